This is an optimization exercise on Yosys and OpenROAD, whose aim is small area, not a production implementation. In this exercise RTL edits were held to simulation tests only and were not proved equivalent to the original. The runs stand in the order in which they began. Some may have run side by side, so a run need not build on the results above it, and the first need not be the original design. The series may have gaps, and a smaller design here may also do less where the tests do not look. In runs 8 to 14 the design's own scripts or RTL, not TritonCTS, make the clock network. The clock input has no modelled driver; a real chip could not lean on it and would need a root buffer or a full tree. Power and IR drop assume default switching activity.

===== flow/design.v =====
`timescale 1ns/1ps
module button_control(clk,rst,button,valid_vote);
input clk,rst,button;
output reg valid_vote;
reg [30:0]counter;
always@(posedge clk)begin 
	if(rst) counter<=0;
	else begin 
		if(button && counter<11) counter<=counter+1;
		else if(button!=0) counter<=0;
	end
end
always@(posedge clk)begin 
	if(rst) valid_vote<=1'b0;
	else begin 
		if(counter==10) valid_vote<=1'b1;
		else valid_vote<=1'b0;
	end
end
endmodule
module mode_control(
input clk,rst,mode,valid_vote_casted,
input [7:0] cand1_vote,cand2_vote,cand3_vote,cand4_vote,
input cand1_button_press,cand2_button_press,cand3_button_press,cand4_button_press,
output reg [7:0] leds);
reg [30:0]counter;
always@(posedge clk)begin 
	if(rst) counter<=0;
	else if(valid_vote_casted) counter<=counter+1;
	else if(counter!=0 && counter<10) counter<=counter+1;
	else counter<=0;
end
always@(posedge clk)begin 
	if(rst) leds <=0;
	else begin 
		if(mode==0 && counter>0) leds <=8'hFF;
		else if(mode==0) leds <=8'h00;
		else if(mode==1) begin 
			if(cand1_button_press) leds<=cand1_vote;
			else if(cand2_button_press) leds<=cand2_vote;
			else if(cand3_button_press) leds<=cand3_vote;
			else if(cand4_button_press) leds<=cand4_vote;
		end
	end
end
endmodule
module Voter_Logger( clk,rst,mode,cand1_valid_vote,cand2_valid_vote,cand3_valid_vote,cand4_valid_vote, cand1_vote_rcvd,cand2_vote_rcvd,cand3_vote_rcvd,cand4_vote_rcvd);
input clk,rst,mode;
input cand1_valid_vote;
input cand2_valid_vote;
input cand3_valid_vote;
input cand4_valid_vote;
output reg  [7:0] cand1_vote_rcvd,cand2_vote_rcvd,cand3_vote_rcvd,cand4_vote_rcvd;
always@(posedge clk)begin 
	if(rst) begin 
		cand1_vote_rcvd <=0;
		cand2_vote_rcvd <=0;
		cand3_vote_rcvd <=0;
		cand4_vote_rcvd <=0;
	end
	else begin 
		if(cand1_valid_vote && mode==0) cand1_vote_rcvd<=cand1_vote_rcvd+1;
		else if(cand2_valid_vote && mode==0) cand2_vote_rcvd<=cand2_vote_rcvd+1;
		else if(cand3_valid_vote && mode==0) cand3_vote_rcvd<=cand3_vote_rcvd+1;
		else if(cand4_valid_vote && mode==0) cand4_vote_rcvd<=cand4_vote_rcvd+1;
	end
end
endmodule
module voting_machine(clk,rst,mode,button1,button2,button3,button4,led);
input clk,rst,mode,button1,button2,button3,button4;
output  [7:0] led;
wire [7:0]cand1_vote_rcvd;
wire [7:0]cand2_vote_rcvd;
wire [7:0]cand3_vote_rcvd;
wire [7:0]cand4_vote_rcvd;
wire valid_vote1;
wire valid_vote2;
wire valid_vote3;
wire valid_vote4;
wire any_valid_vote;
assign any_valid_vote=valid_vote1|valid_vote2|valid_vote3|valid_vote4;
button_control bc1(.clk(clk),.rst(rst),.button(button1),.valid_vote(valid_vote1));
button_control bc2(.clk(clk),.rst(rst),.button(button2),.valid_vote(valid_vote2));
button_control bc3(.clk(clk),.rst(rst),.button(button3),.valid_vote(valid_vote3));
button_control bc4(.clk(clk),.rst(rst),.button(button4),.valid_vote(valid_vote4));
Voter_Logger vl(.clk(clk),
.rst(rst),
.mode(mode),
.cand1_valid_vote(valid_vote1),
.cand2_valid_vote(valid_vote2),
.cand3_valid_vote(valid_vote3),
.cand4_valid_vote(valid_vote4),
.cand1_vote_rcvd(cand1_vote_rcvd),
.cand2_vote_rcvd(cand2_vote_rcvd),
.cand3_vote_rcvd(cand3_vote_rcvd),
.cand4_vote_rcvd(cand4_vote_rcvd));
mode_control mc(.clk(clk),
.rst(rst),
.mode(mode),
.valid_vote_casted(any_valid_vote),
.cand1_vote(cand1_vote_rcvd),
.cand2_vote(cand2_vote_rcvd),
.cand3_vote(cand3_vote_rcvd),
.cand4_vote(cand4_vote_rcvd),
.cand1_button_press(valid_vote1),
.cand2_button_press(valid_vote2),
.cand3_button_press(valid_vote3),
.cand4_button_press(valid_vote4),
.leds(led));
endmodule

===== flow/run.sh =====
#!/bin/bash
# synth_recipe.tcl (not shown) runs the flow's synth.tcl, then flattens the netlist and writes it again
# the make line also repeats each setting of config.mk as NAME=value (left out here)
make -C /OpenROAD-flow-scripts/flow DESIGN_CONFIG=/design/flow/config.mk WORK_HOME=/design/flow/orfs CLKGATE_MAP_FILE= SYNTH_SCRIPT=/design/flow/synth_recipe.tcl finish

===== flow/config.mk =====
export PLATFORM = sky130hd
export DESIGN_NAME = voting_machine
export DESIGN_NICKNAME = voting_machine
export VERILOG_FILES = /design/flow/design.v
export SDC_FILE = /design/flow/constraint.sdc
export NUM_CORES = 4
export LEC_CHECK = 0
export CAP_MARGIN = 20
export CORE_MARGIN = 2
export CORE_UTILIZATION = 40
export SLEW_MARGIN = 20

===== flow/constraint.sdc =====
create_clock -name core_clock -period 5.0 [get_ports {clk}]
set_input_delay 1.0000 -clock core_clock [delete_from_list [all_inputs] [get_ports {clk}]]
set_output_delay 1.0000 -clock core_clock [all_outputs]
set_load 0.01 [all_outputs]

==> results_dict.tcl, run 1 <==
set metrics [dict create \
    finalSetupViolations 0 \
    syn-num-nets 863 \
    min_to "bc2.counter[25]" \
    crit_chain "clkdlybuf4s50_1, or3_1, o31ai_1, a311oi_1" \
    die_area_sq_mm 0.0209 \
    start_util_pct 40.6 \
    max-slew-margin-rel_pct 40.8 \
    nFillCells 1851 \
    gp_congestion 0.796 \
    startpoint_type "input pin" \
    ys_warn_count 3 \
    fmax_mhz 371 \
    fin_cells 1111 \
    cts_sinks 199 \
    core_area_sq_mm 0.0195 \
    synth_edf_count 0 \
    finish.utilization_pct 45.5 \
    die_h_microns 145 \
    layout_commonest_cell "dfxtp_1" \
    dr.pass1.iters 4 \
    synth_seq_area_share_pct 50.4 \
    r2r_start "mc.counter[1]" \
    slew_violations 0 \
    synth_seq_cells 199 \
    grt_first_pass_wirelength_microns 24900 \
    worstHoldStart "bc2.counter[25]" \
    crit_family "buffers and inverters" \
    rows 51 \
    grt_max_degree 63 \
    critPathMaxFanout 16 \
    ys.flop_type "dfxtp_1" \
    tightest_slew_ns 0.884 \
    grt_pass1_vias 5312 \
    synth_area_sq_mm 0.00791 \
    skew_ns 0.0132 \
    fp.dieW_microns 145 \
    rsz0062_at_grt "no" \
    dp_slack_ns 1.90 \
    diodes 0 \
    outcome "complete, no violations" \
    power.leakage_nw 3.13 \
    dpl_cell_area_sq_mm 0.00823 \
    cts_made_buffers 17 \
    worst-path-buf-inv 1 \
    max_stage_delay_ns 0.76 \
    clk_pin_slew_worst_paths_ns 0.07 \
    wl_per_cell_microns 12.9 \
    cellPowerDensity_mw_per_mm2 350 \
    min_period_over_period_pct 53.9 \
    critPathKind "input pin to flip-flop" \
    synthArstFlopShare_pct 0 \
    vias 5696 \
    r2r-end "mc.counter[26]" \
    fin_area_sq_mm 0.00885 \
    synth_cell_types 56 \
    hpwl_microns 9380 \
    hp-class "flip-flop to flip-flop" \
    required_ns 5.27 \
    clk_latency_ns 0.43 \
    ioPinCount 15 \
    post_cts_buffers 0 \
    dp_cells 1079 \
    synthToLayoutAreaGrowth_pct 11.8 \
    fin_nets 854 \
    finalWirelength_microns 14400 \
    clockRootBuffer "clkbuf_16" \
    layout_common_cells "199 x dfxtp_1, 66 x nor2_1, 66 x and2_1, 47 x nor3b_1" \
    r2r_cells 5 \
    min_period_ns 2.70 \
    crit_path_end_kind "flip-flop" \
    synthCells 842 \
    setup_tns_ns 0 \
    cts_tree "yes" \
    post_cts_resized 0 \
    ant_nets 0 \
    min_path_cells 1 \
    drc 0 \
    grtUsageTotal_pct 14.7 \
    peakVddDrop_uv 247 \
    maxCapViolCount 0 \
    viasPerCell 5.13 \
    clock_path_buffers 2 \
    reg2reg_slack_ns 2.68 \
    hold_viol 0 \
    cp_slowest_cell "clkdlybuf4s50_1" \
    cp.arrival_ns 2.97 \
    synth_area_per_cell_sq_um 9.40 \
    fin_ws_ns 2.30 \
    drive_gt1_share_pct 5.20 \
    io_buffer_count 14 \
    cts_htree_levels 4 \
    hold_buffers 0 \
    drt_iter0_drc 284 \
    grt.overflow.total 0 \
    antenna_found_initial 0 \
]
==> worst max path at each step <==
stage | start | slack (ns) | cells after the start | endpoint
floorplan | mode | 2.81 | 5 | vl.cand3_vote_rcvd[5]
global placement | mode | 1.89 | 5 | vl.cand3_vote_rcvd[7]
detailed placement | mode | 1.90 | 5 | vl.cand3_vote_rcvd[6]
CTS | mode | 2.37 | 5 | vl.cand3_vote_rcvd[7]
global route | mode | 2.23 | 5 | vl.cand3_vote_rcvd[4]
finish | mode | 2.30 | 4 | mc.leds[7]
==> worst reg2reg max path: stages (launching register included) <==
cell and delay, ns:
dfxtp_1 0.46, ha_1 0.38, nand3_1 0.10, or4_1 0.63
or4_1 0.54, a21oi_1 0.14
==> registers in the layout, summed over array words and instances, names as in the netlist, 8 cells and up <==
name	flops
vl.cand2_vote_rcvd	8
mc.leds	8
bc3.counter	31
vl.cand3_vote_rcvd	8
mc.counter	31
bc4.counter	31
bc1.counter	31
vl.cand4_vote_rcvd	8
vl.cand1_vote_rcvd	8
bc2.counter	31
==> metrics by stage <==
| step | hold WS [ns] | power [mW] |
|---|---|---|
| after global routing | 0.473 | 3.22 |
| after CTS | 0.465 | 3.13 |
| after floorplan | 0.430 | 1.68 |
| after detailed placement | 0.447 | 1.70 |
| final | 0.462 | 3.09 |
| after global placement | 0.444 | 1.70 |
==> cell families after synthesis <==
group | synth area share, %
flip-flops | 50.4
buffers and inverters | 3.15
adder cells (fa/ha/maj) | 2.21
AO/OA/AOI/OAI | 8.21
multiplexers | 1.80
XOR/XNOR | 4.32
AND/OR/NAND/NOR | 30.0
==> routing by layer <==
metal | vias up | part of all wire (%) | track usage, %
met5 | - | 0 | 0
li1 | 2999 | - | -
met2 | 53 | 45 | 23.4
met3 | 8 | 2.6 | 4.11
met4 | 0 | 0.68 | 3.93
met1 | 2636 | 52 | 19.5
==> report_power, final <==
part / internal [mW] / switching, mW / leakage [nW]
sequential: 1.59 / 0.00870 / 1.60
combinational: 0.0243 / 0.0413 / 1.23
clock: 0.778 / 0.651 / 0.300
total: 2.39 / 0.701 / 3.13
==> Yosys cell counts, drive strengths merged (9+ instances only) <==
library cell / count / area, sq um
o21ai: 27 / 135
buf: 9 / 46.3
mux2i: 12 / 120
and3: 13 / 81.3
ha: 14 / 175
inv: 17 / 63.8
clkbuf: 37 / 139
and2: 66 / 413
nor3: 11 / 55.1
nand3: 22 / 115
nand4: 46 / 288
or3: 14 / 87.6
nor3b: 48 / 365
nor2: 66 / 248
xnor2: 10 / 87.6
nor4: 37 / 231
or4: 11 / 82.6
dfxtp: 199 / 3980
a21oi: 33 / 165
xor2: 29 / 254
nand2: 46 / 173
==> area by class of cell <==
class / count / area, sq um / share of cell area (%)
tap: 265 / 332 / 3.75
inverter: 17 / 63.8 / 0.721
timing repair buffer: 18 / 168 / 1.90
clock buffer: 18 / 439 / 4.96
sequential: 199 / 3980 / 45.0
multi-input combinational: 580 / 3680 / 41.6
clock inverter: 14 / 183 / 2.06
==> inputs of run 2 (changes only) <==
==> flow/design.v (replaced) <==
`timescale 1ns/1ps
module button_control(clk,rst,button,valid_vote);
input clk,rst,button;
output valid_vote;
localparam [3:0] S10A = 4'd10, S11A = 4'd11, S10B = 4'd14, S11B = 4'd15;
reg [3:0] c;
always@(posedge clk)begin
	if(rst) c<=4'd0;
	else if(button) begin
		if(c==S11A || c==S11B) c<=4'd0;
		else if(c==S10A || c==S10B) c<=S11A;
		else c<=c+4'd1;
	end
	else if(c==S10A) c<=S10B;
	else if(c==S11A) c<=S11B;
end
assign valid_vote = (c==S10B) | (c==S11A);
endmodule
module voting_machine(clk,rst,mode,button1,button2,button3,button4,led);
input clk,rst,mode,button1,button2,button3,button4;
output [7:0] led;
wire v1,v2,v3,v4;
button_control bc1(.clk(clk),.rst(rst),.button(button1),.valid_vote(v1));
button_control bc2(.clk(clk),.rst(rst),.button(button2),.valid_vote(v2));
button_control bc3(.clk(clk),.rst(rst),.button(button3),.valid_vote(v3));
button_control bc4(.clk(clk),.rst(rst),.button(button4),.valid_vote(v4));
wire any_v = v1|v2|v3|v4;
reg [7:0] n1,n2,n3,n4;
always@(posedge clk)begin
	if(rst) begin n1<=0; n2<=0; n3<=0; n4<=0; end
	else if(!mode) begin
		if(v1) n1<=n1+8'd1;
		else if(v2) n2<=n2+8'd1;
		else if(v3) n3<=n3+8'd1;
		else if(v4) n4<=n4+8'd1;
	end
end
reg [3:0] m;
always@(posedge clk)begin
	if(rst) m<=0;
	else if(any_v) m<=(m==4'd10) ? m : m+4'd1;
	else if(m!=0 && m!=4'd10) m<=m+4'd1;
	else m<=0;
end
reg [2:0] sel;
always@(posedge clk)begin
	if(rst) sel<=3'd0;
	else if(!mode) sel<={2'b00, m!=0};
	else if(v1) sel<=3'd4;
	else if(v2) sel<=3'd5;
	else if(v3) sel<=3'd6;
	else if(v4) sel<=3'd7;
end
reg [7:0] t;
always@(*)begin
	case(sel[1:0])
	2'd0: t=n1;
	2'd1: t=n2;
	2'd2: t=n3;
	default: t=n4;
	endcase
end
assign led = sel[2] ? t : {8{sel[0]}};
endmodule
==> run 2 against run 1 <==
Still clean on timing, DRC and antenna. Combinational power shrank 9.9%. Die area decreased by 56%. Synthesized cell count is 54% lower. Routed wire length shrank 48%. Final area down 60%. Core utilization shrank 1.9 points. Synthesized area fell by 57%. First-iteration DRC count down 45%. Fmax down 15%. Largest cell class is now multi-input gates. Largest power group unchanged. Highest routed layer unchanged.
==> results_dict.tcl, run 2 <==
set metrics [dict create \
    layout_common_cells "55 x dfxtp_1, 38 x nand2_1, 30 x a21oi_1, 27 x nor2_1, 20 x inv_1" \
    peakVddDrop_uv 124 \
    r2r-end "n2[5]" \
    core_area_sq_mm 0.00822 \
    required_ns 4.00 \
    min_to "n2[7]" \
    sw_frac_of_total_pct 24.9 \
    yosysTopAreaCellShare_pct 32.6 \
    p_int_mw 0.563 \
    cp_slowest_cell "dfxtp_1" \
    dp_cells 485 \
    cts_htree_levels 2 \
    worst-path-buf-inv 1 \
    cp.arrival_ns 2.16 \
    power.leakage_nw 1.16 \
    crit_path_end_kind "output port" \
    io_buffer_count 14 \
    outcome "complete, no violations" \
    synth_seq_area_share_pct 32.6 \
    synthTopCellsByCount "55 x dfxtp_1, 38 x nand2_1, 30 x a21oi_1, 27 x nor2_1, 20 x inv_1" \
    crit_family "flip-flops" \
    drive_gt1_share_pct 7.51 \
    cts_made_buffers 5 \
    clk_latency_ns 0.31 \
    min_period_over_period_pct 63.3 \
    crit_chain "mux4_2, nand2_1, nand2_1, clkdlybuf4s50_1" \
    finalSetupViolations 0 \
    grt_pass1_vias 2515 \
    fin_nets 409 \
    maxCapViolCount 0 \
    yosysMostFrequentCell "dfxtp_1" \
    worstHoldStart "n2[7]" \
    tightest_slew_ns 0.796 \
    grt_max_degree 45 \
    synth_area_sq_mm 0.00338 \
    p_sw_mw 0.187 \
    drt_iter0_drc 157 \
    start_util_pct 41.1 \
    hp-class "flip-flop to flip-flop" \
    clock_path_buffers 2 \
    clk_pin_slew_worst_paths_ns 0.09 \
    ys_warn_count 2 \
    hpwl_microns 5270 \
    hold_buffers 0 \
    critPathKind "flip-flop to output port" \
    fmax_mhz 316 \
    antenna_found_initial 0 \
    grtUsageTotal_pct 16.4 \
    synth_seq_cells 55 \
    synthTopCellsByArea "dfxtp_1 33%, ha_1 5.6%, mux4_2 5.3%, a21oi_1 4.4%, nand2_1 4.2%" \
    cts_sinks 55 \
    ys.flop_type "dfxtp_1" \
    finalWirelength_microns 7390 \
    fp.dieW_microns 95.9 \
    pwr-share-seq_pct 60.7 \
    rsz0062_at_grt "no" \
    critPathMaxFanout 10 \
    syn-num-nets 412 \
    gp_congestion 0.879 \
    clockRootBuffer "clkbuf_8" \
    yosysTopAreaCell "dfxtp_1" \
    slew_violations 0 \
    die_h_microns 95.9 \
    reg2reg_slack_ns 2.77 \
    startpoint_type "flip-flop" \
    synth_edf_count 0 \
    synthToLayoutAreaGrowth_pct 6.00 \
    r2r_start "bc1.c[0]" \
    hold_viol 0 \
    cts_tree "yes" \
    synthArstFlopShare_pct 0 \
    wl_per_cell_microns 15.1 \
    die_area_sq_mm 0.00919 \
    cp_common_cell "nand2_1" \
    synth_cell_types 52 \
    post_cts_buffers 0 \
    min_path_cells 2 \
    r2r_cells 6 \
    layout_commonest_cell "dfxtp_1" \
    grt_first_pass_wirelength_microns 12100 \
    synthCells 390 \
    max-slew-margin-rel_pct 46.9 \
    vias 2851 \
    fin_cells 491 \
    min_period_ns 3.16 \
    clkPwrFrac_pct 31.4 \
    dr.pass1.iters 7 \
    rows 33 \
    cellPowerDensity_mw_per_mm2 209 \
    drc 0 \
    setup_tns_ns 0 \
    post_cts_resized 0 \
    viasPerCell 5.81 \
    skew_ns 0.00707 \
    ioPinCount 15 \
    nFillCells 831 \
    max_stage_delay_ns 0.66 \
    diodes 0 \
    synth_area_per_cell_sq_um 8.66 \
    grt.overflow.total 0 \
    ant_nets 0 \
    combinationalPowerShare_pct 7.9 \
]
[run 2: cell count changes after synthesis, moves of 11 or more]
| cell | before | now |
|---|---|---|
| xor2_1 | 29 | 1 |
| o21ai_0 | 27 | 16 |
| nand4_1 | 46 | 7 |
| and2_1 | 66 | 2 |
| nor2_1 | 66 | 27 |
| dfxtp_1 | 199 | 55 |
| nor3b_1 | 47 | 0 |
| and3_1 | 13 | 0 |
| nor4_1 | 37 | 6 |
| clkbuf_1 | 37 | 10 |
[run 2: cell type report]
| cell class | count | area, sq um | share of cell area [%] |
|---|---|---|---|
| tap | 105 | 131 | 3.67 |
| inverter | 22 | 87.6 | 2.45 |
| clock buffer | 6 | 72.6 | 2.03 |
| multi-input combinational | 288 | 2040 | 57.1 |
| sequential | 55 | 1100 | 30.8 |
| timing repair buffer | 15 | 143 | 3.99 |
[run 2: how the worst max path moves through the flow]
stage,from,to,slack (ns),cells past startpoint
after detailed placement,mode,n4[5],2.10,5
after global routing,sel[0],led[7],1.73,4
after floorplan,sel[0],led[2],2.63,4
after global placement,mode,n4[7],2.17,5
final,sel[0],led[7],1.84,4
after CTS,sel[0],led[2],1.83,4
[run 2: power groups by stage]
stage / combinational (mW) / clock, mW / sequential, mW
2_1_floorplan: 0.0498 / 0 / 0.461
3_3_place_gp: 0.0580 / 0 / 0.465
3_5_place_dp: 0.0595 / 0 / 0.465
4_1_cts: 0.0597 / 0.245 / 0.455
5_1_grt: 0.0654 / 0.259 / 0.457
6_report: 0.0591 / 0.235 / 0.455
[run 2: cell families (layout without fill, tap and decap cells)]
group | Yosys count | count (layout) | share of synthesized area, %
multiplexers | 24 | 24 | 11.4
buffers and inverters | 47 | 43 | 6.86
AND/OR/NAND/NOR | 146 | 146 | 22.0
XOR/XNOR | 5 | 5 | 1.30
flip-flops | 55 | 55 | 32.6
adder cells (fa/ha/maj) | 15 | 15 | 5.56
AO/OA/AOI/OAI | 98 | 98 | 20.2
[run 2: metrics by stage]
step | power (mW) | utilization, % | worst slack, ns | hold slack (ns) | cell area [sq um]
finish | 0.750 | 43.6 | 1.84 | 0.500 | 3580
global route | 0.781 | 43.6 | 1.73 | 0.524 | 3580
CTS | 0.760 | 43.6 | 1.83 | 0.504 | 3580
detailed placement | 0.525 | 42.7 | 2.10 | 0.488 | 3510
global placement | 0.523 | 42.7 | 2.17 | 0.480 | 3510
floorplan | 0.510 | - | 2.63 | 0.449 | 3380
[run 2: layer usage]
| metal | track usage (%) | wire length [microns] |
|---|---|---|
| met4 | 3.57 | 49 |
| met5 | 0 | 0 |
| met1 | 22.3 | 3720 |
| met2 | 27.4 | 3420 |
| met3 | 2.90 | 205 |
[run 2: tightest hold or removal path: stages (launching register included)]
cell,delay (ns)
dfxtp_1,0.33
o31ai_1,0.07
a21oi_1,0.06
==> inputs of run 3 (changes only) <==
--- a/flow/config.mk
+++ b/flow/config.mk
@@ -7,2 +7,3 @@
 export LEC_CHECK = 0
+export ABC_AREA = 1
 export CAP_MARGIN = 20
==> run 3 against run 2 <==
Register-to-register slack gained 0.23 ns. Clock power grew 3%. Largest cell class unchanged. Critical path type unchanged. Final area grew 1.0%. Core utilization grew 0.89 points. Still clean on timing, DRC and antenna. Die area shrank 1.4%. Worst setup slack gained 0.083 ns. Clock skew shrank 0.0014 ns. Clock-buffer cell count is the same. Highest routed layer unchanged.
==> results_dict.tcl, run 3 <==
set metrics [dict create \
    outcome "complete, no violations" \
    cts_made_buffers 5 \
    min_period_ns 3.08 \
    drive_gt1_share_pct 5.12 \
    hold_buffers 0 \
    power.leakage_nw 1.51 \
    peakVddDrop_uv 91.7 \
    r2r-end "n2[4]" \
    post_cts_resized 0 \
    clk_latency_ns 0.31 \
    critPathMaxFanout 8 \
    synth_area_per_cell_sq_um 6.68 \
    cts_htree_levels 2 \
    drt_iter0_drc 181 \
    ant_nets 0 \
    die_area_sq_mm 0.00906 \
    synth_seq_area_share_pct 33.1 \
    die_h_microns 95.2 \
    grt_util_met2_pct 27.5 \
    gp_congestion 0.875 \
    ioPinCount 15 \
    cts_tree "yes" \
    hp-class "flip-flop to flip-flop" \
    grt_pass1_vias 2767 \
    grt_max_degree 31 \
    slew_violations 0 \
    rsz0062_at_grt "no" \
    fin_nets 531 \
    synth_cell_types 33 \
    grt_first_pass_wirelength_microns 12600 \
    layout_common_cells "120 x nand2_1, 58 x inv_1, 55 x dfxtp_1, 49 x nor2_1" \
    yosysTopAreaCellShare_pct 33.1 \
    worst-path-buf-inv 1 \
    startpoint_type "flip-flop" \
    drc 0 \
    cp_slowest_cell "clkdlybuf4s50_1" \
    clock_path_buffers 2 \
    gr-max-usage-layer "met2" \
    cp.arrival_ns 2.08 \
    synth_area_sq_mm 0.00333 \
    r2r_cells 8 \
    vias 3097 \
    start_util_pct 40.9 \
    synthToLayoutAreaGrowth_pct 8.69 \
    grt.overflow.total 0 \
    hold_viol 0 \
    layout_commonest_cell "nand2_1" \
    reg2reg_slack_ns 3.00 \
    io_buffer_count 14 \
    seqCellArea_sq_mm 0.00110 \
    core_area_sq_mm 0.00813 \
    finalWirelength_microns 7430 \
    power_mw 0.799 \
    tightest_slew_ns 0.741 \
    viasPerCell 5.05 \
    ys.flop_type "dfxtp_1" \
    setup_tns_ns 0 \
    syn-num-nets 520 \
    min_period_over_period_pct 61.6 \
    maxCapViolCount 0 \
    crit_start "sel[0]" \
    crit_path_end_kind "output port" \
    hpwl_microns 5430 \
    cellPowerDensity_mw_per_mm2 221 \
    cts_sinks 55 \
    yosysTopAreaCell "dfxtp_1" \
    synthTopCellsByCount "120 x nand2_1, 58 x inv_1, 55 x dfxtp_1, 49 x nor2_1" \
    post_cts_buffers 0 \
    diodes 0 \
    use_met1_pct 24.1 \
    critPathCapture "led[1]" \
    wl_per_cell_microns 12.1 \
    synth_seq_cells 55 \
    r2r_start "bc2.c[0]" \
    clk_pin_slew_worst_paths_ns 0.10 \
    critPathKind "flip-flop to output port" \
    finalSetupViolations 0 \
    skew_ns 0.00564 \
    rows 33 \
    nFillCells 840 \
    synthCells 498 \
    yosysMostFrequentCell "nand2_1" \
    grtUsageTotal_pct 17.4 \
    clockRootBuffer "clkbuf_8" \
    met3_usage_pct 3.08 \
    multi_input_area_sq_mm 0.00194 \
    path_depth 6 \
    synthArstFlopShare_pct 0 \
    synth_edf_count 0 \
    ys_warn_count 2 \
    synthTopCellsByArea "dfxtp_1 33%, nand2_1 14%, a21oi_1 6.8%, nand3_1 6.8%, inv_1 6.5%" \
    dr.pass1.iters 4 \
    fp.dieW_microns 95.2 \
    fmax_mhz 325 \
    cp_common_cell "nand2_1" \
    crit_family "simple AND/OR/NAND/NOR gates" \
    crit_chain "nor2_1, nand2_1, nand3_1, o211ai_1, nand2_1, clkdlybuf4s50_1" \
    max_stage_delay_ns 0.53 \
    max-slew-margin-rel_pct 50.6 \
    required_ns 4.00 \
    antenna_found_initial 0 \
]
[run 3: cells by family after synthesis]
| logic type | Yosys count | share of synthesized area [%] |
|---|---|---|
| adder cells (fa/ha/maj) | 15 | 5.64 |
| AND/OR/NAND/NOR | 247 | 32.9 |
| buffers and inverters | 71 | 8.65 |
| AO/OA/AOI/OAI | 93 | 15.2 |
| XOR/XNOR | 17 | 4.48 |
| flip-flops | 55 | 33.1 |
[run 3: area by class of cell]
class	instances	area share, %
Clock buffer	6	2.01
Inverter	60	6.23
Multi-Input combinational cell	372	53.6
Sequential cell	55	30.5
Tap cell	105	3.63
Timing Repair Buffer	15	4.08
[run 3: per-stage QoR]
step / hold slack (ns) / utilization (%) / area [sq um] / std cells / setup WS, ns
2_1_floorplan: 0.436 / - / 3330 / 498 / 2.98
3_3_place_gp: 0.467 / 43.5 / 3540 / 607 / 2.20
3_5_place_dp: 0.472 / 43.5 / 3540 / 607 / 2.21
4_1_cts: 0.487 / 44.4 / 3610 / 613 / 1.94
5_1_grt: 0.504 / 44.4 / 3610 / 613 / 1.77
6_report: 0.485 / 44.4 / 3610 / 613 / 1.92
[run 3: report_power, final]
group	leakage (nW)	switching (mW)	total, mW	internal, mW
Combinational	1.02	0.0530	0.0907	0.0377
Sequential	0.447	0.0171	0.468	0.450
Clock	0.0371	0.146	0.241	0.0942
Total	1.51	0.217	0.799	0.582
[run 3: routing by layer]
layer,part of all wire [%],vias up
met1,51,1396
met4,1.3,0
met5,0,-
li1,-,1651
met2,44,43
met3,3.4,7
[run 3: worst register-to-register path: cells and delay by family (launching register included)]
| kind | cells | cell delay, ns |
|---|---|---|
| and+or+nand+nor | 5 | 0.83 |
| DFF | 1 | 0.40 |
| adders and majority gates | 1 | 0.26 |
| buffers and inverters | 1 | 0.22 |
| AOI/OAI and AO/OA | 1 | 0.19 |
[run 3: worst min path at each step]
| stage | cells after the start | from | end |
|---|---|---|---|
| floorplan | 2 | n3[4] | n3[4] |
| global placement | 2 | n2[7] | n2[7] |
| detailed placement | 2 | n2[3] | n2[3] |
| CTS | 2 | n2[3] | n2[3] |
| global route | 2 | n2[3] | n2[3] |
| finish | 2 | n2[3] | n2[3] |
==> inputs of run 4 (changes only) <==
==> flow/flow/run.sh (new file) <==
#!/bin/bash
# Own flow: the standard layout (standard.sh), with synthesis mapped by an
# area-oriented ABC script and without Yosys's half/full-adder extraction.
set -euo pipefail
W=$(pwd)
export MY_ABC_SCRIPT=$W/flow/area.abc
sed "s#SYNTH_SCRIPT=[^ ]*#SYNTH_SCRIPT=$W/flow/synth.tcl ADDER_MAP_FILE=#" standard.sh > my_standard.sh
grep -q "SYNTH_SCRIPT=$W/flow/synth.tcl" my_standard.sh
bash my_standard.sh finish > make_flow.log 2>&1
==> flow/flow/area.abc (new file) <==
strash
&get -n
&deepsyn -T 20
&dch -f
&nf -R 1000 -p
&put
==> flow/flow/synth.tcl (new file) <==
# The standard flow's synthesis script (synth_recipe.tcl) with only the ABC mapping script replaced
proc synth {args} { yosys synth -nofsm -noshare {*}$args }
proc abc {args} {
  set i [lsearch -exact $args -script]
  if { $i >= 0 && [info exists ::env(MY_ABC_SCRIPT)] } {
    lset args [expr {$i + 1}] $::env(MY_ABC_SCRIPT)
  }
  yosys abc {*}$args
}
source $::env(SCRIPTS_DIR)/synth.tcl
# left out here: clear keep_hierarchy, flatten, clean up, hide names made inside functions, write 1_2_yosys.v
==> flow/standard.sh (new file) <==
#!/bin/bash
# synth_recipe.tcl (not shown) runs the flow's synth.tcl, then flattens the netlist and writes it again
# the make line also repeats each setting of config.mk as NAME=value (left out here)
make -C /OpenROAD-flow-scripts/flow DESIGN_CONFIG=/design/flow/config.mk WORK_HOME=/design/flow/orfs CLKGATE_MAP_FILE= SYNTH_SCRIPT=/design/flow/synth_recipe.tcl "${@:-finish}"
--- a/flow/config.mk
+++ b/flow/config.mk
@@ -7,3 +7,2 @@
 export LEC_CHECK = 0
-export ABC_AREA = 1
 export CAP_MARGIN = 20
removed: flow/run.sh
==> run 4 against run 3 <==
Hold slack improved by 0.030 ns. Non-clock buffer count decreased by 1. Critical endpoint is now led[4]. Synthesized cell count down 49%. Sequential cell count is the same. Clock power barely moved. Global-route usage shrank 2.0 points. Clock skew grew 0.0023 ns.
==> results_dict.tcl, run 4 <==
set metrics [dict create \
    fin_area_sq_mm 0.00254 \
    drt_iter0_drc 125 \
    setup_tns_ns 0 \
    synth_area_sq_mm 0.00223 \
    cts_tree "yes" \
    fp.dieW_microns 78.7 \
    rows 27 \
    seqCellArea_sq_mm 0.00110 \
    cts_sinks 55 \
    yosysMostFrequentCell "dfxtp_1" \
    critPathMaxFanout 11 \
    die_h_microns 78.7 \
    diodes 0 \
    synth_seq_area_share_pct 49.3 \
    cellPowerDensity_mw_per_mm2 282 \
    clock_path_buffers 2 \
    syn-num-nets 260 \
    power_mw 0.716 \
    synthTopCellsByCount "55 x dfxtp_1, 46 x a21oi_1, 27 x nor3_1, 22 x nor2_1, 19 x and3_1" \
    post_cts_resized 0 \
    synth_area_per_cell_sq_um 8.82 \
    clk_latency_ns 0.31 \
    rsz0062_at_grt "no" \
    core_area_sq_mm 0.00544 \
    layout_commonest_cell "dfxtp_1" \
    crit_path_end_kind "output port" \
    start_util_pct 41.0 \
    reg2reg_slack_ns 2.48 \
    viasPerCell 5.32 \
    grt_pass1_vias 1676 \
    vias 1847 \
    grt.overflow.total 0 \
    skew_ns 0.00795 \
    grtUsageTotal_pct 15.3 \
    synthArstFlopShare_pct 0 \
    slew_violations 0 \
    maxCapViolCount 0 \
    min_period_ns 3.45 \
    cts_made_buffers 5 \
    synthToLayoutAreaGrowth_pct 13.9 \
    required_ns 4.00 \
    critPathKind "flip-flop to output port" \
    layout_common_cells "55 x dfxtp_1, 46 x a21oi_1, 27 x nor3_1, 22 x nor2_1, 19 x and3_1" \
    io_buffer_count 14 \
    startpoint_type "flip-flop" \
    synthTopCellsByArea "dfxtp_1 49%, a21oi_1 10%, nor3_1 6.1%, and3_1 5.3%, nor2_1 3.7%" \
    gp_congestion 0.704 \
    nFillCells 540 \
    synth_seq_cells 55 \
    post_cts_buffers 0 \
    fin_nets 281 \
    die_area_sq_mm 0.00619 \
    ys.flop_type "dfxtp_1" \
    wl_per_cell_microns 12.6 \
    fmax_mhz 290 \
    ant_nets 0 \
    hold_buffers 0 \
    ioPinCount 15 \
    max-slew-margin-rel_pct 39.4 \
    ys_warn_count 2 \
    cp.arrival_ns 2.45 \
    dr.pass1.iters 4 \
    synth_edf_count 0 \
    cts_htree_levels 2 \
    finalSetupViolations 0 \
    grt_max_degree 53 \
    tightest_slew_ns 0.909 \
    drive_gt1_share_pct 2.91 \
    dpl_cell_area_sq_mm 0.00246 \
    hold_viol 0 \
    yosysTopAreaCell "dfxtp_1" \
    finalWirelength_microns 4370 \
    synthCells 253 \
    clockRootBuffer "clkbuf_8" \
    clk_pin_slew_worst_paths_ns 0.10 \
    multi_input_area_sq_mm 0.00113 \
    antenna_found_initial 0 \
    peakVddDrop_uv 128 \
    hpwl_microns 3070 \
    synth_cell_types 22 \
    outcome "complete, no violations" \
    grt_first_pass_wirelength_microns 7600 \
    min_period_over_period_pct 69.0 \
    hp-class "flip-flop to flip-flop" \
    yosysTopAreaCellShare_pct 49.3 \
    drc 0 \
    power.leakage_nw 0.953 \
]
run 4: final cells by class:
| cell class | count | area share (%) |
|---|---|---|
| repair buffers | 14 | 5.31 |
| multi-input cells | 198 | 44.5 |
| clock buffers | 6 | 2.85 |
| flip-flops and latches | 55 | 43.3 |
| clock inverters | 2 | 0.492 |
| well taps | 72 | 3.54 |
run 4: stage by stage:
stage / setup slack, ns / util, % / std cells / hold WS [ns]
finish: 1.55 / 46.7 / 347 / 0.515
global route: 1.29 / 46.7 / 347 / 0.540
CTS: 1.57 / 46.7 / 347 / 0.506
detailed placement: 1.73 / 45.2 / 339 / 0.487
global placement: 1.76 / 45.2 / 339 / 0.483
floorplan: 2.59 / - / 253 / 0.455
run 4: cells by family (layout without fill, tap and decap cells):
family / count (synthesis) / after routing / share of synthesized area (%)
XOR/XNOR: 9 / 9 / 3.53
flip-flops: 55 / 55 / 49.3
AO/OA/AOI/OAI: 81 / 81 / 22.0
buffers and inverters: 0 / 22 / 0
AND/OR/NAND/NOR: 108 / 108 / 25.1
run 4: final timing paths:
path | from | to | cells after the start
min reg2reg | bc4.c[2] | bc4.c[2] | 1
max | sel[2] | led[4] | 5
max reg2reg | bc1.c[0] | n4[7] | 11
min | bc4.c[2] | bc4.c[2] | 1
run 4: metal layers:
layer  global-route usage, %  part of all wire, %  vias to the layer above  wire, microns
met4                    5.26                  1.3                        0             55
met5                       0                    0                        -              0
met3                    3.75                  2.9                        5            128
met1                    21.0                   53                      837           2290
li1                        -                    -                      991              -
met2                    23.6                   43                       14           1890
run 4: worst max-delay path, cell delays in order, from the launching register on:
cell             delay (ns)
dfxtp_1                0.52
nor2b_1                0.51
nand2_1                0.29
o22ai_1                0.26
a21oi_1                0.07
clkdlybuf4s50_1        0.48
run 4: power by group:
part	switching, mW	total [mW]	internal (mW)
logic	0.0137	0.0252	0.0115
clock network	0.144	0.242	0.0982
registers	0.00641	0.449	0.443
total	0.164	0.716	0.553
==> inputs of run 5 (changes only) <==
==> flow/flow/run.sh (replaced) <==
#!/bin/bash
# Own flow: the standard layout (standard.sh) with
#  - synthesis mapped by an area-oriented ABC script (flow/area.abc) and
#    without Yosys's half/full-adder extraction,
#  - the smallest buffer on each port,
#  - clock tree built from small clock buffers, without dummy loads.
set -euo pipefail
W=$(pwd)
export MY_ABC_SCRIPT=$W/flow/area.abc
CTS="-sink_clustering_enable -repair_clock_nets -dont_use_dummy_load -buf_list sky130_fd_sc_hd__clkbuf_8 -sink_clustering_size 30 -sink_clustering_max_diameter 100"
sed "s#SYNTH_SCRIPT=[^ ]*#SYNTH_SCRIPT=$W/flow/synth.tcl ADDER_MAP_FILE=#" standard.sh > my_standard.sh
grep -q "SYNTH_SCRIPT=$W/flow/synth.tcl" my_standard.sh
bash my_standard.sh finish "BUFFER_PORTS_ARGS=-buffer_cell sky130_fd_sc_hd__buf_1" "CTS_ARGS=$CTS" > make_flow.log 2>&1
==> run 5 against run 4 <==
Hold slack got worse by 0.0081 ns. Synthesized area did not move. Core utilization fell by 1.7 points. Synthesized cell count stayed put. Routed wire length down 0.60%. Critical path depth did not move. First-iteration DRC count is 4.0% lower. Non-clock buffer count grew 1. Worst setup slack gained 0.38 ns. Clock skew is 0.0084 ns higher. Critical endpoint unchanged.
==> results_dict.tcl, run 5 <==
set metrics [dict create \
    top_layer "met4" \
    power.leakage_nw 0.921 \
    hpwl_microns 3030 \
    clk_pin_slew_worst_paths_ns 0.10 \
    worst-path-buf-inv 1 \
    synth_seq_area_share_pct 49.3 \
    clock_path_buffers 2 \
    synth_seq_cells 55 \
    cp_slowest_cell "dfxtp_1" \
    wl_per_cell_microns 12.6 \
    yosysTopAreaCell "dfxtp_1" \
    ant_nets 0 \
    critPathMaxFanout 11 \
    hold_buffers 0 \
    core_area_sq_mm 0.00544 \
    synthTopCellsByCount "55 x dfxtp_1, 46 x a21oi_1, 27 x nor3_1, 22 x nor2_1, 19 x and3_1" \
    r2r_start "bc1.c[0]" \
    cp.arrival_ns 2.07 \
    crit_chain "nor2b_1, nand2_1, o22ai_1, a21oi_1, buf_1" \
    dp_slack_ns 2.15 \
    cts_sinks 55 \
    fin_area_sq_mm 0.00245 \
    drive_gt1_share_pct 2.56 \
    hp-class "flip-flop to flip-flop" \
    synth_area_per_cell_sq_um 8.82 \
    p_sw_mw 0.149 \
    clkPwrFrac_pct 31.8 \
    finalSetupViolations 0 \
    antenna_found_initial 0 \
    post_cts_buffers 0 \
    timing.hold.ws_ns 0.507 \
    drc 0 \
    cts_tree "yes" \
    synth_area_sq_mm 0.00223 \
    grt.overflow.total 0 \
    ys.flop_type "dfxtp_1" \
    slew_violations 0 \
    multi_input_area_sq_mm 0.00113 \
    setup_tns_ns 0 \
    viasPerCell 5.41 \
    synth_edf_count 0 \
    maxCapViolCount 0 \
    rsz0062_at_grt "no" \
    dr.pass1.iters 4 \
    hold_viol 0 \
    skew_ns 0.0163 \
    p_int_mw 0.543 \
    crit_family "simple AND/OR/NAND/NOR gates" \
    cts_htree_levels 2 \
    min_period_over_period_pct 61.4 \
    critPathCapture "led[4]" \
    layout_common_cells "55 x dfxtp_1, 46 x a21oi_1, 27 x nor3_1, 22 x nor2_1, 19 x and3_1" \
    critPathKind "flip-flop to output port" \
    fin_ws_ns 1.93 \
    layout_commonest_cell "dfxtp_1" \
    wl_met3_microns 105 \
    gp_congestion 0.770 \
    pwr-share-seq_pct 64.9 \
    synthArstFlopShare_pct 0 \
    combinationalPowerShare_pct 3.3 \
    ioPinCount 15 \
    nFillCells 542 \
    vias 1866 \
    crit_start "sel[2]" \
    rows 27 \
    die_area_sq_mm 0.00619 \
    grt_pass1_vias 1746 \
    tightest_slew_ns 0.548 \
    r2r_cells 10 \
    wl_met1_microns 2190 \
    diodes 0 \
    synth_cell_types 22 \
    sw_frac_of_total_pct 21.6 \
    synthTopCellsByArea "dfxtp_1 49%, a21oi_1 10%, nor3_1 6.1%, and3_1 5.3%, nor2_1 3.7%" \
    yosysTopAreaCellShare_pct 49.3 \
    wl_met2_microns 2000 \
    cts_made_buffers 5 \
    io_buffer_count 14 \
    dpl_cell_area_sq_mm 0.00238 \
    outcome "complete, no violations" \
    fmax_mhz 326 \
    fin_nets 282 \
    synthCells 253 \
    finalWirelength_microns 4340 \
    fp.dieW_microns 78.7 \
    cellPowerDensity_mw_per_mm2 282 \
    seqCellArea_sq_mm 0.00110 \
    syn-num-nets 260 \
    clockRootBuffer "clkbuf_8" \
    required_ns 4.00 \
    start_util_pct 41.0 \
    grtUsageTotal_pct 15.8 \
    clk_latency_ns 0.30 \
    dp_cells 340 \
    yosysMostFrequentCell "dfxtp_1" \
    path_depth 5 \
    r2r-end "n3[7]" \
    die_h_microns 78.7 \
    grt_max_degree 53 \
    crit_path_end_kind "output port" \
    drt_iter0_drc 120 \
    grt_first_pass_wirelength_microns 7820 \
    min_period_ns 3.07 \
    max-slew-margin-rel_pct 63.4 \
    synthToLayoutAreaGrowth_pct 9.87 \
    peakVddDrop_uv 143 \
    reg2reg_slack_ns 2.52 \
    max_stage_delay_ns 0.52 \
    ys_warn_count 2 \
    fin_cells 345 \
    startpoint_type "flip-flop" \
    post_cts_resized 0 \
]
-- run 5: cell counts after synthesis --
No cell type changed its count.
-- run 5: worst min path at each step --
stage               startpoint       end  slack, ns  cells past startpoint
floorplan                n3[6]     n3[6]       0.45                      1
global placement         n3[6]     n3[6]       0.48                      1
detailed placement       n3[6]     n3[6]       0.48                      1
CTS                   bc4.c[2]  bc4.c[2]       0.50                      1
global route          bc4.c[2]  bc4.c[2]       0.54                      1
finish                bc4.c[2]  bc4.c[2]       0.51                      1
-- run 5: layout make-up --
type	instances	share of cell area [%]
multi-input combinational	198	46.1
sequential	55	44.9
tap	72	3.67
clock buffer	5	2.81
timing repair buffer	15	2.50
-- run 5: metal layers --
layer,GRT usage (%),up-vias
met3,3.75,4
li1,-,1000
met4,5.26,0
met5,0,-
met2,26.1,17
met1,20.4,845
-- run 5: kinds of logic after synthesis --
| group | Yosys count | synth area share (%) |
|---|---|---|
| AOI/OAI and AO/OA | 81 | 22.0 |
| xor gates and xnor gates | 9 | 3.53 |
| DFF | 55 | 49.3 |
| and+or+nand+nor | 108 | 25.1 |
-- run 5: power groups by stage --
stage               clock (mW)  combinational [mW]  sequential (mW)
finish                   0.220              0.0231            0.449
CTS                      0.229              0.0233            0.449
global route             0.243              0.0268            0.451
global placement             0              0.0229            0.460
detailed placement           0              0.0233            0.459
floorplan                    0              0.0116            0.458
-- run 5: per-stage QoR --
step | power [mW] | util, %
2_1_floorplan | 0.470 | -
6_report | 0.692 | 45.1
3_5_place_dp | 0.483 | 43.8
3_3_place_gp | 0.482 | 43.8
4_1_cts | 0.702 | 45.1
5_1_grt | 0.721 | 45.1
==> inputs of run 6 (changes only) <==
--- a/flow/flow/run.sh
+++ b/flow/flow/run.sh
@@ -9,3 +9,3 @@
 export MY_ABC_SCRIPT=$W/flow/area.abc
-CTS="-sink_clustering_enable -repair_clock_nets -dont_use_dummy_load -buf_list sky130_fd_sc_hd__clkbuf_8 -sink_clustering_size 30 -sink_clustering_max_diameter 100"
+CTS="-sink_clustering_enable -repair_clock_nets -dont_use_dummy_load -buf_list sky130_fd_sc_hd__clkbuf_8 -sink_clustering_size 60 -sink_clustering_max_diameter 200"
 sed "s#SYNTH_SCRIPT=[^ ]*#SYNTH_SCRIPT=$W/flow/synth.tcl ADDER_MAP_FILE=#" standard.sh > my_standard.sh
--- a/flow/config.mk
+++ b/flow/config.mk
@@ -9,3 +9,3 @@
 export CORE_MARGIN = 2
-export CORE_UTILIZATION = 40
+export CORE_UTILIZATION = 60
 export SLEW_MARGIN = 20
==> run 6 against run 5 <==
Power fell by 0.63%. Critical endpoint is now led[6]. Clock-buffer cell count did not move. Worst setup slack improved by 0.036 ns. Synthesized cell count did not move. Synthesized area did not move.
==> results_dict.tcl, run 6 <==
set metrics [dict create \
    outcome "complete, no violations" \
    syn-num-nets 260 \
    synthTopCellsByArea "dfxtp_1 49%, a21oi_1 10%, nor3_1 6.1%, and3_1 5.3%, nor2_1 3.7%" \
    grtUsageTotal_pct 22.7 \
    synth_cell_types 22 \
    crit_chain "nor2b_1, nand2_1, o22ai_1, a21oi_1, buf_1" \
    r2r_start "bc1.c[0]" \
    hold_buffers 0 \
    cts_sinks 55 \
    die_area_sq_mm 0.00422 \
    grt.overflow.total 0 \
    power.leakage_nw 0.921 \
    clockRootBuffer "clkbuf_8" \
    hold_viol 0 \
    peakVddDrop_uv 230 \
    antenna_found_initial 0 \
    grt_max_degree 53 \
    drt_iter0_drc 137 \
    clk_latency_ns 0.30 \
    clock_path_buffers 2 \
    ys.flop_type "dfxtp_1" \
    p_sw_mw 0.145 \
    viasPerCell 5.95 \
    fmax_mhz 330 \
    ant_nets 0 \
    fp.dieW_microns 65.0 \
    maxCapViolCount 0 \
    required_ns 4.00 \
    post_cts_buffers 0 \
    critPathMaxFanout 11 \
    critPathKind "flip-flop to output port" \
    diodes 0 \
    tightest_slew_ns 0.521 \
    multi_input_area_sq_mm 0.00113 \
    finish.utilization_pct 67.2 \
    synth_area_sq_mm 0.00223 \
    synth_edf_count 0 \
    worst-path-buf-inv 1 \
    cts_htree_levels 2 \
    rsz0062_at_grt "no" \
    skew_ns 0.0250 \
    drc 0 \
    hp-class "flip-flop to flip-flop" \
    hpwl_microns 3010 \
    sw_frac_of_total_pct 21.1 \
    dr.pass1.iters 4 \
    fin_nets 282 \
    ioPinCount 15 \
    die_h_microns 65.0 \
    grt_first_pass_wirelength_microns 7420 \
    max-slew-margin-rel_pct 65.3 \
    layout_commonest_cell "dfxtp_1" \
    min_period_over_period_pct 60.6 \
    synthArstFlopShare_pct 0 \
    cellPowerDensity_mw_per_mm2 284 \
    r2r-end "n4[7]" \
    pwr-share-seq_pct 65.4 \
    setup_tns_ns 0 \
    slew_violations 0 \
    min_to "bc4.c[2]" \
    r2r_cells 11 \
    synthToLayoutAreaGrowth_pct 8.52 \
    finalWirelength_microns 4270 \
    reg2reg_slack_ns 2.50 \
    core_area_sq_mm 0.00361 \
    clkPwrFrac_pct 31.3 \
    drive_gt1_share_pct 2.56 \
    post_cts_resized 0 \
    synthTopCellsByCount "55 x dfxtp_1, 46 x a21oi_1, 27 x nor3_1, 22 x nor2_1, 19 x and3_1" \
    rows 22 \
    vias 1911 \
    synth_area_per_cell_sq_um 8.82 \
    ys_warn_count 2 \
    min_period_ns 3.03 \
    start_util_pct 61.9 \
    gp_congestion 0.762 \
    finalSetupViolations 0 \
    layout_common_cells "55 x dfxtp_1, 46 x a21oi_1, 27 x nor3_1, 22 x nor2_1, 19 x and3_1" \
    crit_family "simple AND/OR/NAND/NOR gates" \
    wl_per_cell_microns 13.3 \
    synth_seq_cells 55 \
    power_mw 0.688 \
    nFillCells 322 \
    seqCellArea_sq_mm 0.00110 \
    timing.hold.ws_ns 0.497 \
    max_stage_delay_ns 0.51 \
    combinationalPowerShare_pct 3.4 \
    cts_tree "yes" \
    yosysMostFrequentCell "dfxtp_1" \
    startpoint_type "flip-flop" \
    p_int_mw 0.543 \
    grt_pass1_vias 1665 \
    io_buffer_count 14 \
    crit_path_end_kind "output port" \
    clk_pin_slew_worst_paths_ns 0.08 \
    min_path_cells 1 \
    cp.arrival_ns 2.03 \
    cts_made_buffers 5 \
    synth_seq_area_share_pct 49.3 \
    synthCells 253 \
    yosysTopAreaCell "dfxtp_1" \
    yosysTopAreaCellShare_pct 49.3 \
    worstHoldStart "bc4.c[2]" \
    cp_slowest_cell "dfxtp_1" \
]
run 6: cell counts in the layout (fill, tap and decap cells not counted):
No cell type changed its count.
run 6: layout make-up:
cell class                      instances  share of cell area, %
Multi-Input combinational cell        198                   46.7
Sequential cell                        55                   45.5
Clock buffer                            5                   2.84
Timing Repair Buffer                   15                   2.53
Tap cell                               48                   2.48
run 6: through the flow:
| step | worst slack (ns) | instance area (sq um) | std cells |
|---|---|---|---|
| floorplan | 2.59 | 2230 | 253 |
| global placement | 2.19 | 2350 | 316 |
| detailed placement | 2.16 | 2350 | 316 |
| CTS | 1.96 | 2420 | 321 |
| global route | 1.71 | 2420 | 321 |
| finish | 1.97 | 2420 | 321 |
run 6: kinds of logic after synthesis:
group,Yosys count,share of synthesized area [%]
compound gates,81,22.0
xor+xnor,9,3.53
flops,55,49.3
simple gates,108,25.1
run 6: layer usage:
| metal | vias up | GRT usage [%] | routed length (microns) |
|---|---|---|---|
| li1 | 990 | - | - |
| met1 | 872 | 32.7 | 2140 |
| met2 | 45 | 33.1 | 1830 |
| met3 | 4 | 6.25 | 273 |
| met4 | 0 | 6.38 | 31 |
| met5 | - | 0 | 0 |
run 6: how the worst max path moves through the flow:
stage | start | end | slack [ns] | depth (start not counted)
6_report | sel[2] | led[6] | 1.97 | 5
5_1_grt | sel[2] | led[6] | 1.71 | 5
4_1_cts | sel[2] | led[4] | 1.96 | 5
3_5_place_dp | mode | n4[7] | 2.16 | 9
3_3_place_gp | mode | n4[7] | 2.19 | 9
2_1_floorplan | mode | n4[7] | 2.59 | 8
run 6: power by group through the flow:
stage | sequential [mW] | combinational, mW | clock (mW)
after floorplan | 0.458 | 0.0116 | 0
after global placement | 0.459 | 0.0227 | 0
after detailed placement | 0.460 | 0.0230 | 0
after CTS | 0.450 | 0.0231 | 0.223
after global routing | 0.451 | 0.0265 | 0.243
final | 0.450 | 0.0231 | 0.215
==> inputs of run 7 (changes only) <==
--- a/flow/flow/run.sh
+++ b/flow/flow/run.sh
@@ -9,3 +9,3 @@
 export MY_ABC_SCRIPT=$W/flow/area.abc
-CTS="-sink_clustering_enable -repair_clock_nets -dont_use_dummy_load -buf_list sky130_fd_sc_hd__clkbuf_8 -sink_clustering_size 60 -sink_clustering_max_diameter 200"
+CTS="-sink_clustering_enable -repair_clock_nets -dont_use_dummy_load -buf_list sky130_fd_sc_hd__clkbuf_16 -sink_clustering_size 60 -sink_clustering_max_diameter 200"
 sed "s#SYNTH_SCRIPT=[^ ]*#SYNTH_SCRIPT=$W/flow/synth.tcl ADDER_MAP_FILE=#" standard.sh > my_standard.sh
==> run 7 against run 6 <==
Still clean. Final area grew 2.3%. Die area did not move. Routed wire length grew 1.8%. Largest cell class unchanged.
==> results_dict.tcl, run 7 <==
set metrics [dict create \
    synth_edf_count 0 \
    ys_warn_count 2 \
    wl_per_cell_microns 13.5 \
    slew_violations 0 \
    rows 22 \
    tightest_slew_ns 0.517 \
    viasPerCell 5.98 \
    grt_first_pass_wirelength_microns 7610 \
    finish.utilization_pct 68.7 \
    max_stage_delay_ns 0.51 \
    power.leakage_nw 0.947 \
    clk_latency_ns 0.29 \
    vias 1918 \
    core_area_sq_mm 0.00361 \
    layout_common_cells "55 x dfxtp_1, 46 x a21oi_1, 27 x nor3_1, 22 x nor2_1, 19 x and3_1" \
    required_ns 4.00 \
    timing.hold.ws_ns 0.494 \
    yosysTopAreaCell "dfxtp_1" \
    power_mw 0.788 \
    skew_ns 0.0158 \
    cts_sinks 55 \
    post_cts_buffers 0 \
    ant_nets 0 \
    cp.arrival_ns 2.06 \
    synth_area_per_cell_sq_um 8.82 \
    grtUsageTotal_pct 23.5 \
    ioPinCount 15 \
    syn-num-nets 260 \
    synthToLayoutAreaGrowth_pct 11.0 \
    fin_area_sq_mm 0.00248 \
    cts_made_buffers 5 \
    diodes 0 \
    clk_pin_slew_worst_paths_ns 0.06 \
    synthArstFlopShare_pct 0 \
    synth_cell_types 22 \
    hold_viol 0 \
    drc 0 \
    cts_htree_levels 2 \
    rsz0062_at_grt "no" \
    critPathMaxFanout 11 \
    crit_path_end_kind "output port" \
    max-slew-margin-rel_pct 65.6 \
    setup_tns_ns 0 \
    synthCells 253 \
    grt_pass1_vias 1690 \
    fin_ws_ns 1.94 \
    synth_seq_cells 55 \
    drt_iter0_drc 120 \
    dpl_cell_area_sq_mm 0.00235 \
    fmax_mhz 327 \
    fin_cells 321 \
    min_period_over_period_pct 61.1 \
    worst-path-buf-inv 1 \
    finalSetupViolations 0 \
    post_cts_resized 0 \
    cellPowerDensity_mw_per_mm2 318 \
    reg2reg_slack_ns 2.50 \
    finalWirelength_microns 4350 \
    dp_slack_ns 2.16 \
    clock_path_buffers 2 \
    drive_gt1_share_pct 2.56 \
    gp_congestion 0.762 \
    die_area_sq_mm 0.00422 \
    io_buffer_count 14 \
    ys.flop_type "dfxtp_1" \
    dp_cells 316 \
    layout_commonest_cell "dfxtp_1" \
    maxCapViolCount 0 \
    crit_chain "nor2b_1, nand2_1, o22ai_1, a21oi_1, buf_1" \
    dr.pass1.iters 4 \
    synth_seq_area_share_pct 49.3 \
    grt_max_degree 53 \
    outcome "complete, no violations" \
    min_period_ns 3.06 \
    antenna_found_initial 0 \
    yosysMostFrequentCell "dfxtp_1" \
    hp-class "flip-flop to flip-flop" \
    critPathKind "flip-flop to output port" \
    start_util_pct 61.9 \
    peakVddDrop_uv 290 \
    crit_family "simple AND/OR/NAND/NOR gates" \
    synthTopCellsByCount "55 x dfxtp_1, 46 x a21oi_1, 27 x nor3_1, 22 x nor2_1, 19 x and3_1" \
    hpwl_microns 3010 \
    fp.dieW_microns 65.0 \
    hold_buffers 0 \
    cts_tree "yes" \
    fin_nets 282 \
    synth_area_sq_mm 0.00223 \
    die_h_microns 65.0 \
    cp_slowest_cell "dfxtp_1" \
    startpoint_type "flip-flop" \
    grt.overflow.total 0 \
    clockRootBuffer "clkbuf_16" \
    synthTopCellsByArea "dfxtp_1 49%, a21oi_1 10%, nor3_1 6.1%, and3_1 5.3%, nor2_1 3.7%" \
    yosysTopAreaCellShare_pct 49.3 \
]
==> run 7: cell counts after synthesis <==
No cell type changed its count.
==> run 7: worst reg2reg max path: cells and delay by family (launching register included) <==
family,cells,cell delay [ns]
flip-flops,1,0.35
AND/OR/NAND/NOR,9,1.72
XOR/XNOR,2,0.31
==> run 7: cell type report <==
class	count	area, sq um
multi-input combinational	198	1130
sequential	55	1100
tap	48	60.1
timing repair buffer	15	61.3
fill	319	1130
clock buffer	5	125
==> run 7: path summary, 6_finish.rpt <==
| path | to | depth (start not counted) | start |
|---|---|---|---|
| setup / recovery | led[7] | 5 | sel[2] |
| hold / removal | bc4.c[2] | 1 | bc4.c[2] |
| setup reg to reg | n4[7] | 11 | bc1.c[0] |
| hold reg to reg | bc4.c[2] | 1 | bc4.c[2] |
==> run 7: cells by family after synthesis <==
logic type	count (synthesis)	synth area share, %
and+or+nand+nor	108	25.1
AOI/OAI and AO/OA	81	22.0
DFF	55	49.3
xor gates and xnor gates	9	3.53
==> run 7: layer usage <==
metal / vias to the layer above / GRT usage, % / part of all wire [%]
met5: - / 0 / 0
met4: 0 / 8.78 / 1.4
met3: 6 / 5.73 / 5.5
met2: 37 / 35.2 / 43
met1: 874 / 32.9 / 50
li1: 1001 / - / -
==> run 7: power breakdown <==
part	switching (mW)	total, mW	internal [mW]
sequential	0.00649	0.450	0.443
combinational	0.0138	0.0231	0.00930
clock	0.137	0.315	0.177
==> inputs of run 8 (changes only) <==
==> flow/flow/run.sh (replaced) <==
#!/bin/bash
# Own flow: the standard layout (standard.sh) with
#  - synthesis mapped by an area-oriented ABC script (flow/area.abc) and
#    without Yosys's half/full-adder extraction,
#  - the smallest buffer on each port,
#  - a clock tree of a few clock buffers fed by the clock port (flow/cts.tcl).
set -euo pipefail
W=$(pwd)
export MY_ABC_SCRIPT=$W/flow/area.abc
sed "s#SYNTH_SCRIPT=[^ ]*#SYNTH_SCRIPT=$W/flow/synth.tcl ADDER_MAP_FILE=#" standard.sh > my_standard.sh
grep -q "SYNTH_SCRIPT=$W/flow/synth.tcl" my_standard.sh
bash my_standard.sh finish "BUFFER_PORTS_ARGS=-buffer_cell sky130_fd_sc_hd__buf_1" "PRE_CTS_TCL=$W/flow/cts.tcl" > make_flow.log 2>&1
==> flow/flow/cts.tcl (new file) <==
# Clock tree: the flip-flops are split into 4 groups by position (k-means),
# and each group gets one clock buffer driven from the clock port. The
# buffers are equal and equally loaded, so the registers' clock arrivals stay
# balanced. Replaces clock_tree_synthesis for this design.
proc clock_tree_synthesis {args} {
  set k 4
  set cell sky130_fd_sc_hd__clkbuf_8
  set block [ord::get_db_block]
  set dbu [$block getDbUnitsPerMicron]
  set pts {}
  foreach inst [$block getInsts] {
    if { [[$inst getMaster] isSequential] } {
      set bb [$inst getBBox]
      lappend pts [list $inst [expr {([$bb xMin] + [$bb xMax]) / 2.0}] \
        [expr {([$bb yMin] + [$bb yMax]) / 2.0}]]
    }
  }
  set pts [lsort -real -index 1 $pts]
  set n [llength $pts]
  # start from k groups of the flip-flops sorted by x
  set cs {}
  for {set i 0} {$i < $k} {incr i} {
    set p [lindex $pts [expr {int(($i + 0.5) * $n / $k)}]]
    lappend cs [list [lindex $p 1] [lindex $p 2]]
  }
  for {set it 0} {$it < 50} {incr it} {
    set sums {}
    for {set i 0} {$i < $k} {incr i} { lappend sums [list 0.0 0.0 0] }
    set asg {}
    foreach p $pts {
      set best 0
      set bd 1e30
      for {set i 0} {$i < $k} {incr i} {
        set c [lindex $cs $i]
        set d [expr {abs([lindex $p 1] - [lindex $c 0]) + abs([lindex $p 2] - [lindex $c 1])}]
        if { $d < $bd } { set bd $d; set best $i }
      }
      lappend asg $best
      set s [lindex $sums $best]
      lset sums $best [list [expr {[lindex $s 0] + [lindex $p 1]}] \
        [expr {[lindex $s 1] + [lindex $p 2]}] [expr {[lindex $s 2] + 1}]]
    }
    for {set i 0} {$i < $k} {incr i} {
      set s [lindex $sums $i]
      if { [lindex $s 2] > 0 } {
        lset cs $i [list [expr {[lindex $s 0] / [lindex $s 2]}] [expr {[lindex $s 1] / [lindex $s 2]}]]
      }
    }
  }
  foreach sp [get_pins -of_objects [get_nets clk]] {
    set it [sta::sta_to_db_pin $sp]
    if { $it != "NULL" && $it != "" } {
      set pinof([[$it getInst] getName]) $sp
    }
  }
  for {set i 0} {$i < $k} {incr i} {
    set pins {}
    foreach p $pts a $asg {
      if { $a == $i } {
        lappend pins $pinof([[lindex $p 0] getName])
      }
    }
    if { [llength $pins] == 0 } { continue }
    set c [lindex $cs $i]
    set x [expr {[lindex $c 0] / $dbu}]
    set y [expr {[lindex $c 1] / $dbu}]
    puts "clock buffer $i ($cell) at $x $y for [llength $pins] flip-flops"
    insert_buffer -buffer_cell $cell -net clk -load_pins $pins \
      -location [list $x $y] -buffer_name clkbuf_$i -net_name clknet_$i
  }
  set_propagated_clock [all_clocks]
}
==> run 8 against run 7 <==
Still clean. Synthesized area shrank 0.11%. Sequential cell count is the same. Core utilization is 2.2 points lower. Critical endpoint is now led[0]. Largest cell class unchanged.
==> results_dict.tcl, run 8 <==
set metrics [dict create \
    maxCapViolCount 0 \
    crit_chain "nor2b_1, nand2_1, o22ai_1, a21oi_1, buf_1" \
    syn-num-nets 261 \
    viasPerCell 5.82 \
    synth_area_per_cell_sq_um 8.78 \
    min_period_over_period_pct 58.3 \
    drive_gt1_share_pct 1.84 \
    die_area_sq_mm 0.00422 \
    hold_viol 0 \
    critPathKind "flip-flop to output port" \
    finalWirelength_microns 4270 \
    yosysMostFrequentCell "dfxtp_1" \
    timing.hold.ws_ns 0.504 \
    hp-class "flip-flop to flip-flop" \
    slew_violations 0 \
    synth_seq_cells 55 \
    fin_area_sq_mm 0.00240 \
    layout_commonest_cell "dfxtp_1" \
    required_ns 4.00 \
    cp_slowest_cell "dfxtp_1" \
    max_stage_delay_ns 0.51 \
    setup_tns_ns 0 \
    power.leakage_nw 0.881 \
    hpwl_microns 3010 \
    synthTopCellsByArea "dfxtp_1 49%, a21oi_1 11%, nor3_1 6.3%, and3_1 4.8%, o21a_1 4.4%" \
    synthToLayoutAreaGrowth_pct 7.58 \
    die_h_microns 65.0 \
    vias 1862 \
    finalSetupViolations 0 \
    power_mw 0.665 \
    grt_max_degree 53 \
    max-slew-margin-rel_pct 31.4 \
    grtUsageTotal_pct 21.4 \
    grt.overflow.total 0 \
    tightest_slew_ns 1.03 \
    crit_family "simple AND/OR/NAND/NOR gates" \
    cp.arrival_ns 1.91 \
    yosysTopAreaCellShare_pct 49.4 \
    clk_pin_slew_worst_paths_ns 0.10 \
    yosysTopAreaCell "dfxtp_1" \
    antenna_found_initial 0 \
    synth_cell_types 21 \
    wl_per_cell_microns 13.4 \
    min_period_ns 2.91 \
    post_cts_resized 0 \
    io_buffer_count 14 \
    drc 0 \
    rows 22 \
    ant_nets 0 \
    ys.flop_type "dfxtp_1" \
    synth_area_sq_mm 0.00223 \
    core_area_sq_mm 0.00361 \
    outcome "complete, no violations" \
    synthArstFlopShare_pct 0 \
    worst-path-buf-inv 1 \
    diodes 0 \
    layout_common_cells "55 x dfxtp_1, 48 x a21oi_1, 28 x nor3_1, 23 x nor2_1, 17 x and3_1" \
    clk_latency_ns 0.15 \
    synthTopCellsByCount "55 x dfxtp_1, 48 x a21oi_1, 28 x nor3_1, 23 x nor2_1, 17 x and3_1" \
    post_cts_buffers 0 \
    synthCells 254 \
    start_util_pct 61.8 \
    ioPinCount 15 \
    rsz0062_at_grt "no" \
    synth_seq_area_share_pct 49.4 \
    dr.pass1.iters 4 \
    fp.dieW_microns 65.0 \
    grt_first_pass_wirelength_microns 7550 \
    drt_iter0_drc 120 \
    peakVddDrop_uv 191 \
    synth_edf_count 0 \
    grt_pass1_vias 1711 \
    dpl_cell_area_sq_mm 0.00234 \
    startpoint_type "flip-flop" \
    hold_buffers 0 \
    skew_ns 0.0151 \
    gp_congestion 0.763 \
    critPathMaxFanout 11 \
    cellPowerDensity_mw_per_mm2 277 \
    fmax_mhz 343 \
    ys_warn_count 2 \
    crit_path_end_kind "output port" \
    dp_cells 316 \
    fin_cells 320 \
    fin_nets 281 \
]
## run 8: logic make-up after synthesis
family,after synthesis,synth area share [%]
simple gates,106,24.1
xor+xnor,10,3.93
flops,55,49.4
compound gates,83,22.6
## run 8: layout make-up, clock buffers not listed
| cell class | instances | area (sq um) |
|---|---|---|
| Fill cell | 322 | 1210 |
| Multi-Input combinational cell | 199 | 1130 |
| Sequential cell | 55 | 1100 |
| Tap cell | 48 | 60.1 |
| Timing Repair Buffer | 14 | 53.8 |
## run 8: power by group
group | internal [mW] | switching [mW]
Combinational | 0.0123 | 0.0189
Clock | 0.0737 | 0.109
Sequential | 0.443 | 0.00784
Total | 0.529 | 0.136
## run 8: final timing paths
path	from	end	slack, ns	cells after the start
max	sel[2]	led[0]	2.09	5
min	bc4.c[2]	bc4.c[2]	0.50	1
max reg2reg	bc1.c[0]	n4[7]	2.44	11
min reg2reg	bc4.c[2]	bc4.c[2]	0.50	1
## run 8: layer usage
layer  GRT usage, %  wire length, microns  up-vias
met3           1.91                   117        6
li1               -                     -      987
met4           2.39                    51        0
met5              0                     0        -
met2           36.3                  1860       14
met1           30.6                  2240      855
## run 8: stage by stage
step | setup slack (ns) | util (%)
2_1_floorplan | 2.59 | -
3_3_place_gp | 2.15 | 65.0
3_5_place_dp | 2.12 | 65.0
4_1_cts | 2.11 | 66.5
5_1_grt | 1.83 | 66.5
6_report | 2.09 | 66.5
## run 8: worst register-to-register path, cell delays in order (launching register included)
cell and delay [ns]:
dfxtp_1 0.36, xor2_1 0.17, nand3_1 0.15, nand2_1 0.15
nor3_1 0.31, and2_0 0.29, and3_1 0.24, and2_0 0.25
and3_1 0.23, nand2_1 0.09, xor2_1 0.14, nor2_1 0.05
==> inputs of run 9 (changes only) <==
--- a/flow/flow/cts.tcl
+++ b/flow/flow/cts.tcl
@@ -1,2 +1,2 @@
-# Clock tree: the flip-flops are split into 4 groups by position (k-means),
+# Clock tree: the flip-flops are split into 3 groups by position (k-means),
 # and each group gets one clock buffer driven from the clock port. The
@@ -5,3 +5,3 @@
 proc clock_tree_synthesis {args} {
-  set k 4
+  set k 3
   set cell sky130_fd_sc_hd__clkbuf_8
==> run 9 against run 8 <==
Hold slack better by 0.0037 ns. Cell count down 0.31%. Combinational power down 26%. Clock skew down 0.0039 ns. Synthesized cell count down 0.39%. Sequential share of layout area up 0.072 points. Die area up 0.11%. Largest cell class unchanged. Highest routed layer unchanged.
==> results_dict.tcl, run 9 <==
set metrics [dict create \
    skew_ns 0.0112 \
    ys.flop_type "dfxtp_1" \
    hold_viol 0 \
    clk_pin_slew_worst_paths_ns 0.11 \
    fin_ws_ns 2.10 \
    hold_buffers 0 \
    nFillCells 325 \
    fmax_mhz 345 \
    grt.overflow.total 0 \
    synth_edf_count 0 \
    startpoint_type "flip-flop" \
    hpwl_microns 3010 \
    r2r_start "bc4.c[0]" \
    clkPwrFrac_pct 25.4 \
    worstHoldStart "bc4.c[2]" \
    die_h_microns 65.0 \
    dp_cells 316 \
    core_area_sq_mm 0.00361 \
    grt_first_pass_wirelength_microns 7320 \
    synth_area_per_cell_sq_um 8.82 \
    rsz0062_at_grt "no" \
    dpl_cell_area_sq_mm 0.00235 \
    min_period_over_period_pct 58.0 \
    dr.pass1.iters 4 \
    wl_per_cell_microns 13.1 \
    cp.arrival_ns 1.90 \
    sw_frac_of_total_pct 19.8 \
    timing.hold.ws_ns 0.507 \
    setup_tns_ns 0 \
    dp_slack_ns 2.16 \
    maxCapViolCount 0 \
    cellPowerDensity_mw_per_mm2 265 \
    io_buffer_count 14 \
    drt_iter0_drc 100 \
    crit_path_end_kind "output port" \
    fin_cells 319 \
    finalWirelength_microns 4190 \
    synthCells 253 \
    slew_violations 0 \
    crit_start "sel[2]" \
    critPathKind "flip-flop to output port" \
    synthTopCellsByArea "dfxtp_1 49%, a21oi_1 10%, nor3_1 6.1%, and3_1 5.3%, nor2_1 3.7%" \
    fin_nets 280 \
    combinationalPowerShare_pct 3.6 \
    synth_area_sq_mm 0.00223 \
    fp.dieW_microns 65.0 \
    grt_max_degree 53 \
    power_mw 0.634 \
    tightest_slew_ns 0.524 \
    synth_seq_cells 55 \
    top_layer "met4" \
    power.leakage_nw 0.907 \
    finish.utilization_pct 66.4 \
    viasPerCell 5.99 \
    peakVddDrop_uv 280 \
    synth_seq_area_share_pct 49.3 \
    clk_latency_ns 0.16 \
    reg2reg_slack_ns 2.48 \
    ys_warn_count 2 \
    fin_area_sq_mm 0.00239 \
    r2r_cells 11 \
    die_area_sq_mm 0.00422 \
    gp_congestion 0.762 \
    post_cts_buffers 0 \
    min_period_ns 2.90 \
    synthToLayoutAreaGrowth_pct 7.29 \
    grtUsageTotal_pct 21.0 \
    required_ns 4.00 \
    ant_nets 0 \
    vias 1910 \
    grt_pass1_vias 1657 \
    pwr-share-seq_pct 70.9 \
    layout_commonest_cell "dfxtp_1" \
    yosysTopAreaCellShare_pct 49.3 \
    wl_met3_microns 201 \
    hp-class "flip-flop to flip-flop" \
    synthTopCellsByCount "55 x dfxtp_1, 46 x a21oi_1, 27 x nor3_1, 22 x nor2_1, 19 x and3_1" \
    wl_met2_microns 1830 \
    finalSetupViolations 0 \
    rows 22 \
    yosysTopAreaCell "dfxtp_1" \
    ioPinCount 15 \
    diodes 0 \
    start_util_pct 61.9 \
    max-slew-margin-rel_pct 65.1 \
    syn-num-nets 260 \
    yosysMostFrequentCell "dfxtp_1" \
    min_path_cells 1 \
    p_sw_mw 0.125 \
    post_cts_resized 0 \
    wl_met1_microns 2140 \
    min_to "bc4.c[2]" \
    antenna_found_initial 0 \
    critPathMaxFanout 11 \
    layout_common_cells "55 x dfxtp_1, 46 x a21oi_1, 27 x nor3_1, 22 x nor2_1, 19 x and3_1" \
    synth_cell_types 22 \
    r2r-end "n4[7]" \
    outcome "complete, no violations" \
    drc 0 \
    drive_gt1_share_pct 1.85 \
    synthArstFlopShare_pct 0 \
    p_int_mw 0.508 \
]
-- run 9: cell count changes after synthesis, sizes merged, moves of 2 or more --
cell / before / now
o21a: 13 / 11
nor3b: 4 / 6
nand2b: 2 / 0
and3: 17 / 19
o21bai: 0 / 3
a21oi: 48 / 46
-- run 9: worst max-delay path by stage --
| stage | end | slack [ns] | cells past startpoint |
|---|---|---|---|
| 2_1_floorplan | n4[7] | 2.59 | 8 |
| 3_3_place_gp | n4[7] | 2.19 | 9 |
| 3_5_place_dp | n4[7] | 2.16 | 9 |
| 4_1_cts | led[4] | 2.10 | 5 |
| 5_1_grt | led[6] | 1.85 | 5 |
| 6_report | led[6] | 2.10 | 5 |
-- run 9: logic make-up after synthesis --
logic type	synth area share (%)
and+or+nand+nor	25.1
AOI/OAI and AO/OA	22.0
DFF	49.3
xor gates and xnor gates	3.53
-- run 9: layout make-up, clock buffers not listed --
type | instances | area [sq um] | area share, %
multi-input cells | 198 | 1130 | 47.2
repair buffers | 15 | 61.3 | 2.56
well taps | 48 | 60.1 | 2.51
flip-flops and latches | 55 | 1100 | 46.0
-- run 9: worst max-delay path: stages (launching register included) --
cell,delay [ns]
dfxtp_1,0.52
nor2b_1,0.49
nand2_1,0.30
o22ai_1,0.24
a21oi_1,0.06
buf_1,0.13
-- run 9: routing by layer --
metal	track usage, %	vias to the layer above
met2	34.3	38
met4	1.33	0
met3	1.56	4
met1	31.8	878
met5	0	-
li1	-	990
-- run 9: power by group through the flow --
| stage | Combinational [mW] | Sequential, mW | Clock, mW |
|---|---|---|---|
| global route | 0.0265 | 0.451 | 0.182 |
| finish | 0.0231 | 0.450 | 0.161 |
| global placement | 0.0227 | 0.459 | 0 |
| floorplan | 0.0116 | 0.458 | 0 |
| CTS | 0.0231 | 0.450 | 0.165 |
| detailed placement | 0.0230 | 0.460 | 0 |
==> inputs of run 10 (changes only) <==
==> flow/flow/run.sh (replaced) <==
#!/bin/bash
# Own flow: the standard layout (standard.sh) with
#  - synthesis mapped by area-oriented ABC scripts (flow/area*.abc, the
#    smallest result kept; see flow/synth.tcl) and without Yosys's
#    half/full-adder extraction,
#  - the smallest buffer on each port,
#  - a clock tree of four clock buffers fed by the clock port (flow/cts.tcl).
# Each tool's output is in make_flow.log and orfs/logs/.
set -euo pipefail
W=$(pwd)
export MY_ABC_SCRIPTS="$(ls $W/flow/area*.abc | tr '\n' ' ')"
sed "s#SYNTH_SCRIPT=[^ ]*#SYNTH_SCRIPT=$W/flow/synth.tcl ADDER_MAP_FILE=#" standard.sh > my_standard.sh
grep -q "SYNTH_SCRIPT=$W/flow/synth.tcl" my_standard.sh
bash my_standard.sh finish "BUFFER_PORTS_ARGS=-buffer_cell sky130_fd_sc_hd__buf_1" "PRE_CTS_TCL=$W/flow/cts.tcl" > make_flow.log 2>&1
==> flow/flow/area1.abc (new file) <==
strash
&get -n
&deepsyn -T 20 -S 1
&dch -f
&nf -R 1000 -p
&put
==> flow/flow/area10.abc (new file) <==
strash
&get -n
&deepsyn -T 20 -S 10
&dch -f
&nf -R 1000 -p
&put
==> flow/flow/area11.abc (new file) <==
strash
&get -n
&deepsyn -T 20 -S 11
&dch -f
&nf -R 1000 -p
&put
==> flow/flow/area12.abc (new file) <==
strash
&get -n
&deepsyn -T 20 -S 12
&dch -f
&nf -R 1000 -p
&put
==> flow/flow/area2.abc (new file) <==
strash
&get -n
&deepsyn -T 20 -S 2
&dch -f
&nf -R 1000 -p
&put
==> flow/flow/area3.abc (new file) <==
strash
&get -n
&deepsyn -T 20 -S 3
&dch -f
&nf -R 1000 -p
&put
==> flow/flow/area4.abc (new file) <==
strash
&get -n
&deepsyn -T 20 -S 4
&dch -f
&nf -R 1000 -p
&put
==> flow/flow/area5.abc (new file) <==
strash
&get -n
&deepsyn -T 20 -S 5
&dch -f
&nf -R 1000 -p
&put
==> flow/flow/area6.abc (new file) <==
strash
&get -n
&deepsyn -T 20 -S 6
&dch -f
&nf -R 1000 -p
&put
==> flow/flow/area7.abc (new file) <==
strash
&get -n
&deepsyn -T 20 -S 7
&dch -f
&nf -R 1000 -p
&put
==> flow/flow/area8.abc (new file) <==
strash
&get -n
&deepsyn -T 20 -S 8
&dch -f
&nf -R 1000 -p
&put
==> flow/flow/area9.abc (new file) <==
strash
&get -n
&deepsyn -T 20 -S 9
&dch -f
&nf -R 1000 -p
&put
--- a/flow/flow/cts.tcl
+++ b/flow/flow/cts.tcl
@@ -1,2 +1,2 @@
-# Clock tree: the flip-flops are split into 3 groups by position (k-means),
+# Clock tree: the flip-flops are split into 4 groups by position (k-means),
 # and each group gets one clock buffer driven from the clock port. The
@@ -5,3 +5,3 @@
 proc clock_tree_synthesis {args} {
-  set k 3
+  set k 4
   set cell sky130_fd_sc_hd__clkbuf_8
==> flow/flow/synth.tcl (replaced) <==
# The standard flow's synthesis script (synth_recipe.tcl), except that the ABC mapping is
# run with each of the area scripts flow/area*.abc and the smallest result kept.
proc synth {args} { yosys synth -nofsm -noshare {*}$args }
proc abc {args} {
  set i [lsearch -exact $args -script]
  set l [lsearch -exact $args -liberty]
  if { $i < 0 || $l < 0 || ![info exists ::env(MY_ABC_SCRIPTS)] } {
    yosys abc {*}$args
    return
  }
  set lib [lindex $args [expr {$l + 1}]]
  yosys design -save pre_abc
  set best 1e30
  foreach script $::env(MY_ABC_SCRIPTS) {
    yosys design -load pre_abc
    lset args [expr {$i + 1}] $script
    yosys abc {*}$args
    set s [tee -q -s result.string stat -liberty $lib]
    if { [regexp {Chip area for (?:module|top module)[^:]*:\s+([0-9.]+)} $s -> a] } {
      puts "ABC script $script: area $a"
      if { $a < $best } {
        set best $a
        yosys design -save best_abc
      }
    }
  }
  yosys design -load best_abc
  puts "ABC: kept area $best"
}
source $::env(SCRIPTS_DIR)/synth.tcl
# left out here: clear keep_hierarchy, flatten, clean up, hide names made inside functions, write 1_2_yosys.v
removed: flow/flow/area.abc
==> run 10 against run 9 <==
Critical path depth is the same. Global-route usage shrank 0.81 points. Sequential cell count is the same. Core utilization grew 3.0 points. Clock power grew 11%. Routed wire length shrank 6.6%. Register-to-register slack gained 0.05 ns. Fmax grew 12%. Sequential share of layout area grew 0.46 points. Synthesized area shrank 1.5%. Still clean on timing, DRC and antenna. Power grew 2.4%.
==> results_dict.tcl, run 10 <==
set metrics [dict create \
    io_buffer_count 14 \
    crit_start "sel[1]" \
    diodes 0 \
    dp_slack_ns 2.33 \
    peakVddDrop_uv 183 \
    synthTopCellsByCount "55 x dfxtp_1, 33 x a21oi_1, 21 x nor2_1, 21 x o21ai_0, 19 x and3_1" \
    crit_chain "nand2b_1, nor2_1, a22oi_1, nand2_1, buf_1" \
    hpwl_microns 2740 \
    synth_seq_area_share_pct 50.1 \
    required_ns 4.00 \
    clk_latency_ns 0.15 \
    ys_warn_count 2 \
    grt_pass1_vias 1635 \
    post_cts_buffers 0 \
    maxCapViolCount 0 \
    max-slew-margin-rel_pct 62.8 \
    synth_seq_cells 55 \
    reg2reg_slack_ns 2.53 \
    slew_violations 0 \
    min_period_ns 2.59 \
    ys.flop_type "dfxtp_1" \
    fmax_mhz 386 \
    gp_congestion 0.790 \
    layout_common_cells "55 x dfxtp_1, 33 x a21oi_1, 21 x nor2_1, 21 x o21ai_0, 19 x and3_1" \
    rows 21 \
    skew_ns 0.0145 \
    hp-class "flip-flop to flip-flop" \
    synth_area_per_cell_sq_um 9.01 \
    wl_per_cell_microns 12.7 \
    hold_buffers 0 \
    cp_slowest_cell "nor2_1" \
    grtUsageTotal_pct 20.2 \
    power_mw 0.649 \
    min_period_over_period_pct 51.8 \
    viasPerCell 5.80 \
    finalSetupViolations 0 \
    r2r-end "n4[7]" \
    startpoint_type "flip-flop" \
    cp.arrival_ns 1.59 \
    outcome "complete, no violations" \
    synth_edf_count 0 \
    r2r_start "bc1.c[0]" \
    start_util_pct 64.4 \
    fp.dieW_microns 64.5 \
    max_stage_delay_ns 0.43 \
    grt_first_pass_wirelength_microns 7140 \
    die_h_microns 64.5 \
    rsz0062_at_grt "no" \
    synth_area_sq_mm 0.00220 \
    cellPowerDensity_mw_per_mm2 274 \
    critPathCapture "led[1]" \
    power.leakage_nw 0.947 \
    ioPinCount 15 \
    grt.overflow.total 0 \
    synthArstFlopShare_pct 0 \
    synthCells 244 \
    fin_ws_ns 2.41 \
    fin_nets 272 \
    timing.hold.ws_ns 0.496 \
    critPathMaxFanout 9 \
    hold_viol 0 \
    synth_cell_types 27 \
    nFillCells 288 \
    syn-num-nets 251 \
    r2r_cells 11 \
    antenna_found_initial 0 \
    setup_tns_ns 0 \
    ant_nets 0 \
    synthTopCellsByArea "dfxtp_1 50%, a21oi_1 7.5%, and3_1 5.4%, o21ai_0 4.8%, nor3_1 3.6%" \
    vias 1793 \
    crit_path_end_kind "output port" \
    drt_iter0_drc 90 \
    drive_gt1_share_pct 1.90 \
    layout_commonest_cell "dfxtp_1" \
    die_area_sq_mm 0.00416 \
    tightest_slew_ns 0.554 \
    critPathKind "flip-flop to output port" \
    synthToLayoutAreaGrowth_pct 7.85 \
    finalWirelength_microns 3920 \
    yosysTopAreaCell "dfxtp_1" \
    dr.pass1.iters 4 \
    yosysTopAreaCellShare_pct 50.1 \
    yosysMostFrequentCell "dfxtp_1" \
    core_area_sq_mm 0.00342 \
    drc 0 \
    post_cts_resized 0 \
    grt_max_degree 32 \
    clk_pin_slew_worst_paths_ns 0.09 \
]
-- run 10: changes by cell type after synthesis, sizes merged, moves of 9 or more --
cell,before,now
o21ai,0,21
a21oi,46,33
nor3,27,16
nand3,15,6
-- run 10: metrics by stage --
step | cell area, sq um | instances | util [%]
after floorplan | 2200 | 244 | -
after global placement | 2320 | 305 | 67.8
after detailed placement | 2320 | 305 | 67.8
after CTS | 2370 | 309 | 69.4
after global routing | 2370 | 309 | 69.4
final | 2370 | 309 | 69.4
-- run 10: worst max-delay path, delay by kind of cell, from the launching register on --
family                 cells  cell delay [ns]
AO/OA/AOI/OAI              1             0.14
AND/OR/NAND/NOR            3             0.82
buffers and inverters      1             0.15
flip-flops                 1             0.33
-- run 10: logic make-up (layout without fill, tap and decap cells) --
group           count (synthesis)  count (layout)  share of synthesized area (%)
compound gates                 91              91                           26.0
xor+xnor                        8               8                           3.19
buf+inv                         1              20                          0.171
flops                          55              55                           50.1
simple gates                   89              89                           20.5
-- run 10: power by group --
group          leakage (nW)  total, mW  switching [mW]  internal (mW)
clock network        0.0288      0.178           0.104         0.0735
logic                 0.473     0.0218          0.0134        0.00841
registers             0.445      0.449         0.00640          0.443
total                 0.947      0.649           0.124          0.525
-- run 10: worst min-delay path by stage --
stage / start / end / slack, ns / cells after the start
floorplan: n4[7] / n4[7] / 0.43 / 1
global placement: n4[7] / n4[7] / 0.46 / 1
detailed placement: n3[1] / n3[1] / 0.48 / 1
CTS: n4[7] / n4[7] / 0.49 / 1
global route: n2[5] / n2[5] / 0.51 / 1
finish: n4[7] / n4[7] / 0.50 / 1
-- run 10: area by class of cell, clock buffers not listed --
cell class | instances | area, sq um | area share (%)
sequential | 55 | 1100 | 46.4
inverter | 1 | 3.75 | 0.158
timing repair buffer | 15 | 60.1 | 2.53
multi-input combinational | 188 | 1090 | 46.1
tap | 46 | 57.6 | 2.43
-- run 10: layer usage --
metal | GRT usage [%] | vias up | routed length (microns)
met3 | 1.39 | 6 | 60
met2 | 33.2 | 11 | 1610
met1 | 29.6 | 809 | 2170
met4 | 3.72 | 0 | 83
li1 | - | 967 | -
met5 | 0 | - | 0
==> inputs of run 11 (changes only) <==
--- a/flow/flow/run.sh
+++ b/flow/flow/run.sh
@@ -6,3 +6,3 @@
 #  - the smallest buffer on each port,
-#  - a clock tree of four clock buffers fed by the clock port (flow/cts.tcl).
+#  - a clock tree of three clock buffers fed by the clock port (flow/cts.tcl).
 # Each tool's output is in make_flow.log and orfs/logs/.
--- a/flow/flow/cts.tcl
+++ b/flow/flow/cts.tcl
@@ -1,2 +1,3 @@
-# Clock tree: the flip-flops are split into 4 groups by position (k-means),
+# Clock tree: the flip-flops are split into 3 equal groups by position
+# (k-means with balanced group sizes),
 # and each group gets one clock buffer driven from the clock port. The
@@ -5,4 +6,5 @@
 proc clock_tree_synthesis {args} {
-  set k 4
+  set k 3
   set cell sky130_fd_sc_hd__clkbuf_8
+  set bufs {}
   set block [ord::get_db_block]
@@ -28,14 +30,25 @@
     for {set i 0} {$i < $k} {incr i} { lappend sums [list 0.0 0.0 0] }
-    set asg {}
+    # balanced assignment: nearest centre first, at most ceil(n/k) per centre
+    set cap [expr {($n + $k - 1) / $k}]
+    set cand {}
+    set j 0
     foreach p $pts {
-      set best 0
-      set bd 1e30
       for {set i 0} {$i < $k} {incr i} {
         set c [lindex $cs $i]
-        set d [expr {abs([lindex $p 1] - [lindex $c 0]) + abs([lindex $p 2] - [lindex $c 1])}]
-        if { $d < $bd } { set bd $d; set best $i }
+        lappend cand [list [expr {abs([lindex $p 1] - [lindex $c 0]) + abs([lindex $p 2] - [lindex $c 1])}] $j $i]
       }
-      lappend asg $best
-      set s [lindex $sums $best]
-      lset sums $best [list [expr {[lindex $s 0] + [lindex $p 1]}] \
+      incr j
+    }
+    set asg [lrepeat $n -1]
+    set cnt [lrepeat $k 0]
+    foreach e [lsort -real -index 0 $cand] {
+      lassign $e d j i
+      if { [lindex $asg $j] < 0 && [lindex $cnt $i] < $cap } {
+        lset asg $j $i
+        lset cnt $i [expr {[lindex $cnt $i] + 1}]
+      }
+    }
+    foreach p $pts a $asg {
+      set s [lindex $sums $a]
+      lset sums $a [list [expr {[lindex $s 0] + [lindex $p 1]}] \
         [expr {[lindex $s 1] + [lindex $p 2]}] [expr {[lindex $s 2] + 1}]]
@@ -67,6 +80,23 @@
     puts "clock buffer $i ($cell) at $x $y for [llength $pins] flip-flops"
-    insert_buffer -buffer_cell $cell -net clk -load_pins $pins \
-      -location [list $x $y] -buffer_name clkbuf_$i -net_name clknet_$i
+    lappend bufs [insert_buffer -buffer_cell $cell -net clk -load_pins $pins \
+      -location [list $x $y] -buffer_name clkbuf_$i -net_name clknet_$i]
   }
   set_propagated_clock [all_clocks]
+  # a buffer whose flip-flops would see a slow clock edge is made stronger
+  estimate_parasitics -placement
+  foreach b $bufs {
+    set net [get_nets -of_objects [get_pins [get_full_name $b]/X]]
+    set mx 0.0
+    foreach p [get_pins -of_objects $net] {
+      if { [get_property $p direction] == "input" } {
+        set s [get_property $p slew_max]
+        if { $s > $mx } { set mx $s }
+      }
+    }
+    puts "clock buffer [get_full_name $b]: largest clock pin slew $mx ns"
+    if { $mx > 0.115 } {
+      puts "  replaced by sky130_fd_sc_hd__clkbuf_16"
+      replace_cell $b sky130_fd_sc_hd__clkbuf_16
+    }
+  }
 }
==> run 11 against run 10 <==
Still clean. Global-route usage is 0.11 points lower. Sequential power is essentially flat. Hold slack better by 0.0016 ns. Fmax down 0.84%. Final area down 0.58%. Synthesized area unchanged. Power shrank 2.7%. Synthesized cell count unchanged. Routed wire length shrank 0.49%. Critical path type unchanged. Largest cell class unchanged. Highest routed layer unchanged.
==> results_dict.tcl, run 11 <==
set metrics [dict create \
    yosysTopAreaCellShare_pct 50.1 \
    critPathMaxFanout 9 \
    rows 21 \
    clk_latency_ns 0.16 \
    finalSetupViolations 0 \
    syn-num-nets 251 \
    hp-class "flip-flop to flip-flop" \
    diodes 0 \
    grt_max_degree 32 \
    multi_input_area_sq_mm 0.00109 \
    max_stage_delay_ns 0.42 \
    crit_family "simple AND/OR/NAND/NOR gates" \
    gp_congestion 0.790 \
    synth_edf_count 0 \
    fin_ws_ns 2.39 \
    r2r_cells 11 \
    maxCapViolCount 0 \
    fin_area_sq_mm 0.00236 \
    grt_first_pass_wirelength_microns 7120 \
    ys.flop_type "dfxtp_1" \
    io_buffer_count 14 \
    fp.dieW_microns 64.5 \
    setup_tns_ns 0 \
    layout_common_cells "55 x dfxtp_1, 33 x a21oi_1, 21 x nor2_1, 21 x o21ai_0, 19 x and3_1" \
    dr.pass1.iters 4 \
    max-slew-margin-rel_pct 63.2 \
    synthTopCellsByCount "55 x dfxtp_1, 33 x a21oi_1, 21 x nor2_1, 21 x o21ai_0, 19 x and3_1" \
    min_period_ns 2.61 \
    hold_buffers 0 \
    post_cts_buffers 0 \
    tightest_slew_ns 0.549 \
    rsz0062_at_grt "no" \
    worst-path-buf-inv 1 \
    cp.arrival_ns 1.61 \
    dpl_cell_area_sq_mm 0.00232 \
    ys_warn_count 2 \
    finalWirelength_microns 3900 \
    fin_nets 271 \
    seqCellArea_sq_mm 0.00110 \
    synth_seq_cells 55 \
    antenna_found_initial 0 \
    synthToLayoutAreaGrowth_pct 7.23 \
    synthTopCellsByArea "dfxtp_1 50%, a21oi_1 7.5%, and3_1 5.4%, o21ai_0 4.8%, nor3_1 3.6%" \
    drt_iter0_drc 110 \
    viasPerCell 5.90 \
    dp_slack_ns 2.33 \
    ioPinCount 15 \
    fin_cells 308 \
    start_util_pct 64.4 \
    wl_per_cell_microns 12.7 \
    min_path_cells 1 \
    nFillCells 286 \
    ant_nets 0 \
    min_period_over_period_pct 52.2 \
    reg2reg_slack_ns 2.51 \
    grtUsageTotal_pct 20.1 \
    clk_pin_slew_worst_paths_ns 0.11 \
    hpwl_microns 2740 \
    synth_cell_types 27 \
    synth_seq_area_share_pct 50.1 \
    slew_violations 0 \
    cp_slowest_cell "nor2_1" \
    drive_gt1_share_pct 1.53 \
    peakVddDrop_uv 204 \
    yosysTopAreaCell "dfxtp_1" \
    synth_area_per_cell_sq_um 9.01 \
    synth_area_sq_mm 0.00220 \
    core_area_sq_mm 0.00342 \
    yosysMostFrequentCell "dfxtp_1" \
    synthCells 244 \
    layout_commonest_cell "dfxtp_1" \
    hold_viol 0 \
    power.leakage_nw 0.940 \
    skew_ns 0.00641 \
    path_depth 5 \
    dp_cells 305 \
    die_h_microns 64.5 \
    crit_chain "nand2b_1, nor2_1, a22oi_1, nand2_1, buf_1" \
    outcome "complete, no violations" \
    die_area_sq_mm 0.00416 \
    grt.overflow.total 0 \
    grt_pass1_vias 1622 \
    drc 0 \
    startpoint_type "flip-flop" \
    crit_path_end_kind "output port" \
    vias 1816 \
    cellPowerDensity_mw_per_mm2 268 \
    required_ns 4.00 \
    fmax_mhz 383 \
    synthArstFlopShare_pct 0 \
    post_cts_resized 0 \
    critPathKind "flip-flop to output port" \
]
[run 11: power breakdown]
| part | switching, mW | leakage, nW | internal [mW] | total [mW] |
|---|---|---|---|---|
| Sequential | 0.00638 | 0.445 | 0.443 | 0.450 |
| Clock | 0.104 | 0.0216 | 0.0559 | 0.160 |
| Combinational | 0.0133 | 0.473 | 0.00841 | 0.0217 |
| Total | 0.123 | 0.940 | 0.507 | 0.631 |
[run 11: per-layer routing]
metal | vias up | GRT usage, % | share of wire (%)
met4 | 0 | 2.39 | 1.3
met3 | 5 | 1.39 | 2.6
met2 | 18 | 32.9 | 42
li1 | 968 | - | -
met5 | - | 0 | 0
met1 | 825 | 30.0 | 54
[run 11: metrics by stage]
| stage | power [mW] | util (%) | hold WS [ns] |
|---|---|---|---|
| 2_1_floorplan | 0.470 | - | 0.426 |
| 3_3_place_gp | 0.481 | 67.8 | 0.462 |
| 3_5_place_dp | 0.481 | 67.8 | 0.476 |
| 4_1_cts | 0.637 | 69.0 | 0.493 |
| 5_1_grt | 0.657 | 69.0 | 0.516 |
| 6_report | 0.631 | 69.0 | 0.498 |
[run 11: final cells by class, clock buffers not listed]
cell class                      count  share of cell area (%)
Timing Repair Buffer               15                    2.55
Sequential cell                    55                    46.7
Multi-Input combinational cell    188                    46.4
Inverter                            1                   0.159
Tap cell                           46                    2.44
[run 11: worst paths after layout]
kind | from | end
worst min register to register | n4[7] | n4[7]
worst max register to register | bc1.c[0] | n4[7]
worst max-delay path | sel[1] | led[1]
worst min-delay path | n4[7] | n4[7]
[run 11: logic make-up (layout without fill, tap and decap cells)]
logic type | after synthesis | count (layout) | synth area share (%)
XOR/XNOR | 8 | 8 | 3.19
flip-flops | 55 | 55 | 50.1
buffers and inverters | 1 | 19 | 0.171
AO/OA/AOI/OAI | 91 | 91 | 26.0
AND/OR/NAND/NOR | 89 | 89 | 20.5
==> inputs of run 12 (changes only) <==
==> flow/flow/area_b2.abc (new file) <==
strash
&get -n
&deepsyn -T 20 -S 2
&put
dc2
&get -n
&dch -f
&nf -R 1000 -p
&put
==> flow/flow/area_b3.abc (new file) <==
strash
&get -n
&deepsyn -T 20 -S 3
&put
dc2
&get -n
&dch -f
&nf -R 1000 -p
&put
==> flow/flow/area_c2.abc (new file) <==
strash
&get -n
&deepsyn -T 20 -S 2
&dch
&nf -R 1000 -p
&put
==> flow/flow/area_c3.abc (new file) <==
strash
&get -n
&deepsyn -T 20 -S 3
&dch
&nf -R 1000 -p
&put
==> run 12 against run 11 <==
Register-to-register slack hardly changed. Core utilization stayed put. Power stayed put. Clock skew stayed put. Fmax stayed put. Die area stayed put. Clock power hardly changed. Largest cell class unchanged.
==> results_dict.tcl, run 12 <==
set metrics [dict create \
    r2r-end "n4[7]" \
    synthTopCellsByArea "dfxtp_1 50%, a21oi_1 7.5%, and3_1 5.4%, o21ai_0 4.8%, nor3_1 3.6%" \
    critPathMaxFanout 9 \
    worst-path-buf-inv 1 \
    synth_compound_area_share_pct 26.0 \
    post_cts_resized 0 \
    die_h_microns 64.5 \
    drc 0 \
    io_buffer_count 14 \
    r2r_start "bc1.c[0]" \
    syn-num-nets 251 \
    synth_top_family_by_area "compound AO/OA/AOI/OAI gates" \
    finalWirelength_microns 3900 \
    crit_chain "nand2b_1, nor2_1, a22oi_1, nand2_1, buf_1" \
    yosysTopAreaCell "dfxtp_1" \
    cellPowerDensity_mw_per_mm2 268 \
    ioPinCount 15 \
    cp.arrival_ns 1.61 \
    drt_iter0_drc 110 \
    synthArstFlopShare_pct 0 \
    grt.overflow.total 0 \
    peakVddDrop_uv 204 \
    ys.flop_type "dfxtp_1" \
    min_period_ns 2.61 \
    r2r_cells 11 \
    hold_buffers 0 \
    reg2reg_slack_ns 2.51 \
    yosysTopAreaCellShare_pct 50.1 \
    viasPerCell 5.90 \
    dr.pass1.iters 4 \
    layout_common_cells "55 x dfxtp_1, 33 x a21oi_1, 21 x nor2_1, 21 x o21ai_0, 19 x and3_1" \
    setup_tns_ns 0 \
    drive_gt1_share_pct 1.53 \
    tightest_slew_ns 0.549 \
    synthTopCellsByCount "55 x dfxtp_1, 33 x a21oi_1, 21 x nor2_1, 21 x o21ai_0, 19 x and3_1" \
    min_period_over_period_pct 52.2 \
    gp_congestion 0.790 \
    synthXorXnorAreaFrac_pct 3.19 \
    ys_warn_count 2 \
    ant_nets 0 \
    synth_area_sq_mm 0.00220 \
    skew_ns 0.00641 \
    max-slew-margin-rel_pct 63.2 \
    vias 1816 \
    dpl_cell_area_sq_mm 0.00232 \
    fin_cells 308 \
    cp_slowest_cell "nor2_1" \
    synth_seq_cells 55 \
    slew_violations 0 \
    grt_max_degree 32 \
    hp-class "flip-flop to flip-flop" \
    rsz0062_at_grt "no" \
    power_mw 0.631 \
    antenna_found_initial 0 \
    grtUsageTotal_pct 20.1 \
    startpoint_type "flip-flop" \
    synthCells 244 \
    die_area_sq_mm 0.00416 \
    hpwl_microns 2740 \
    grt_pass1_vias 1622 \
    core_area_sq_mm 0.00342 \
    synth.area.mux_share_pct 0 \
    clk_latency_ns 0.16 \
    synth_area_per_cell_sq_um 9.01 \
    synth-simple-area-share_pct 20.5 \
    fin_area_sq_mm 0.00236 \
    wl_per_cell_microns 12.7 \
    finalSetupViolations 0 \
    rows 21 \
    crit_path_end_kind "output port" \
    fp.dieW_microns 64.5 \
    dp_cells 305 \
    start_util_pct 64.4 \
    crit_family "simple AND/OR/NAND/NOR gates" \
    power.leakage_nw 0.940 \
    grt_first_pass_wirelength_microns 7120 \
    maxCapViolCount 0 \
    hold_viol 0 \
    max_stage_delay_ns 0.42 \
    min_path_cells 1 \
    synth_fa_ha_area_share_pct 0 \
    layout_commonest_cell "dfxtp_1" \
    worstHoldStart "n4[7]" \
    yosysMostFrequentCell "dfxtp_1" \
    required_ns 4.00 \
    outcome "complete, no violations" \
    fmax_mhz 383 \
    clk_pin_slew_worst_paths_ns 0.11 \
    critPathKind "flip-flop to output port" \
    synth_edf_count 0 \
    post_cts_buffers 0 \
    synth_seq_area_share_pct 50.1 \
    min_to "n4[7]" \
    fin_nets 271 \
    diodes 0 \
    synth_cell_types 27 \
    synthToLayoutAreaGrowth_pct 7.23 \
]
==> run 12: how the worst max path moves through the flow <==
stage | startpoint | end | slack [ns] | depth (start not counted)
2_1_floorplan | mode | n2[7] | 2.67 | 7
3_3_place_gp | mode | n2[7] | 2.38 | 8
3_5_place_dp | mode | n4[7] | 2.33 | 8
4_1_cts | sel[1] | led[0] | 2.38 | 5
5_1_grt | bc1.c[0] | n4[7] | 2.20 | 11
6_report | sel[1] | led[1] | 2.39 | 5
==> run 12: worst register-to-register path, stage by stage (launching register included) <==
cell and delay, ns:
dfxtp_1 0.36, xor2_1 0.17, nand3_1 0.16, and2_0 0.25, nand2_1 0.07, nor3_1 0.28
and3_1 0.24, and2_0 0.23, and3_1 0.24, and3_1 0.21, o21ai_0 0.10, a21oi_1 0.14
==> run 12: per-layer routing <==
metal	GRT usage (%)	part of all wire [%]
met3	1.39	2.6
met1	30.0	54
met2	32.9	42
met5	0	0
met4	2.39	1.3
==> run 12: logic make-up (layout without fill, tap and decap cells) <==
family	after synthesis	count (layout)
xor+xnor	8	8
simple gates	89	89
compound gates	91	91
buf+inv	1	19
flops	55	55
==> run 12: layout make-up, clock buffers not listed <==
cell class | instances | area [sq um]
multi-input combinational | 188 | 1090
timing repair buffer | 15 | 60.1
inverter | 1 | 3.75
sequential | 55 | 1100
tap | 46 | 57.6
fill | 286 | 1060
==> run 12: where the power goes <==
part / total [mW] / switching [mW] / internal, mW
clock: 0.160 / 0.104 / 0.0559
combinational: 0.0217 / 0.0133 / 0.00841
sequential: 0.450 / 0.00638 / 0.443
==> run 12: per-stage QoR <==
stage	utilization, %	worst slack, ns	hold slack (ns)
floorplan	-	2.67	0.426
global placement	67.8	2.38	0.462
detailed placement	67.8	2.33	0.476
CTS	69.0	2.38	0.493
global route	69.0	2.20	0.516
finish	69.0	2.39	0.498
==> inputs of run 13 (changes only) <==
--- a/flow/flow/run.sh
+++ b/flow/flow/run.sh
@@ -6,3 +6,3 @@
 #  - the smallest buffer on each port,
-#  - a clock tree of three clock buffers fed by the clock port (flow/cts.tcl).
+#  - a clock tree of four clock buffers fed by the clock port (flow/cts.tcl).
 # Each tool's output is in make_flow.log and orfs/logs/.
--- a/flow/flow/cts.tcl
+++ b/flow/flow/cts.tcl
@@ -1,2 +1,2 @@
-# Clock tree: the flip-flops are split into 3 equal groups by position
+# Clock tree: the flip-flops are split into 4 equal groups by position
 # (k-means with balanced group sizes),
@@ -6,4 +6,4 @@
 proc clock_tree_synthesis {args} {
-  set k 3
-  set cell sky130_fd_sc_hd__clkbuf_8
+  set k 4
+  set cell sky130_fd_sc_hd__clkbuf_4
   set bufs {}
@@ -97,4 +97,4 @@
     if { $mx > 0.115 } {
-      puts "  replaced by sky130_fd_sc_hd__clkbuf_16"
-      replace_cell $b sky130_fd_sc_hd__clkbuf_16
+      puts "  replaced by sky130_fd_sc_hd__clkbuf_8"
+      replace_cell $b sky130_fd_sc_hd__clkbuf_8
     }
--- a/flow/config.mk
+++ b/flow/config.mk
@@ -9,3 +9,3 @@
 export CORE_MARGIN = 2
-export CORE_UTILIZATION = 60
+export CORE_UTILIZATION = 80
 export SLEW_MARGIN = 20
removed: flow/flow/area_b2.abc
removed: flow/flow/area_b3.abc
removed: flow/flow/area_c2.abc
removed: flow/flow/area_c3.abc
==> run 13 against run 12 <==
Still clean on timing, DRC and antenna. Core utilization is 19 points higher. Sequential power hardly changed. Hold slack worse by 0.035 ns. Global-route usage is 8.7 points higher. Cell count is 4.5% lower. Clock skew is 0.0014 ns lower. First-iteration DRC count is 5.5% lower. Die area is 24% lower. Fmax is 2.7% lower. Largest cell class unchanged. Highest routed layer unchanged.
==> results_dict.tcl, run 13 <==
set metrics [dict create \
    outcome "complete, no violations" \
    clk_pin_slew_worst_paths_ns 0.09 \
    synthToLayoutAreaGrowth_pct 7.00 \
    synth_area_per_cell_sq_um 9.01 \
    drt_iter0_drc 104 \
    post_cts_resized 0 \
    fin_ws_ns 2.32 \
    maxCapViolCount 0 \
    crit_path_end_kind "output port" \
    layout_common_cells "55 x dfxtp_1, 33 x a21oi_1, 21 x nor2_1, 21 x o21ai_0, 19 x and3_1" \
    critPathMaxFanout 9 \
    yosysTopAreaCellShare_pct 50.1 \
    wl_per_cell_microns 14.9 \
    ioPinCount 15 \
    grt_max_degree 32 \
    fin_cells 294 \
    min_period_over_period_pct 53.6 \
    rsz0062_at_grt "no" \
    hpwl_microns 2990 \
    layout_commonest_cell "dfxtp_1" \
    drc 0 \
    fin_nets 272 \
    skew_ns 0.00499 \
    core_area_sq_mm 0.00269 \
    antenna_found_initial 0 \
    ys.flop_type "dfxtp_1" \
    synth_seq_cells 55 \
    synth_area_sq_mm 0.00220 \
    dp_slack_ns 2.29 \
    grt_first_pass_wirelength_microns 7730 \
    clk_latency_ns 0.15 \
    hp-class "flip-flop to flip-flop" \
    rows 19 \
    cp.arrival_ns 1.68 \
    gp_congestion 0.789 \
    synthTopCellsByArea "dfxtp_1 50%, a21oi_1 7.5%, and3_1 5.4%, o21ai_0 4.8%, nor3_1 3.6%" \
    slew_violations 0 \
    startpoint_type "flip-flop" \
    die_area_sq_mm 0.00318 \
    tightest_slew_ns 0.618 \
    timing.hold.ws_ns 0.463 \
    hold_viol 0 \
    dp_cells 290 \
    setup_tns_ns 0 \
    ys_warn_count 2 \
    synthTopCellsByCount "55 x dfxtp_1, 33 x a21oi_1, 21 x nor2_1, 21 x o21ai_0, 19 x and3_1" \
    io_buffer_count 14 \
    start_util_pct 81.8 \
    cellPowerDensity_mw_per_mm2 277 \
    post_cts_buffers 0 \
    vias 1900 \
    die_h_microns 56.4 \
    nFillCells 151 \
    synth_edf_count 0 \
    finalSetupViolations 0 \
    grtUsageTotal_pct 28.7 \
    synthArstFlopShare_pct 0 \
    diodes 0 \
    synth_cell_types 27 \
    viasPerCell 6.46 \
    peakVddDrop_uv 255 \
    hold_buffers 0 \
    drive_gt1_share_pct 1.90 \
    finalWirelength_microns 4380 \
    syn-num-nets 251 \
    synthCells 244 \
    max-slew-margin-rel_pct 58.2 \
    power.leakage_nw 0.947 \
    dr.pass1.iters 4 \
    fmax_mhz 373 \
    synth_seq_area_share_pct 50.1 \
    yosysMostFrequentCell "dfxtp_1" \
    ant_nets 0 \
    fp.dieW_microns 56.4 \
    grt.overflow.total 0 \
    critPathKind "flip-flop to output port" \
    min_period_ns 2.68 \
    grt_pass1_vias 1899 \
    yosysTopAreaCell "dfxtp_1" \
    required_ns 4.00 \
]
[run 13: logic make-up after synthesis]
logic type	Yosys count	share of synthesized area [%]
buffers and inverters	1	0.171
and+or+nand+nor	89	20.5
xor gates and xnor gates	8	3.19
DFF	55	50.1
AOI/OAI and AO/OA	91	26.0
[run 13: worst paths after layout]
| path | startpoint | cells after the start | slack [ns] | end |
|---|---|---|---|---|
| setup reg to reg | bc1.c[2] | 11 | 2.40 | n3[7] |
| setup / recovery | sel[1] | 5 | 2.32 | led[1] |
| hold / removal | n4[7] | 1 | 0.46 | n4[7] |
| hold reg to reg | n4[7] | 1 | 0.46 | n4[7] |
[run 13: layout make-up, clock buffers not listed]
| type | instances | area, sq um | area share (%) |
|---|---|---|---|
| timing repair buffer | 15 | 60.1 | 2.55 |
| sequential | 55 | 1100 | 46.8 |
| tap | 31 | 38.8 | 1.65 |
| multi-input combinational | 188 | 1090 | 46.5 |
| inverter | 1 | 3.75 | 0.160 |
[run 13: critical path, cell delays in order (launching register included)]
cell,delay (ns)
dfxtp_1,0.33
nand2b_1,0.30
nor2_1,0.49
a22oi_1,0.15
nand2_1,0.10
buf_1,0.15
[run 13: report_power, final]
part / internal, mW / switching [mW]
clock: 0.0736 / 0.108
sequential: 0.443 / 0.00663
combinational: 0.00841 / 0.0133
[run 13: stage by stage]
stage	total power, mW	utilization (%)	cell area (sq um)
after global routing	0.669	87.6	2350
after global placement	0.480	85.5	2300
after CTS	0.651	87.6	2350
after detailed placement	0.481	85.5	2300
after floorplan	0.470	-	2200
final	0.653	87.6	2350
[run 13: per-layer routing]
metal  share of wire (%)  track usage (%)  up-vias
li1                    -                -      960
met3                 3.3             1.84        6
met5                   0                0        -
met2                  51             54.7       39
met1                  45             35.5      895
met4                 1.0             5.44        0
==> inputs of run 14 (changes only) <==
--- a/flow/config.mk
+++ b/flow/config.mk
@@ -9,3 +9,3 @@
 export CORE_MARGIN = 2
-export CORE_UTILIZATION = 80
+export CORE_UTILIZATION = 60
 export SLEW_MARGIN = 20
==> run 14 against run 13 <==
First-iteration DRC count is 2.9% higher. Largest power group unchanged. Clock power is essentially flat. Die area rose by 31%. Highest routed layer unchanged. Still clean on timing, DRC and antenna. Global-route usage fell by 8.5 points. Critical endpoint unchanged. Via count down 4.9%. Critical path depth stayed put. Sequential power about the same. Final area grew 0.80%. Hold slack improved by 0.034 ns.
==> results_dict.tcl, run 14 <==
set metrics [dict create \
    synthCells 244 \
    yosysMostFrequentCell "dfxtp_1" \
    fin_nets 272 \
    ant_nets 0 \
    max_stage_delay_ns 0.43 \
    ys.flop_type "dfxtp_1" \
    start_util_pct 64.4 \
    reg2reg_slack_ns 2.49 \
    min_period_over_period_pct 51.7 \
    post_cts_resized 0 \
    synthTopCellsByArea "dfxtp_1 50%, a21oi_1 7.5%, and3_1 5.4%, o21ai_0 4.8%, nor3_1 3.6%" \
    rsz0062_at_grt "no" \
    finalSetupViolations 0 \
    clk_pin_slew_worst_paths_ns 0.08 \
    synthTopCellsByCount "55 x dfxtp_1, 33 x a21oi_1, 21 x nor2_1, 21 x o21ai_0, 19 x and3_1" \
    grt_pass1_vias 1648 \
    fin_cells 309 \
    cp_slowest_cell "nor2_1" \
    die_area_sq_mm 0.00416 \
    cp.arrival_ns 1.58 \
    synth_area_per_cell_sq_um 9.01 \
    outcome "complete, no violations" \
    crit_chain "nand2b_1, nor2_1, a22oi_1, nand2_1, buf_1" \
    fmax_mhz 387 \
    ioPinCount 15 \
    post_cts_buffers 0 \
    io_buffer_count 14 \
    worst-path-buf-inv 1 \
    peakVddDrop_uv 183 \
    die_h_microns 64.5 \
    tightest_slew_ns 0.563 \
    vias 1806 \
    grt_first_pass_wirelength_microns 7160 \
    hold_buffers 0 \
    crit_family "simple AND/OR/NAND/NOR gates" \
    required_ns 4.00 \
    layout_commonest_cell "dfxtp_1" \
    grtUsageTotal_pct 20.2 \
    clk_latency_ns 0.15 \
    dp_cells 305 \
    cellPowerDensity_mw_per_mm2 275 \
    synth_area_sq_mm 0.00220 \
    grt_max_degree 32 \
    ys_warn_count 2 \
    maxCapViolCount 0 \
    min_to "sel[2]" \
    yosysTopAreaCellShare_pct 50.1 \
    critPathKind "flip-flop to output port" \
    worstHoldStart "sel[2]" \
    antenna_found_initial 0 \
    layout_common_cells "55 x dfxtp_1, 33 x a21oi_1, 21 x nor2_1, 21 x o21ai_0, 19 x and3_1" \
    drc 0 \
    synth_edf_count 0 \
    synth_seq_cells 55 \
    r2r-end "n4[7]" \
    syn-num-nets 251 \
    drt_iter0_drc 107 \
    r2r_start "bc1.c[0]" \
    yosysTopAreaCell "dfxtp_1" \
    critPathMaxFanout 9 \
    min_path_cells 1 \
    crit_path_end_kind "output port" \
    synth_seq_area_share_pct 50.1 \
    slew_violations 0 \
    power_mw 0.653 \
    hp-class "flip-flop to flip-flop" \
    setup_tns_ns 0 \
    nFillCells 289 \
    power.leakage_nw 0.947 \
    viasPerCell 5.84 \
    dr.pass1.iters 4 \
    drive_gt1_share_pct 1.90 \
    core_area_sq_mm 0.00342 \
    min_period_ns 2.58 \
    synthToLayoutAreaGrowth_pct 7.85 \
    hold_viol 0 \
    synthArstFlopShare_pct 0 \
    wl_per_cell_microns 12.9 \
    hpwl_microns 2740 \
    r2r_cells 11 \
    finalWirelength_microns 3980 \
    max-slew-margin-rel_pct 62.2 \
    startpoint_type "flip-flop" \
    diodes 0 \
    fp.dieW_microns 64.5 \
    synth_cell_types 27 \
    gp_congestion 0.790 \
    skew_ns 0.00997 \
    grt.overflow.total 0 \
    rows 21 \
]
run 14: cell counts after synthesis:
No cell type changed its count.
run 14: stage by stage:
step | utilization [%] | setup WS, ns | hold WS, ns | instance area [sq um]
2_1_floorplan | - | 2.67 | 0.426 | 2200
3_3_place_gp | 67.8 | 2.38 | 0.462 | 2320
3_5_place_dp | 67.8 | 2.33 | 0.476 | 2320
4_1_cts | 69.4 | 2.41 | 0.492 | 2370
5_1_grt | 69.4 | 2.21 | 0.511 | 2370
6_report | 69.4 | 2.42 | 0.498 | 2370
run 14: power breakdown:
part,total [mW],switching [mW],internal [mW]
Sequential,0.449,0.00637,0.443
Combinational,0.0218,0.0134,0.00841
Clock,0.181,0.108,0.0736
Total,0.653,0.128,0.525
run 14: layout make-up, clock buffers not listed:
cell class | instances | area [sq um] | share of cell area, %
multi-input combinational | 188 | 1090 | 46.1
timing repair buffer | 15 | 60.1 | 2.53
sequential | 55 | 1100 | 46.4
inverter | 1 | 3.75 | 0.158
tap | 46 | 57.6 | 2.43
run 14: logic make-up (layout without fill, tap and decap cells):
kind of cell | count (synthesis) | count (layout) | synth area share, %
simple gates | 89 | 89 | 20.5
compound gates | 91 | 91 | 26.0
flops | 55 | 55 | 50.1
buf+inv | 1 | 20 | 0.171
xor+xnor | 8 | 8 | 3.19
run 14: worst register-to-register path, stage by stage, from the launching register on:
cell and delay [ns]:
dfxtp_1 0.36, xor2_1 0.17, nand3_1 0.16, and2_0 0.25, nand2_1 0.07, nor3_1 0.28
and3_1 0.23, and2_0 0.23, and3_1 0.23, and3_1 0.21, o21ai_0 0.10, a21oi_1 0.16
run 14: worst max path at each step:
stage | start | to | slack [ns] | cells after the start
final | sel[1] | led[1] | 2.42 | 5
after global routing | bc1.c[0] | n4[7] | 2.21 | 11
after CTS | sel[1] | led[0] | 2.41 | 5
after detailed placement | mode | n4[7] | 2.33 | 8
after global placement | mode | n2[7] | 2.38 | 8
after floorplan | mode | n2[7] | 2.67 | 7
run 14: routing by layer:
| layer | up-vias | share of wire, % | track usage [%] |
|---|---|---|---|
| met4 | 0 | 1.4 | 3.19 |
| met2 | 15 | 43 | 34.2 |
| li1 | 967 | - | - |
| met5 | - | 0 | 0 |
| met3 | 5 | 2.3 | 1.39 |
| met1 | 819 | 54 | 29.1 |

static timing again, ports no longer ideal:
The flow's constraints put no driver on any port. The routed layouts listed below were extracted and timed again, unchanged, in two steps.
Step 1: set_driving_cell puts a clkbuf_16 on clk and a buf_2 on each other input, an assumption about the parent block.
Step 2 adds t to the input delays and takes it off the output delays; t is the mean of the earliest and latest rising clock arrival at the registers after step 1. Input paths then give back, and output paths get back, about the clock's delay inside the block.
Slacks: ideal ports / drivers / drivers and shift; pairs: ideal ports / drivers.
run | t (ns) | slack for setup (ns) | worst setup path after step 2 | cell pins on the clock port's net
run 1 | 0.469 | 2.304 / 2.324 / 1.855 | input to register | 1
run 2 | 0.337 | 1.836 / 1.804 / 2.083 | input to register | 1
run 3 | 0.339 | 1.919 / 1.885 / 2.224 | register to output | 1
run 4 | 0.335 | 1.548 / 1.523 / 1.735 | input to register | 1
run 5 | 0.324 | 1.932 / 1.906 / 2.163 | input to register | 1
run 6 | 0.315 | 1.968 / 1.941 / 2.164 | input to register | 1
run 7 | 0.313 | 1.943 / 1.909 / 2.147 | input to register | 1
run 8 | 0.200 | 2.087 / 2.033 / 2.076 | input to register | 4
run 9 | 0.203 | 2.102 / 2.059 / 2.147 | input to register | 3
run 10 | 0.195 | 2.412 / 2.357 / 2.311 | input to register | 4
run 11 | 0.204 | 2.390 / 2.345 / 2.319 | input to register | 3
run 12 | 0.204 | 2.390 / 2.345 / 2.319 | input to register | 3
run 13 | 0.194 | 2.318 / 2.268 / 2.269 | input to register | 4
run 14 | 0.197 | 2.417 / 2.364 / 2.299 | input to register | 4
After both steps setup and hold are still met in every run listed. The setup slack of run 1, which loses most, moves by +0.020 ns with the drivers and by -0.449 ns with both steps.
